Background: an optimization exercise with open tools, aiming at small area. Do not read the settings as production practice.
The RTL was checked by simulation tests, not by an equivalence proof against the original design.
Order is by start time. A run may have started before the one above it ended, and the first run may already hold edits.
Some runs may be left out. An edit can pass the tests and still lose a function that they never use.
The clock port is modelled as an ideal driver; clocking choices that lean on that would not hold on a real chip.

==> flow/design.v <==
`timescale 1ns / 1ps
module debouncer(
  clk, button,
  bounce_state
  );
  input clk;
  input button;
  output bounce_state;
  reg debounce_temp;
  reg [7:0] counter;
  reg sync_to_clk0;
  reg sync_to_clk1;
  always @ (posedge clk) begin
    sync_to_clk0 <= button;
  end
  always @ (posedge clk) begin
    sync_to_clk1 <= sync_to_clk0;
  end
  always @ (posedge clk) begin
  	if (debounce_temp == sync_to_clk1) begin
		counter <= 0;
	end
	else begin
		counter <= counter + 1'b1;
		if (counter == 8'hff) begin
	     		debounce_temp <= ~bounce_state;
		end
        end
  end
  assign bounce_state = debounce_temp;
endmodule
`timescale 1ns / 1ps
module clk_div(
    sys_clk, rst,
    onehz_clk, twohz_clk, fast_clk, blink_clk,
    onehz_rise, twohz_rise, fast_rise
    );
input sys_clk;
input rst;
output wire onehz_clk;
reg onehz_clk_temp;
output wire twohz_clk;
reg twohz_clk_temp;
output wire fast_clk;
reg fast_clk_temp;
output wire blink_clk;
reg blink_clk_temp;
output wire onehz_rise;
output wire twohz_rise;
output wire fast_rise;
reg [31:0] onehz_count;
reg [31:0] twohz_count;
reg [31:0] fasthz_count;
reg [31:0] blinkhz_count;
    always @ (posedge sys_clk) begin
        if (rst == 1'b1) begin
            onehz_count <= 32'b0;
            onehz_clk_temp <= 1'b0;
        end
        else if (onehz_count == 32'd1000 - 32'b1) begin
            onehz_count <= 32'b0;
            onehz_clk_temp <= ~onehz_clk;
        end
        else begin
            onehz_count <= onehz_count + 32'b1;
            onehz_clk_temp <= onehz_clk;
        end
    end
    always @ (posedge sys_clk) begin
        if (rst == 1'b1) begin
            twohz_count <= 32'b0;
            twohz_clk_temp <= 1'b0;
        end
        else if (twohz_count == 32'd500 - 32'b1) begin
            twohz_count <= 32'b0;
            twohz_clk_temp <= ~twohz_clk;
        end
        else begin
            twohz_count <= twohz_count + 32'b1;
            twohz_clk_temp <= twohz_clk;
        end
    end
    always @ (posedge sys_clk) begin
        if (rst == 1'b1) begin
            fasthz_count <= 32'b0;
            fast_clk_temp <= 1'b0;
        end
        else if (fasthz_count == 32'd25 - 32'b1) begin
            fasthz_count <= 32'b0;
            fast_clk_temp <= ~fast_clk;
        end
        else begin
            fasthz_count <= fasthz_count + 32'b1;
            fast_clk_temp <= fast_clk;
        end
    end
    always @ (posedge sys_clk) begin
        if (rst == 1'b1) begin
            blinkhz_count <= 32'b0;
            blink_clk_temp <= 1'b0;
        end
        else if (blinkhz_count == 32'd250 - 32'b1) begin
            blinkhz_count <= 32'b0;
            blink_clk_temp <= ~blink_clk;
        end
        else begin
            blinkhz_count <= blinkhz_count + 32'b1;
            blink_clk_temp <= blink_clk;
        end
    end
	 assign onehz_clk = onehz_clk_temp;
	 assign twohz_clk = twohz_clk_temp;
	 assign fast_clk = fast_clk_temp;
	 assign blink_clk = blink_clk_temp;
	 assign onehz_rise = ~rst & ~onehz_clk_temp & (onehz_count == 32'd1000 - 32'b1);
	 assign twohz_rise = ~rst & ~twohz_clk_temp & (twohz_count == 32'd500 - 32'b1);
	 assign fast_rise  = ~rst & ~fast_clk_temp  & (fasthz_count == 32'd25 - 32'b1);
endmodule
`timescale 1ns / 1ps
module sel_adj(
	adj, onehz_clk, twohz_clk,
	which_clk
    );
	input adj;
	input onehz_clk;
	input twohz_clk;
	output which_clk;
	reg which_clk_temp;
	always @ (*) begin
		if (adj) begin
			which_clk_temp = twohz_clk;
		end
		else begin
			which_clk_temp = onehz_clk;
		end
	end
	assign which_clk = which_clk_temp;
endmodule
`timescale 1ns / 1ps
module counter(
	clk, onehz_clk, twohz_clk, pause, rst, sel, adj,
	minutes, seconds
    );
	input clk;
	input onehz_clk;
	input twohz_clk;
	input pause;
	input rst;
	input sel;
	input adj;
	output [5:0] minutes;
	output [5:0] seconds;
	reg [5:0] minutes_temp;
	reg [5:0] seconds_temp;
	reg is_pause;
	reg pause_prev;
	wire tick;
   sel_adj adjust(.adj(adj), .onehz_clk(onehz_clk), .twohz_clk(twohz_clk), .which_clk(tick));
	always @ (posedge clk) begin
		if (rst) begin
			is_pause <= 1'b0;
			pause_prev <= pause;
		end
		else begin
			pause_prev <= pause;
			if (pause && !pause_prev) begin
				is_pause <= ~is_pause;
			end
		end
	end
	always @ (posedge clk) begin
		if (rst) begin
			minutes_temp <= 5'b0;
			seconds_temp <= 5'b0;
		end
		else if (tick) begin
		if (~is_pause) begin
			minutes_temp <= minutes;
			seconds_temp <= seconds;
			if (adj) begin
				if (sel) begin
					if (seconds_temp == 59) begin
						seconds_temp <= 5'b0;
					end
					else begin
						seconds_temp <= seconds_temp + 5'b1;
					end
				end
				else begin
					if (minutes_temp == 59) begin
						minutes_temp <= 5'b0;
					end
					else begin
						minutes_temp <= minutes_temp + 5'b1;
					end
				end
			end
			else begin
                if (minutes_temp == 59 && seconds_temp == 59) begin
                    minutes_temp <= 5'b0;
                    seconds_temp <= 5'b0;
                end
                else if (minutes_temp != 59 && seconds_temp == 59) begin
                    minutes_temp <= minutes_temp + 5'b1;
                    seconds_temp <= 5'b0;
                end
                else begin
                    seconds_temp <= seconds_temp + 5'b1;
                end
			end
		end
		end
	end
	assign minutes = minutes_temp;
	assign seconds = seconds_temp;
endmodule
`timescale 1ns / 1ps
module separate_digits(
	minutes, seconds,
	min_10s, min_1s, sec_10s, sec_1s
    );
	input [5:0] minutes;
	input [5:0] seconds;
	output [3:0] min_10s;
	output [3:0] min_1s;
	output [3:0] sec_10s;
	output [3:0] sec_1s;
	assign min_10s = minutes/10;
	assign sec_10s = seconds/10;
	assign min_1s = minutes - (10 * min_10s);
	assign sec_1s = seconds - (10 * sec_10s);
endmodule
`timescale 1ns / 1ps
module display(
	placeholder,
	cathode_vec
   );
	input [3:0] placeholder;
	output [6:0] cathode_vec;
	reg [6:0] cathode_vec_temp;
	always @ (*) begin
		case(placeholder)
			0: cathode_vec_temp = 7'b1000000; 
         1: cathode_vec_temp = 7'b1111001;
         2: cathode_vec_temp = 7'b0100100; 
         3: cathode_vec_temp = 7'b0110000; 
         4: cathode_vec_temp = 7'b0011001; 
         5: cathode_vec_temp = 7'b0010010; 
         6: cathode_vec_temp = 7'b0000010; 
         7: cathode_vec_temp = 7'b1111000; 
         8: cathode_vec_temp = 7'b0000000; 
         9: cathode_vec_temp = 7'b0010000; 
   default: cathode_vec_temp = 7'b1111111;
		endcase
	end
	assign cathode_vec = cathode_vec_temp;
endmodule
`timescale 1ns / 1ps
module final_display(
	clk, rst, fast_en, blink_clk, sel, adj, left_light, middleleft_light, middleright_light, right_light,
	cathode_vec, anode_vec
    );
	input clk;
	input rst;
	input fast_en;
   	input blink_clk;
	input sel;
	input adj;
	input [6:0] left_light;
	input [6:0] middleleft_light;
	input [6:0] middleright_light;
	input [6:0] right_light;
	output [6:0] cathode_vec;
	output [3:0] anode_vec;
	reg [1:0] switch_segment;
	reg [6:0] cathode_vec_temp;
	reg [3:0] anode_vec_temp;
	always @ (posedge clk) begin
		if (rst) begin
			switch_segment <= 2'b00;
			anode_vec_temp <= 4'b1111;
			cathode_vec_temp <= 7'b1111111;
		end
		else if (fast_en) begin
		if (switch_segment == 0) begin
			switch_segment <= switch_segment + 2'b1;
			anode_vec_temp <= 4'b0111;
			if (adj && !sel) begin
				if (blink_clk) begin
					cathode_vec_temp <= left_light;
				end
				else begin
					cathode_vec_temp <= 7'b1111111;
				end
			end
			else begin
				cathode_vec_temp <= left_light;
			end
		end
		else if (switch_segment == 1) begin
			switch_segment <= switch_segment + 2'b1;
			anode_vec_temp <= 4'b1011;
			if (adj && !sel) begin
				if (blink_clk) begin
					cathode_vec_temp <= middleleft_light;
				end
				else begin
					cathode_vec_temp <= 7'b1111111;
				end
			end
			else begin
				cathode_vec_temp <= middleleft_light;
			end
		end
		else if (switch_segment == 2) begin
			switch_segment <= switch_segment + 2'b1;
			anode_vec_temp <= 4'b1101;
			if (adj && sel) begin
				if (blink_clk) begin
					cathode_vec_temp <= middleright_light;
				end
				else begin
					cathode_vec_temp <= 7'b1111111;
				end
			end
			else begin
				cathode_vec_temp <= middleright_light;
			end
		end
		else if (switch_segment == 3) begin
			switch_segment <= 2'b0;
			anode_vec_temp <= 4'b1110;
			if (adj && sel) begin
				if (blink_clk) begin
					cathode_vec_temp <= right_light;
				end
				else begin
					cathode_vec_temp <= 7'b1111111;
				end
			end
			else begin
				cathode_vec_temp <= right_light;
			end
		end
		end
	end
	assign cathode_vec = cathode_vec_temp;
	assign anode_vec = anode_vec_temp;
endmodule
`timescale 1ns / 1ps
module top(
	sel, adj, rst, pause, clk,
	anode_vec, cathode_vec
    );
	input sel;
	input adj;
	input rst;
	input pause;
	input clk;
	output [3:0] anode_vec;
	output [6:0] cathode_vec;
	wire rst_db;
	wire pause_db;
	wire sel_db;
	wire adj_db;
	wire onehz_clk;
	wire twohz_clk;
	wire fast_clk;
	wire blink_clk;
	wire onehz_rise;
	wire twohz_rise;
	wire fast_rise;
	debouncer pause_db_func(.clk(clk), .button(pause), .bounce_state(pause_db));
	debouncer rst_db_func(.clk(clk), .button(rst), .bounce_state(rst_db));
	debouncer sel_db_func(.clk(clk), .button(sel), .bounce_state(sel_db));
	debouncer adj_db_func(.clk(clk), .button(adj), .bounce_state(adj_db));
	clk_div clock_divider(.sys_clk(clk), .rst(rst_db), .onehz_clk(onehz_clk), .twohz_clk(twohz_clk), .fast_clk(fast_clk), .blink_clk(blink_clk),
		.onehz_rise(onehz_rise), .twohz_rise(twohz_rise), .fast_rise(fast_rise));
	wire [5:0] minutes;
	wire [5:0] seconds;
	wire [3:0] min_10s;
	wire [3:0] min_1s;
	wire [3:0] sec_10s;
	wire [3:0] sec_1s;
	wire [6:0] cathode_vec0;
	wire [6:0] cathode_vec1;
	wire [6:0] cathode_vec2;
	wire [6:0] cathode_vec3;
	counter min_sec_counter(.clk(clk), .onehz_clk(onehz_rise), .twohz_clk(twohz_rise), .pause(pause_db), .rst(rst_db), .sel(sel_db), .adj(adj_db), .minutes(minutes), .seconds(seconds));
	separate_digits digits(.minutes(minutes), .seconds(seconds), .min_10s(min_10s), .min_1s(min_1s), .sec_10s(sec_10s), .sec_1s(sec_1s));
	display seven_seg_min10s(.placeholder(min_10s), .cathode_vec(cathode_vec0));
	display seven_seg_min1s(.placeholder(min_1s), .cathode_vec(cathode_vec1));
	display seven_seg_sec10s(.placeholder(sec_10s), .cathode_vec(cathode_vec2));
	display seven_seg_sec1s(.placeholder(sec_1s), .cathode_vec(cathode_vec3));
	final_display cathode_and_anode(.clk(clk), .rst(rst_db), .fast_en(fast_rise), .blink_clk(blink_clk), .sel(sel_db), .adj(adj_db), .left_light(cathode_vec0), .middleleft_light(cathode_vec1), .middleright_light(cathode_vec2), .right_light(cathode_vec3), .cathode_vec(cathode_vec), .anode_vec(anode_vec));
endmodule
==> flow/run.sh <==
#!/bin/bash
# synth_recipe.tcl (not shown) runs the flow's synth.tcl, then flattens the netlist and writes it again
# the make line also repeats each setting of config.mk as NAME=value (left out here)
make -C /OpenROAD-flow-scripts/flow DESIGN_CONFIG=/design/flow/config.mk WORK_HOME=/design/flow/orfs CLKGATE_MAP_FILE= SYNTH_SCRIPT=/design/flow/synth_recipe.tcl finish
==> flow/constraint.sdc <==
create_clock -name core_clock -period 10.0 [get_ports {clk}]
set_input_delay 2.0000 -clock core_clock [delete_from_list [all_inputs] [get_ports {clk}]]
set_output_delay 2.0000 -clock core_clock [all_outputs]
set_load 0.01 [all_outputs]
==> flow/config.mk <==
export PLATFORM = sky130hd
export DESIGN_NAME = top
export DESIGN_NICKNAME = top
export VERILOG_FILES = /design/flow/design.v
export SDC_FILE = /design/flow/constraint.sdc
export NUM_CORES = 4
export LEC_CHECK = 0
export CAP_MARGIN = 20
export CORE_MARGIN = 2
export CORE_UTILIZATION = 40
export SLEW_MARGIN = 20
==> results.py, run 1 <==
metrics = {
    "run_status": {
        "outcome": "no timing/DRC/antenna violations",
    },
    "timing": {
        "worst_pin_slew_ps": 810,
        "slew_viol_final": 0,
        "post-route-period-util": 0.514,
        "rsz0062_at_grt": "no",
        "holdWs_ps": 324,
        "min_period_ps": 5140,
        "hold_viol": 0,
        "timing.setup.tns_ps": 0,
        "worst_slack_ps": 4860,
        "timing.fmax_ghz": 0.195,
        "slew_headroom": 0.456,
        "setup-violations-final": 0,
        "finClkSkew_ps": 9.44,
    },
    "floorplan": {
        "boundaryPins": 16,
        "die-area_um2": 26400,
        "initial_core_util": 0.411,
        "core-area_um2": 24500,
        "fp-row-count": 57,
        "die_h_um": 162,
        "dieWidth_um": 162,
    },
    "global_route": {
        "track_usage": 0.151,
        "antenna_found_initial": 0,
        "grt_pass1_wl_um": 34400,
        "grt_pass1_vias": 7311,
        "grt_max_degree": 33,
        "gr-total-overflow": 0,
    },
    "detailed_routing": {
        "drt_iter0_drc": 499,
        "wl_um": 19200,
        "vias": 7725,
        "ant_nets": 0,
        "drc": 0,
        "vias_per_cell": 5.07,
        "first_pass_iters": 4,
        "wl_per_cell_um": 12.6,
    },
    "clock_network": {
        "insertion_delay_ps": 510,
        "cts_tree": "built",
        "ctsLongestPathBuffers": 3,
        "path_clk_slew_ps": 60,
        "cts.htree.levels": 1,
        "post_cts_buffers": 0,
        "cts_buffers": 24,
        "clock-sinks": 203,
        "postCtsHoldBufs": 0,
        "post_cts_resized": 0,
        "clock-root-buffer": "clkbuf_16",
    },
    "final_layout": {
        "syn2layout_area_growth_pct": 12.9,
        "nets": 1237,
        "multi_input_area_um2": 5590,
        "diodes": 0,
        "regArea_um2": 4100,
        "nFillCells": 2382,
        "drive_gt1_frac": 0.0626,
        "fin_area_um2": 11300,
    },
    "synth": {
        "syn_area_um2": 10000,
        "yosysWarnings": 6,
        "async_flop_share": 0,
        "ys_types": 80,
        "seq_area_frac_synth": 0.409,
        "syn_area_per_cell_um2": 8.59,
        "ys.flop_type": "dfxtp_1",
        "synth-seq-cells": 203,
        "syn_inst": 1170,
        "synth_nets": 1226,
        "synth_edf_count": 4,
    },
    "setup_path": {
        "end_kind": "flip-flop",
        "timing.reg2reg.setup_slack_ps": 4860,
        "required_ps": 10370,
        "start_kind": "flip-flop",
        "cp.arrival_ps": 5510,
        "setup.worst_path.class": "flip-flop to flip-flop",
        "crit_fanout": 14,
    },
    "placement": {
        "dpl.hpwl_um": 13300,
        "place.gp.congestion": 0.848,
        "place_area_um2": 10400,
        "dp_slack_ps": 4880,
        "portBuffers": 15,
    },
    "run": {
        "cap_violations": 0,
    },
    "hold_path": {
        "holdCritPathClass": "flip-flop to flip-flop",
    },
}
## logic make-up after synthesis
group,Yosys count,share of synthesized area
XOR/XNOR,137,0.119
adder cells (fa/ha/maj),51,0.0650
flip-flops,203,0.409
AND/OR/NAND/NOR,547,0.267
multiplexers,7,0.00698
buffers and inverters,77,0.0356
AO/OA/AOI/OAI,148,0.0969
## registers in the layout, indices dropped and copies added (netlist names), 2 cells and up
name                                count
sel_db_func.counter                     8
cathode_and_anode.anode_vec_temp        4
clock_divider.twohz_count              32
rst_db_func.counter                     8
min_sec_counter.seconds_temp            6
pause_db_func.counter                   8
adj_db_func.counter                     8
cathode_and_anode.switch_segment        2
clock_divider.blinkhz_count            32
min_sec_counter.minutes_temp            6
clock_divider.onehz_count              32
cathode_and_anode.cathode_vec_temp      7
clock_divider.fasthz_count             32
## routing by layer
layer	wire, um	up-vias	track usage
li1	-	4060	-
met1	9710	3531	0.213
met2	8400	99	0.238
met3	646	35	0.0227
met4	442	0	0.0471
met5	0	-	0
## critical path, stage by stage, from the launching register on
cell,delay (ps)
dfxtp_1,430
nor2_1,240
inv_1,100
ha_1,310
and2b_1,240
nand2_1,60
a22oi_1,410
ha_1,190
nor3b_1,230
a211oi_2,110
a21oi_1,350
inv_1,140
ha_1,210
fa_1,400
nor3_2,320
nor2_2,80
a211o_2,310
and2_4,200
o31a_1,230
a221oi_1,320
o41ai_1,120
## synthesized netlist by cell type (all sizes together), types with 7 or more instances
library cell,instances,area (um2)
a21oi,43,215
nand4,31,194
nor4b,8,70.1
and4,7,61.3
nand2,93,352
and3,23,149
xnor2,55,482
o31ai,7,52.6
dfxtp,199,3980
buf,9,72.6
nand3,71,360
mux2i,7,70.1
clkbuf,24,120
nor4,26,169
inv,43,161
nor2b,13,81.3
or3,20,125
o21ai,44,224
xor2,82,718
ha,49,613
nor3,18,95.1
nor2,201,757
## stage by stage
step / utilization / cells
5_1_grt: 0.463 / 1523
2_1_floorplan: - / 1170
3_5_place_dp: 0.427 / 1479
4_1_cts: 0.463 / 1523
6_report: 0.463 / 1523
3_3_place_gp: 0.427 / 1479
## final cells by class
type,count,share of cell area
Clock buffer,36,0.0668
Timing Repair Buffer,18,0.0152
Tap cell,324,0.0358
Inverter,44,0.0146
Sequential cell,203,0.362
Multi-Input combinational cell,890,0.493
Clock inverter,8,0.0126
## path summary, 6_finish.rpt
path | depth (start not counted) | startpoint | end
setup / recovery | 20 | min_sec_counter.seconds_temp[3] | cathode_and_anode.cathode_vec_temp[3]
hold / removal | 0 | sel_db_func.sync_to_clk0 | sel_db_func.sync_to_clk1
setup reg to reg | 20 | min_sec_counter.seconds_temp[3] | cathode_and_anode.cathode_vec_temp[3]
hold reg to reg | 0 | sel_db_func.sync_to_clk0 | sel_db_func.sync_to_clk1
## cells in the final DEF, fill, tap and decap left out, drive strengths merged, types with 8 or more instances in the layout
master / instances
clkbuf: 36
nand3: 71
xnor2: 55
nor2b: 13
o21ai: 44
dfxtp: 199
nor4b: 8
inv: 43
ha: 49
nor3: 18
nand4: 31
a21oi: 43
or3: 20
and3: 23
nor4: 26
nor2: 201
clkdlybuf4s50: 15
nand2: 93
xor2: 82
Power of run 1 is not shown: the default activity estimate is doubtful for this run.
==> run 2: changes to the inputs <==
==> flow/design.v (replaced) <==
`timescale 1ns / 1ps
module debouncer(
  input  clk,
  input  button,
  output bounce_state
  );
  reg sync_to_clk0;
  reg sync_to_clk1;
  reg debounce_temp;
  reg [7:0] counter;
  wire differ = debounce_temp ^ sync_to_clk1;
  always @ (posedge clk) begin
    sync_to_clk0 <= button;
    sync_to_clk1 <= sync_to_clk0;
    counter <= differ ? counter + 8'd1 : 8'd0;
    if (differ && counter == 8'hff)
      debounce_temp <= sync_to_clk1;
  end
  assign bounce_state = debounce_temp;
endmodule
`timescale 1ns / 1ps
module clk_div(
    input        sys_clk,
    input        rst,
    output       fast_rise,
    output       twohz_rise,
    output       onehz_rise,
    output       blink_clk,
    output [1:0] digit,
    output [1:0] next_digit
    );
    reg [4:0] c;
    reg       f;
    reg [2:0] p;
    reg [2:0] q;
    wire c_end = (c == 5'd24);
    wire p_step = c_end & f;
    always @ (posedge sys_clk) begin
        if (rst) begin
            c <= 5'd0;
            f <= 1'b0;
            p <= 3'd0;
            q <= 3'd0;
        end
        else begin
            c <= c_end ? 5'd0 : c + 5'd1;
            if (c_end)
                f <= ~f;
            if (p_step) begin
                p <= p + 3'd1;
                q <= (q == 3'd4) ? 3'd0 : q + 3'd1;
            end
        end
    end
    wire q_end = (q == 3'd4);
    assign fast_rise  = c_end & ~f;
    assign twohz_rise = p_step & q_end & ~p[1] & p[0];
    assign onehz_rise = p_step & q_end & ~p[2] & p[1] & p[0];
    assign blink_clk  = p[0] ^ q[0];
    assign digit = p[1:0] - {1'b0, ~f};
    assign next_digit = p[1:0];
endmodule
`timescale 1ns / 1ps
module sel_adj(
	input  adj,
	input  onehz_clk,
	input  twohz_clk,
	output which_clk
    );
	assign which_clk = adj ? twohz_clk : onehz_clk;
endmodule
`timescale 1ns / 1ps
module counter(
	input        clk,
	input        onehz_clk,
	input        twohz_clk,
	input        pause,
	input        rst,
	input        sel,
	input        adj,
	output [2:0] min_10s,
	output [3:0] min_1s,
	output [2:0] sec_10s,
	output [3:0] sec_1s
    );
	reg [2:0] m10;
	reg [3:0] m1;
	reg [2:0] s10;
	reg [3:0] s1;
	reg is_pause;
	reg pause_prev;
	wire tick;
	sel_adj adjust(.adj(adj), .onehz_clk(onehz_clk), .twohz_clk(twohz_clk), .which_clk(tick));
	always @ (posedge clk) begin
		pause_prev <= pause;
		if (rst)
			is_pause <= 1'b0;
		else if (pause && !pause_prev)
			is_pause <= ~is_pause;
	end
	wire run    = tick & ~is_pause;
	wire s1_end = (s1 == 4'd9);
	wire s_end  = s1_end & (s10 == 3'd5);
	wire m1_end = (m1 == 4'd9);
	wire sec_en = run & (~adj | sel);
	wire min_en = run & (adj ? ~sel : s_end);
	always @ (posedge clk) begin
		if (rst) begin
			s1 <= 4'd0; s10 <= 3'd0;
		end
		else if (sec_en) begin
			s1 <= s1_end ? 4'd0 : s1 + 4'd1;
			if (s1_end)
				s10 <= (s10 == 3'd5) ? 3'd0 : s10 + 3'd1;
		end
	end
	always @ (posedge clk) begin
		if (rst) begin
			m1 <= 4'd0; m10 <= 3'd0;
		end
		else if (min_en) begin
			m1 <= m1_end ? 4'd0 : m1 + 4'd1;
			if (m1_end)
				m10 <= (m10 == 3'd5) ? 3'd0 : m10 + 3'd1;
		end
	end
	assign min_10s = m10;
	assign min_1s  = m1;
	assign sec_10s = s10;
	assign sec_1s  = s1;
endmodule
`timescale 1ns / 1ps
module separate_digits(
	input  [1:0] sel,
	input  [2:0] min_10s,
	input  [3:0] min_1s,
	input  [2:0] sec_10s,
	input  [3:0] sec_1s,
	output [3:0] digit
    );
	assign digit = sel[1] ? (sel[0] ? sec_1s : {1'b0, sec_10s})
	                      : (sel[0] ? min_1s : {1'b0, min_10s});
endmodule
`timescale 1ns / 1ps
module display(
	input  [3:0] placeholder,
	output reg [6:0] cathode_vec
   );
	always @ (*) begin
		case (placeholder)
			4'd0: cathode_vec = 7'b1000000;
			4'd1: cathode_vec = 7'b1111001;
			4'd2: cathode_vec = 7'b0100100;
			4'd3: cathode_vec = 7'b0110000;
			4'd4: cathode_vec = 7'b0011001;
			4'd5: cathode_vec = 7'b0010010;
			4'd6: cathode_vec = 7'b0000010;
			4'd7: cathode_vec = 7'b1111000;
			4'd8: cathode_vec = 7'b0000000;
			4'd9: cathode_vec = 7'b0010000;
			default: cathode_vec = 7'b1111111;
		endcase
	end
endmodule
`timescale 1ns / 1ps
module final_display(
	input        clk,
	input        rst,
	input        fast_en,
	input        blink_clk,
	input        sel,
	input        adj,
	input  [1:0] next_digit,
	input  [1:0] shown_digit,
	input  [3:0] digit_value,
	output [6:0] cathode_vec,
	output [3:0] anode_vec
    );
	reg [3:0] code;
	reg       started;
	wire blank = adj & (next_digit[1] ~^ sel) & ~blink_clk;
	always @ (posedge clk) begin
		if (rst) begin
			code <= 4'hf;
			started <= 1'b0;
		end
		else if (fast_en) begin
			code <= blank ? 4'hf : digit_value;
			started <= 1'b1;
		end
	end
	display seg_dec(.placeholder(code), .cathode_vec(cathode_vec));
	assign anode_vec[3] = ~(started & (shown_digit == 2'd0));
	assign anode_vec[2] = ~(started & (shown_digit == 2'd1));
	assign anode_vec[1] = ~(started & (shown_digit == 2'd2));
	assign anode_vec[0] = ~(started & (shown_digit == 2'd3));
endmodule
`timescale 1ns / 1ps
module top(
	input        sel,
	input        adj,
	input        rst,
	input        pause,
	input        clk,
	output [3:0] anode_vec,
	output [6:0] cathode_vec
    );
	wire rst_db, pause_db, sel_db, adj_db;
	debouncer pause_db_func(.clk(clk), .button(pause), .bounce_state(pause_db));
	debouncer rst_db_func(.clk(clk), .button(rst), .bounce_state(rst_db));
	debouncer sel_db_func(.clk(clk), .button(sel), .bounce_state(sel_db));
	debouncer adj_db_func(.clk(clk), .button(adj), .bounce_state(adj_db));
	wire fast_rise, twohz_rise, onehz_rise, blink_clk;
	wire [1:0] shown_digit;
	wire [1:0] next_digit;
	clk_div clock_divider(.sys_clk(clk), .rst(rst_db), .fast_rise(fast_rise), .twohz_rise(twohz_rise),
		.onehz_rise(onehz_rise), .blink_clk(blink_clk), .digit(shown_digit), .next_digit(next_digit));
	wire [2:0] min_10s, sec_10s;
	wire [3:0] min_1s, sec_1s;
	counter min_sec_counter(.clk(clk), .onehz_clk(onehz_rise), .twohz_clk(twohz_rise), .pause(pause_db),
		.rst(rst_db), .sel(sel_db), .adj(adj_db),
		.min_10s(min_10s), .min_1s(min_1s), .sec_10s(sec_10s), .sec_1s(sec_1s));
	wire [3:0] digit_value;
	separate_digits digits(.sel(next_digit), .min_10s(min_10s), .min_1s(min_1s), .sec_10s(sec_10s),
		.sec_1s(sec_1s), .digit(digit_value));
	final_display cathode_and_anode(.clk(clk), .rst(rst_db), .fast_en(fast_rise), .blink_clk(blink_clk),
		.sel(sel_db), .adj(adj_db), .next_digit(next_digit), .shown_digit(shown_digit),
		.digit_value(digit_value), .cathode_vec(cathode_vec), .anode_vec(anode_vec));
endmodule
==> results.py, run 2 <==
metrics = {
    "synth": {
        "synth_compound_area_frac": 0.0939,
        "syn_area_per_cell_um2": 9.72,
        "yosysMostFrequentCell": "dfxtp_1",
        "yosysWarnings": 5,
        "synth_commonest_cells": "dfxtp_1, nor2_1, nand3_1",
        "synth_top_area_frac": 0.437,
        "synth.area.top_cells": "dfxtp_1, ha_1, nor2_1, xnor2_1, xor2_1",
        "ys_types": 51,
        "yosys.area_share.simple": 0.231,
        "syn_area_um2": 3670,
        "async_flop_share": 0,
        "synthAdderAreaFrac": 0.0512,
        "synthXorXnorAreaFrac": 0.0812,
        "ys.flop_type": "dfxtp_1",
        "synth_nets": 397,
        "synth-seq-cells": 84,
        "seq_area_frac_synth": 0.470,
        "synth_area_leader_cell": "dfxtp_1",
        "synth_edf_count": 4,
        "synth_top_family_by_area": "simple AND/OR/NAND/NOR gates",
        "synth_mux_area_frac": 0.0386,
        "syn_inst": 377,
    },
    "timing": {
        "setup-violations-final": 0,
        "slew_viol_final": 0,
        "finClkSkew_ps": 10.9,
        "slew_headroom": 0.504,
        "post-route-period-util": 0.418,
        "rsz0062_at_grt": "no",
        "timing.setup.tns_ps": 0,
        "hold_viol": 0,
        "worst_pin_slew_ps": 738,
        "timing.fmax_ghz": 0.239,
        "min_period_ps": 4180,
        "worst_slack_ps": 5820,
    },
    "clock_network": {
        "cts_tree": "built",
        "cts.htree.levels": 3,
        "clock-root-buffer": "clkbuf_8",
        "path_clk_slew_ps": 90,
        "ctsLongestPathBuffers": 2,
        "insertion_delay_ps": 370,
        "post_cts_resized": 0,
        "clock-sinks": 84,
        "post_cts_buffers": 0,
        "cts_buffers": 9,
        "postCtsHoldBufs": 0,
    },
    "global_route": {
        "grt_use_met3": 0.0450,
        "track_usage": 0.137,
        "busiest_layer": "met2",
        "grt_pass1_wl_um": 10900,
        "grt_pass1_vias": 2380,
        "grtUsageMet2": 0.219,
        "gr-total-overflow": 0,
        "grtUsageMet1": 0.170,
        "antenna_found_initial": 0,
        "grt_max_degree": 37,
    },
    "setup_path": {
        "crit_chain": "inv_1 > ha_1 > nor2b_1 > nand2_1 > clkdlybuf4s50_1",
        "worst_path_largest_cell_delay_ps": 600,
        "setup.worst_path.start": "clock_divider.f",
        "start_kind": "flip-flop",
        "cp_top_family": "buffers and inverters",
        "end_kind": "output port",
        "path_buf_inv": 2,
        "crit_fanout": 12,
        "r2r_start": "clock_divider.c[0]",
        "required_ps": 8000,
        "timing.reg2reg.setup_slack_ps": 7420,
        "setup.worst_path.class": "flip-flop to output port",
        "cp.arrival_ps": 2180,
        "slowest_stage": "dfxtp_1",
    },
    "run": {
        "cap_violations": 0,
    },
    "detailed_routing": {
        "ant_nets": 0,
        "wl_um": 6040,
        "drc": 0,
        "drt_iter0_drc": 132,
        "wl_per_cell_um": 11.9,
        "vias_per_cell": 5.02,
        "first_pass_iters": 4,
        "vias": 2543,
    },
    "floorplan": {
        "fp-row-count": 34,
        "boundaryPins": 16,
        "core-area_um2": 8810,
        "die_h_um": 99.7,
        "dieWidth_um": 99.7,
        "initial_core_util": 0.416,
        "die-area_um2": 9950,
    },
    "final_layout": {
        "diodes": 0,
        "nets": 414,
        "final_cell_mix": "dfxtp_1, nor2_1, nand3_1",
        "mostFrequentLayoutCell": "dfxtp_1",
        "syn2layout_area_growth_pct": 11.4,
        "drive_gt1_frac": 0.0877,
        "instances_no_fill": 507,
    },
    "placement": {
        "dp_slack_ps": 6220,
        "dpl.hpwl_um": 4260,
        "placed_cells": 491,
        "place.gp.congestion": 0.799,
        "portBuffers": 15,
    },
    "hold_path": {
        "holdCritPathClass": "flip-flop to flip-flop",
        "holdCritStartpoint": "pause_db_func.sync_to_clk0",
    },
    "run_status": {
        "outcome": "no timing/DRC/antenna violations",
    },
}
run 2: cell types whose count changed after synthesis, sizes merged, moves of 34 or more:
cell | previous run | this run
ha | 49 | 15
nor2 | 201 | 49
nand2 | 93 | 22
xnor2 | 55 | 20
nand3 | 71 | 23
dfxtp | 199 | 80
xor2 | 82 | 14
run 2: worst register-to-register path, stage by stage (launching register included):
cell and delay, ps:
dfxtp_1 340, inv_1 60, ha_1 160, nand4b_1 230
or3_4 440, o31ai_1 510, inv_1 180, ha_1 220
nor3_1 260, nor3_1 80
run 2: stage by stage:
step           utilization  area, um2  hold slack, ps
2_1_floorplan            -       3670             310
3_3_place_gp         0.443       3900             311
3_5_place_dp         0.443       3900             312
4_1_cts              0.464       4080             334
5_1_grt              0.464       4080             345
6_report             0.464       4080             334
run 2: cells by family after synthesis:
logic type,after synthesis
flops,84
simple gates,158
xor+xnor,34
buf+inv,28
fa+ha+maj,15
mux,10
compound gates,48
run 2: final timing paths:
kind,end,depth (start not counted)
setup / recovery,anode_vec[0],5
hold / removal,pause_db_func.sync_to_clk1,0
setup reg to reg,cathode_vec[0],9
hold reg to reg,pause_db_func.sync_to_clk1,0
run 2: layout make-up:
class | count | area (um2)
clock buffers | 9 | 124
clock inverters | 7 | 57.6
fillers | 860 | 4720
inverters | 18 | 70.1
multi-input cells | 265 | 1820
flip-flops and latches | 84 | 1720
well taps | 108 | 135
repair buffers | 16 | 158
run 2: routing by layer:
metal | vias up | part of all wire
li1 | 1334 | -
met1 | 1173 | 0.48
met2 | 26 | 0.46
met3 | 10 | 0.037
met4 | 0 | 0.017
met5 | - | 0
Power of run 2 is not shown: the default activity estimate is doubtful for this run.
==> run 3: changes to the inputs <==
==> flow/design.v (replaced) <==
`timescale 1ns / 1ps
module debouncer(
  input  clk,
  input  button,
  output bounce_state
  );
  reg sync_to_clk0;
  reg sync_to_clk1;
  reg debounce_temp;
  reg [8:0] counter;
  wire differ = debounce_temp ^ sync_to_clk1;
  wire last   = ((counter & 9'h0cf) == 9'h08a);
  always @ (posedge clk) begin
    sync_to_clk0 <= button;
    sync_to_clk1 <= sync_to_clk0;
    counter <= (differ & ~last) ? {~counter[7:0], counter[8] ^ counter[4]} : 9'h150;
    if (differ & last)
      debounce_temp <= sync_to_clk1;
  end
  assign bounce_state = debounce_temp;
endmodule
`timescale 1ns / 1ps
module clk_div(
    input        sys_clk,
    input        rst,
    output       fast_rise,
    output       twohz_rise,
    output       onehz_rise,
    output       blink_clk,
    output [1:0] d
    );
    reg       g;
    reg [4:0] c;
    reg [1:0] d_r;
    reg       e;
    reg [2:0] q;
    wire c_end = c[4] & ~c[3] & ~c[1];
    wire step  = c_end & ~g;
    always @ (posedge sys_clk) begin
        g <= ~rst & ~g;
        c <= (rst | c_end) ? 5'b00000 : {~c[3:0], c[4] ^ c[1]};
        if (rst) begin
            d_r <= 2'b00;
            e <= 1'b0;
            q <= 3'b000;
        end
        else if (step) begin
            d_r <= {d_r[0], ~d_r[1]};
            if (d_r == 2'b10)
                e <= ~e;
            q <= {q[1:0], ~(q[2] | q[1])};
        end
    end
    wire q0    = ~q[2] & ~q[0];           
    wire mid   = c_end & g;               
    assign fast_rise  = step;
    assign twohz_rise = mid & q0 & (d_r == 2'b11);
    assign onehz_rise = mid & q0 & (d_r == 2'b00) & e;
    assign blink_clk  = d_r[0] ^ d_r[1] ^ q[0] ^ q[1];
    assign d = d_r;
endmodule
`timescale 1ns / 1ps
module sel_adj(
	input  adj,
	input  onehz_clk,
	input  twohz_clk,
	output which_clk
    );
	assign which_clk = adj ? twohz_clk : onehz_clk;
endmodule
`timescale 1ns / 1ps
module counter(
	input        clk,
	input        onehz_clk,
	input        twohz_clk,
	input        pause,
	input        rst,
	input        sel,
	input        adj,
	output [2:0] min_10s,
	output [3:0] min_1s,
	output [2:0] sec_10s,
	output [3:0] sec_1s
    );
	reg [2:0] m10;
	reg [3:0] m1;
	reg [2:0] s10;
	reg [3:0] s1;
	reg is_pause;
	reg pause_prev;
	wire tick;
	sel_adj adjust(.adj(adj), .onehz_clk(onehz_clk), .twohz_clk(twohz_clk), .which_clk(tick));
	always @ (posedge clk) begin
		pause_prev <= pause;
		if (rst)
			is_pause <= 1'b0;
		else if (pause && !pause_prev)
			is_pause <= ~is_pause;
	end
	wire run    = tick & ~is_pause;
	wire s1_end = (s1 == 4'd9);
	wire s_end  = s1_end & (s10 == 3'd5);
	wire m1_end = (m1 == 4'd9);
	wire sec_en = run & (~adj | sel);
	wire min_en = run & (adj ? ~sel : s_end);
	always @ (posedge clk) begin
		if (rst) begin
			s1 <= 4'd0; s10 <= 3'd0;
		end
		else if (sec_en) begin
			s1 <= s1_end ? 4'd0 : s1 + 4'd1;
			if (s1_end)
				s10 <= (s10 == 3'd5) ? 3'd0 : s10 + 3'd1;
		end
	end
	always @ (posedge clk) begin
		if (rst) begin
			m1 <= 4'd0; m10 <= 3'd0;
		end
		else if (min_en) begin
			m1 <= m1_end ? 4'd0 : m1 + 4'd1;
			if (m1_end)
				m10 <= (m10 == 3'd5) ? 3'd0 : m10 + 3'd1;
		end
	end
	assign min_10s = m10;
	assign min_1s  = m1;
	assign sec_10s = s10;
	assign sec_1s  = s1;
endmodule
`timescale 1ns / 1ps
module separate_digits(
	input  [1:0] d,
	input  [2:0] min_10s,
	input  [3:0] min_1s,
	input  [2:0] sec_10s,
	input  [3:0] sec_1s,
	output [3:0] digit
    );
	assign digit = d[1] ? (d[0] ? {1'b0, sec_10s} : sec_1s)
	                    : (d[0] ? min_1s : {1'b0, min_10s});
endmodule
`timescale 1ns / 1ps
module display(
	input  [3:0] placeholder,
	output [6:0] cathode_vec
   );
	wire [3:0] a = placeholder;
	wire n00 = ~(a[1] & a[0]);
	wire n01 = ~(a[2] & n00);
	wire n03 = ~(a[1] | a[0]);
	wire n04 = ~(a[2] & a[3]);
	wire n06 = ~(a[3] | n03);
	wire n07 = ~(a[1] | a[3]);
	wire n08 = ~((a[0] & n07) | a[2]);
	assign cathode_vec[0] = ~((a[2] & n06) | n08);
	assign cathode_vec[1] = ~((n01 | n03) & n04);
	assign cathode_vec[2] = ~((~a[1] | a[3] | a[2] | a[0]) & n04);
	assign cathode_vec[3] = (a[1] & a[0] & a[2]) | cathode_vec[0];
	assign cathode_vec[4] = (~a[1] | a[3] | a[0]) & (a[0] | a[2]);
	assign cathode_vec[5] = ~((~n01 | n03 | a[3]) & n04);
	assign cathode_vec[6] = (a[3] | n01) & (a[2] | n07);
endmodule
`timescale 1ns / 1ps
module final_display(
	input        clk,
	input        rst,
	input        fast_en,
	input        blink_clk,
	input        sel,
	input        adj,
	input  [1:0] d,
	input  [3:0] digit_value,
	output [6:0] cathode_vec,
	output [3:0] anode_vec
    );
	reg [3:0] code;
	reg       started;
	wire blank = adj & (d[1] ~^ sel) & ~blink_clk;
	always @ (posedge clk) begin
		if (rst) begin
			code <= 4'hf;
			started <= 1'b0;
		end
		else if (fast_en) begin
			code <= blank ? 4'hf : digit_value;
			started <= 1'b1;
		end
	end
	display seg_dec(.placeholder(code), .cathode_vec(cathode_vec));
	assign anode_vec[3] = ~(started & (d == 2'b01));
	assign anode_vec[2] = ~(started & (d == 2'b11));
	assign anode_vec[1] = ~(started & (d == 2'b10));
	assign anode_vec[0] = ~(started & (d == 2'b00));
endmodule
`timescale 1ns / 1ps
module top(
	input        sel,
	input        adj,
	input        rst,
	input        pause,
	input        clk,
	output [3:0] anode_vec,
	output [6:0] cathode_vec
    );
	wire rst_db, pause_db, sel_db, adj_db;
	debouncer pause_db_func(.clk(clk), .button(pause), .bounce_state(pause_db));
	debouncer rst_db_func(.clk(clk), .button(rst), .bounce_state(rst_db));
	debouncer sel_db_func(.clk(clk), .button(sel), .bounce_state(sel_db));
	debouncer adj_db_func(.clk(clk), .button(adj), .bounce_state(adj_db));
	wire fast_rise, twohz_rise, onehz_rise, blink_clk;
	wire [1:0] d;
	clk_div clock_divider(.sys_clk(clk), .rst(rst_db), .fast_rise(fast_rise), .twohz_rise(twohz_rise),
		.onehz_rise(onehz_rise), .blink_clk(blink_clk), .d(d));
	wire [2:0] min_10s, sec_10s;
	wire [3:0] min_1s, sec_1s;
	counter min_sec_counter(.clk(clk), .onehz_clk(onehz_rise), .twohz_clk(twohz_rise), .pause(pause_db),
		.rst(rst_db), .sel(sel_db), .adj(adj_db),
		.min_10s(min_10s), .min_1s(min_1s), .sec_10s(sec_10s), .sec_1s(sec_1s));
	wire [3:0] digit_value;
	separate_digits digits(.d(d), .min_10s(min_10s), .min_1s(min_1s), .sec_10s(sec_10s),
		.sec_1s(sec_1s), .digit(digit_value));
	final_display cathode_and_anode(.clk(clk), .rst(rst_db), .fast_en(fast_rise), .blink_clk(blink_clk),
		.sel(sel_db), .adj(adj_db), .d(d),
		.digit_value(digit_value), .cathode_vec(cathode_vec), .anode_vec(anode_vec));
endmodule
==> results.py, run 3 <==
metrics = {
    "run_status": {
        "outcome": "no timing/DRC/antenna violations",
    },
    "clock_network": {
        "path_clk_slew_ps": 80,
        "clock-root-buffer": "clkbuf_8",
        "cts_tree": "built",
        "clock-sinks": 81,
        "insertion_delay_ps": 350,
        "cts_buffers": 9,
        "post_cts_resized": 0,
        "ctsLongestPathBuffers": 2,
        "postCtsHoldBufs": 0,
        "cts.htree.levels": 3,
        "post_cts_buffers": 0,
    },
    "setup_path": {
        "crit_chain": "inv_1 > ha_1 > nand2_1 > clkdlybuf4s50_1",
        "setup.worst_path.class": "flip-flop to output port",
        "worst_path_largest_cell_delay_ps": 570,
        "setup.worst_path.start": "clock_divider.d_r[1]",
        "required_ps": 8000,
        "start_kind": "flip-flop",
        "r2r_start": "clock_divider.d_r[1]",
        "slowest_stage": "dfxtp_1",
        "cp.arrival_ps": 1840,
        "cp_top_family": "buffers and inverters",
        "path_buf_inv": 2,
        "end_kind": "output port",
        "crit_fanout": 11,
    },
    "hold_path": {
        "holdCritStartpoint": "pause_db_func.sync_to_clk0",
        "holdCritPathClass": "flip-flop to flip-flop",
    },
    "synth": {
        "yosysWarnings": 4,
        "ys.flop_type": "dfxtp_1",
        "syn_inst": 317,
        "synthXorXnorAreaFrac": 0.0395,
        "synth_top_area_frac": 0.497,
        "synth_area_leader_cell": "dfxtp_1",
        "async_flop_share": 0,
        "synth-seq-cells": 81,
        "ys_types": 50,
        "synth.area.top_cells": "dfxtp_1, nor2_1, nand2_1, edfxtp_1, xnor2_1",
        "syn_area_um2": 3100,
        "synth_top_family_by_area": "simple AND/OR/NAND/NOR gates",
        "syn_area_per_cell_um2": 9.79,
        "yosysMostFrequentCell": "dfxtp_1",
        "synth_compound_area_frac": 0.102,
        "synth_mux_area_frac": 0.0391,
        "synth_nets": 326,
        "synth_commonest_cells": "dfxtp_1, nor2_1, nand2_1",
        "synth_edf_count": 4,
        "seq_area_frac_synth": 0.535,
        "synthAdderAreaFrac": 0.0161,
        "yosys.area_share.simple": 0.240,
    },
    "final_layout": {
        "syn2layout_area_growth_pct": 13.7,
        "diodes": 0,
        "final_cell_mix": "dfxtp_1, nor2_1, nand2_1",
        "nets": 344,
        "mostFrequentLayoutCell": "dfxtp_1",
        "drive_gt1_frac": 0.109,
    },
    "global_route": {
        "grt_pass1_vias": 2050,
        "gr-total-overflow": 0,
        "antenna_found_initial": 0,
        "track_usage": 0.138,
        "grt_max_degree": 34,
        "grt_pass1_wl_um": 9260,
    },
    "timing": {
        "worst_pin_slew_ps": 488,
        "post-route-period-util": 0.384,
        "rsz0062_at_grt": "no",
        "holdWs_ps": 327,
        "min_period_ps": 3840,
        "setup-violations-final": 0,
        "slew_viol_final": 0,
        "slew_headroom": 0.675,
        "timing.setup.tns_ps": 0,
        "hold_viol": 0,
        "timing.fmax_ghz": 0.261,
        "finClkSkew_ps": 7.51,
    },
    "placement": {
        "portBuffers": 15,
        "place.gp.congestion": 0.737,
        "dpl.hpwl_um": 3720,
    },
    "detailed_routing": {
        "wl_um": 5370,
        "first_pass_iters": 4,
        "drt_iter0_drc": 79,
        "drc": 0,
        "wl_per_cell_um": 12.1,
        "vias_per_cell": 4.98,
        "ant_nets": 0,
        "vias": 2200,
    },
    "run": {
        "cap_violations": 0,
    },
    "floorplan": {
        "die_h_um": 92.1,
        "die-area_um2": 8480,
        "fp-row-count": 32,
        "boundaryPins": 16,
        "initial_core_util": 0.408,
        "dieWidth_um": 92.1,
        "core-area_um2": 7610,
    },
}
-- run 3: final cells by class --
cell class / count / area [um2]
fillers: 741 / 4080
flip-flops and latches: 81 / 1660
multi-input cells: 217 / 1360
repair buffers: 17 / 165
clock buffers: 10 / 138
well taps: 102 / 128
clock inverters: 6 / 47.5
inverters: 9 / 33.8
-- run 3: path summary, 6_finish.rpt --
path	endpoint	slack, ps	depth (start not counted)
worst min register to register	pause_db_func.sync_to_clk1	330	0
worst min-delay path	pause_db_func.sync_to_clk1	330	0
worst max-delay path	anode_vec[0]	6160	4
worst max register to register	min_sec_counter.m10[0]	7880	6
-- run 3: cell families (layout without fill, tap and decap cells) --
| group | Yosys count | count (layout) |
|---|---|---|
| compound gates | 49 | 49 |
| xor+xnor | 12 | 12 |
| fa+ha+maj | 4 | 4 |
| buf+inv | 19 | 42 |
| flops | 81 | 81 |
| mux | 8 | 8 |
| simple gates | 144 | 144 |
-- run 3: per-layer routing --
layer | GRT usage | part of all wire
met1 | 0.168 | 0.49
met4 | 0.0485 | 0.011
met3 | 0.0493 | 0.042
met5 | 0 | 0
met2 | 0.226 | 0.45
-- run 3: stage by stage --
step                      worst slack [ps]  instances  utilization  instance area [um2]
final                                 6160        442        0.464                 3530
after detailed placement              6520        426        0.440                 3340
after floorplan                       6980        317            -                 3100
after global placement                6570        426        0.440                 3340
after CTS                             6130        442        0.464                 3530
after global routing                  6040        442        0.464                 3530
Power of run 3 is not shown: the default activity estimate is doubtful for this run.
==> run 4: changes to the inputs <==
==> flow/flow/run.sh (new file) <==
#!/bin/bash
# Layout flow: the standard flow (standard.sh) with these changes:
#  - synthesis maps logic with an area-oriented ABC script (abc_area.script:
#    strash; dch -f; amap) instead of ORFS's speed script; everything else in
#    synthesis, including synth_recipe.tcl's flags, flattening and renaming, is
#    unchanged, so the registers are the standard synthesis's;
#  - port buffers are sky130_fd_sc_hd__buf_1;
#  - CTS builds its tree from clkbuf_4 without dummy loads; post_cts.tcl then
#    upsizes any clock buffer whose clock-pin slew estimate is high.
set -euo pipefail
HERE=$(pwd)
F=$HERE/flow

# ORFS's synth.tcl, with the ABC script replaced
sed "s#^source \$::env(SCRIPTS_DIR)/synth_preamble.tcl#&\nset abc_args [lreplace \$abc_args 1 1 $F/abc_area.script]#" \
  "$FLOW_HOME/scripts/synth.tcl" > "$HERE/synth_core.tcl"
sed "s#source \$::env(SCRIPTS_DIR)/synth.tcl#source $HERE/synth_core.tcl#" \
  synth_recipe.tcl > "$HERE/synth_area.tcl"
grep -q "abc_area.script" "$HERE/synth_core.tcl"
grep -q "synth_core.tcl" "$HERE/synth_area.tcl"

export BUFFER_PORTS_ARGS="-buffer_cell sky130_fd_sc_hd__buf_1"
export CTS_ARGS="-sink_clustering_enable -repair_clock_nets -dont_use_dummy_load -buf_list sky130_fd_sc_hd__clkbuf_4 -root_buf sky130_fd_sc_hd__clkbuf_4"
export POST_CTS_TCL="$F/post_cts.tcl"

bash standard.sh SYNTH_SCRIPT="$HERE/synth_area.tcl" finish > "$HERE/flow.log" 2>&1
==> flow/flow/abc_area.script (new file) <==
strash
dch -f
amap
topo
==> flow/flow/post_cts.tcl (new file) <==
# After CTS: upsize any clock buffer whose flip-flop clock pins would see a
# slew above the target, then legalise placement again.
set target 0.112
if { [info exists ::env(CLK_SLEW_TARGET)] } { set target $::env(CLK_SLEW_TARGET) }
set_propagated_clock [all_clocks]
estimate_parasitics -placement
set changed 0
foreach inst [get_cells *] {
  set ref [get_property $inst ref_name]
  if { ![string match "sky130_fd_sc_hd__clkbuf_*" $ref] } { continue }
  set out [get_pins -of_objects $inst -filter "direction == output"]
  set worst 0
  foreach p [get_pins -of_objects [get_nets -of_objects $out] -filter "direction == input"] {
    set s [get_property $p slew_max]
    if { $s > $worst } { set worst $s }
  }
  set next ""
  if { $worst > $target } {
    switch $ref {
      sky130_fd_sc_hd__clkbuf_1 { set next sky130_fd_sc_hd__clkbuf_2 }
      sky130_fd_sc_hd__clkbuf_2 { set next sky130_fd_sc_hd__clkbuf_4 }
      sky130_fd_sc_hd__clkbuf_4 { set next sky130_fd_sc_hd__clkbuf_8 }
      sky130_fd_sc_hd__clkbuf_8 { set next sky130_fd_sc_hd__clkbuf_16 }
    }
  }
  puts "clock buffer [get_full_name $inst] $ref worst load slew $worst -> $next"
  if { $next ne "" } {
    replace_cell $inst $next
    incr changed
  }
}
if { $changed } {
  detailed_placement
  estimate_parasitics -placement
}
==> flow/standard.sh (new file) <==
#!/bin/bash
# synth_recipe.tcl (not shown) runs the flow's synth.tcl, then flattens the netlist and writes it again
# the make line also repeats each setting of config.mk as NAME=value (left out here)
make -C /OpenROAD-flow-scripts/flow DESIGN_CONFIG=/design/flow/config.mk WORK_HOME=/design/flow/orfs CLKGATE_MAP_FILE= SYNTH_SCRIPT=/design/flow/synth_recipe.tcl "${@:-finish}"
removed: flow/run.sh
==> results.py, run 4 <==
metrics = {
    "floorplan": {
        "fp-row-count": 30,
        "boundaryPins": 16,
        "initial_core_util": 0.410,
        "die-area_um2": 7560,
        "core-area_um2": 6720,
        "die_h_um": 87.0,
        "dieWidth_um": 87.0,
    },
    "setup_path": {
        "cp.arrival_ps": 1800,
        "crit_fanout": 11,
        "setup.worst_path.class": "flip-flop to output port",
        "required_ps": 8000,
        "worstRegToRegCells": 8,
        "timing.reg2reg.setup_slack_ps": 7400,
        "crit_chain": "clkinv_1 > ha_1 > nand2_1 > buf_1",
        "end_kind": "output port",
        "path_buf_inv": 2,
        "start_kind": "flip-flop",
        "slowest_stage": "dfxtp_1",
        "r2r_start": "clock_divider.d_r[0]",
        "cp_top_family": "flip-flops",
        "worst_path_largest_cell_delay_ps": 540,
        "r2r_end": "cathode_and_anode.code[1]",
    },
    "timing": {
        "worst_pin_slew_ps": 864,
        "setup-violations-final": 0,
        "post-route-period-util": 0.380,
        "min_period_ps": 3800,
        "finClkSkew_ps": 26.6,
        "rsz0062_at_grt": "no",
        "slew_viol_final": 0,
        "timing.fmax_ghz": 0.263,
        "slew_headroom": 0.422,
        "timing.setup.tns_ps": 0,
        "hold_viol": 0,
    },
    "synth": {
        "syn_area_per_cell_um2": 9.21,
        "synth_commonest_cells": "dfxtp_1, nor2_1, nand2_1",
        "synth_edf_count": 4,
        "ys_types": 27,
        "synth.area.top_cells": "dfxtp_1, nor2_1, edfxtp_1, nand2_1, clkinv_1",
        "yosysWarnings": 4,
        "syn_inst": 299,
        "synth_area_leader_cell": "dfxtp_1",
        "async_flop_share": 0,
        "seq_area_frac_synth": 0.604,
        "syn_area_um2": 2750,
        "synth_top_area_frac": 0.560,
        "synth-seq-cells": 81,
        "synth_nets": 308,
        "ys.flop_type": "dfxtp_1",
        "yosysMostFrequentCell": "dfxtp_1",
    },
    "detailed_routing": {
        "ant_nets": 0,
        "vias": 1998,
        "drc": 0,
        "first_pass_iters": 4,
        "wl_um": 4600,
        "vias_per_cell": 4.95,
        "drt_iter0_drc": 71,
        "wl_per_cell_um": 11.4,
    },
    "final_layout": {
        "nFillCells": 676,
        "nets": 335,
        "final_cell_mix": "dfxtp_1, nor2_1, nand2_1",
        "regArea_um2": 1660,
        "multi_input_area_um2": 991,
        "diodes": 0,
        "syn2layout_area_growth_pct": 9.36,
        "mostFrequentLayoutCell": "dfxtp_1",
        "drive_gt1_frac": 0.0309,
    },
    "global_route": {
        "antenna_found_initial": 0,
        "gr-total-overflow": 0,
        "grt_pass1_wl_um": 8050,
        "track_usage": 0.136,
        "grt_pass1_vias": 1808,
        "grt_max_degree": 22,
    },
    "placement": {
        "portBuffers": 15,
        "dpl.hpwl_um": 3340,
        "place.gp.congestion": 0.851,
    },
    "clock_network": {
        "clock-sinks": 81,
        "insertion_delay_ps": 340,
        "cts_tree": "built",
        "path_clk_slew_ps": 90,
    },
    "run_status": {
        "outcome": "no timing/DRC/antenna violations",
    },
    "hold_path": {
        "holdCritStartpoint": "adj_db_func.sync_to_clk0",
        "holdPathStages": 0,
        "holdCritPathClass": "flip-flop to flip-flop",
        "min_to": "adj_db_func.sync_to_clk1",
    },
    "run": {
        "cap_violations": 0,
    },
}
[run 4: cell count changes after synthesis, moves of 5 or more]
cell / previous run / this run
clkinv_1: 0 / 27
nor2_1: 51 / 69
o22ai_1: 1 / 6
nor3_1: 5 / 10
inv_1: 9 / 0
clkbuf_1: 8 / 0
a21oi_1: 16 / 9
a211oi_1: 0 / 8
xnor2_1: 10 / 0
or4_1: 5 / 0
nand2_1: 37 / 30
o21ai_0: 12 / 17
[run 4: logic make-up (layout without fill, tap and decap cells)]
kind of cell	Yosys count	count (layout)	share of synthesized area
AOI/OAI and AO/OA	61	61	0.148
adders and majority gates	4	4	0.0182
buffers and inverters	27	52	0.0368
DFF	81	81	0.604
and+or+nand+nor	126	126	0.194
[run 4: worst max path at each step]
stage                         start           end  slack (ps)  depth (start not counted)
2_1_floorplan  clock_divider.d_r[0]  anode_vec[1]        6880                          3
3_3_place_gp   clock_divider.d_r[0]  anode_vec[1]        6630                          4
3_5_place_dp   clock_divider.d_r[0]  anode_vec[1]        6570                          4
5_1_grt        clock_divider.d_r[0]  anode_vec[1]        6010                          4
6_report       clock_divider.d_r[0]  anode_vec[1]        6200                          4
[run 4: per-layer routing]
layer | wire length, um | vias to the layer above | share of wire | track usage
li1 | - | 1084 | - | -
met1 | 2420 | 888 | 0.53 | 0.183
met2 | 1970 | 19 | 0.43 | 0.199
met3 | 153 | 7 | 0.033 | 0.0483
met4 | 56 | 0 | 0.012 | 0.0511
met5 | 0 | - | 0 | 0
[run 4: stage by stage]
stage | instance area (um2) | worst slack (ps) | utilization | hold slack, ps | instances
2_1_floorplan | 2750 | 6880 | - | 310 | 299
3_3_place_gp | 2920 | 6630 | 0.434 | 311 | 395
3_5_place_dp | 2920 | 6570 | 0.434 | 312 | 395
5_1_grt | 3010 | 6010 | 0.448 | 342 | 404
6_report | 3010 | 6200 | 0.448 | 331 | 404
[run 4: worst register-to-register path: cells and delay by family, from the launching register on]
family | cells | cell delay, ps
compound gates | 5 | 1190
flops | 1 | 540
fa+ha+maj | 1 | 410
buf+inv | 1 | 340
simple gates | 1 | 40
[run 4: layout make-up]
cell class,count,area share
sequential,81,0.552
multi-input combinational,191,0.329
inverter,27,0.0337
tap,80,0.0333
clock buffer,9,0.0308
timing repair buffer,16,0.0212
Power of run 4 is not shown: the default activity estimate is doubtful for this run.
==> run 5: changes to the inputs <==
--- a/flow/design.v
+++ b/flow/design.v
@@ -98,30 +98,22 @@
 			is_pause <= ~is_pause;
 	end
 	wire run    = tick & ~is_pause;
-	wire s1_end = (s1 == 4'd9);
-	wire s_end  = s1_end & (s10 == 3'd5);
-	wire m1_end = (m1 == 4'd9);
 	wire sec_en = run & (~adj | sel);
-	wire min_en = run & (adj ? ~sel : s_end);
+	wire s1_9  = s1[3] & s1[0];
+	wire s10_5 = s10[2] & s10[0];
+	wire m1_9  = m1[3] & m1[0];
+	wire min_en = run & (adj ? ~sel : (s1_9 & s10_5));
+	wire s10_en = sec_en & s1_9;
+	wire m10_en = min_en & m1_9;
+	wire [3:0] s1_t = {sec_en & s1[0] & (s1[3] | (s1[2] & s1[1])), sec_en & s1[0] & s1[1], sec_en & s1[0] & ~s1[3], sec_en};
+	wire [2:0] s10_t = {s10_en & s10[0] & (s10[2] | s10[1]), s10_en & s10[0] & ~s10[2], s10_en};
+	wire [3:0] m1_t = {min_en & m1[0] & (m1[3] | (m1[2] & m1[1])), min_en & m1[0] & m1[1], min_en & m1[0] & ~m1[3], min_en};
+	wire [2:0] m10_t = {m10_en & m10[0] & (m10[2] | m10[1]), m10_en & m10[0] & ~m10[2], m10_en};
 	always @ (posedge clk) begin
-		if (rst) begin
-			s1 <= 4'd0; s10 <= 3'd0;
-		end
-		else if (sec_en) begin
-			s1 <= s1_end ? 4'd0 : s1 + 4'd1;
-			if (s1_end)
-				s10 <= (s10 == 3'd5) ? 3'd0 : s10 + 3'd1;
-		end
-	end
-	always @ (posedge clk) begin
-		if (rst) begin
-			m1 <= 4'd0; m10 <= 3'd0;
-		end
-		else if (min_en) begin
-			m1 <= m1_end ? 4'd0 : m1 + 4'd1;
-			if (m1_end)
-				m10 <= (m10 == 3'd5) ? 3'd0 : m10 + 3'd1;
-		end
+		s1  <= rst ? 4'd0 : s1 ^ s1_t;
+		s10 <= rst ? 3'd0 : s10 ^ s10_t;
+		m1  <= rst ? 4'd0 : m1 ^ m1_t;
+		m10 <= rst ? 3'd0 : m10 ^ m10_t;
 	end
 	assign min_10s = m10;
 	assign min_1s  = m1;
@@ -175,23 +167,19 @@
 	output [3:0] anode_vec
     );
 	reg [3:0] code;
-	reg       started;
 	wire blank = adj & (d[1] ~^ sel) & ~blink_clk;
 	always @ (posedge clk) begin
-		if (rst) begin
-			code <= 4'hf;
-			started <= 1'b0;
-		end
-		else if (fast_en) begin
+		if (rst)
+			code <= 4'he;
+		else if (fast_en)
 			code <= blank ? 4'hf : digit_value;
-			started <= 1'b1;
-		end
 	end
+	wire off = code[3] & code[2] & ~code[0];
 	display seg_dec(.placeholder(code), .cathode_vec(cathode_vec));
-	assign anode_vec[3] = ~(started & (d == 2'b01));
-	assign anode_vec[2] = ~(started & (d == 2'b11));
-	assign anode_vec[1] = ~(started & (d == 2'b10));
-	assign anode_vec[0] = ~(started & (d == 2'b00));
+	assign anode_vec[3] = off | (d != 2'b01);
+	assign anode_vec[2] = off | (d != 2'b11);
+	assign anode_vec[1] = off | (d != 2'b10);
+	assign anode_vec[0] = off | (d != 2'b00);
 endmodule
 `timescale 1ns / 1ps
 module top(
--- a/flow/flow/run.sh
+++ b/flow/flow/run.sh
@@ -1,9 +1,13 @@
 #!/bin/bash
 # Layout flow: the standard flow (standard.sh) with these changes:
 #  - synthesis maps logic with an area-oriented ABC script (abc_area.script:
-#    strash; dch -f; amap) instead of ORFS's speed script; everything else in
+#    AIG optimisation with &deepsyn, then dch and amap) instead of ORFS's
+#    speed script; everything else in
 #    synthesis, including synth_recipe.tcl's flags, flattening and renaming, is
 #    unchanged, so the registers are the standard synthesis's;
+#  - synthesis skips ORFS's half/full adder extraction (ADDER_MAP_FILE empty):
+#    the design has no adders, and the pass only turned XOR/AND pairs into
+#    larger half-adder cells;
 #  - port buffers are sky130_fd_sc_hd__buf_1;
 #  - CTS builds its tree from clkbuf_4 without dummy loads; post_cts.tcl then
 #    upsizes any clock buffer whose clock-pin slew estimate is high.
@@ -23,4 +27,4 @@
 export CTS_ARGS="-sink_clustering_enable -repair_clock_nets -dont_use_dummy_load -buf_list sky130_fd_sc_hd__clkbuf_4 -root_buf sky130_fd_sc_hd__clkbuf_4"
 export POST_CTS_TCL="$F/post_cts.tcl"
 
-bash standard.sh SYNTH_SCRIPT="$HERE/synth_area.tcl" finish > "$HERE/flow.log" 2>&1
+bash standard.sh SYNTH_SCRIPT="$HERE/synth_area.tcl" ADDER_MAP_FILE= finish > "$HERE/flow.log" 2>&1
==> flow/flow/abc_area.script (replaced) <==
strash
&get -n
&deepsyn -I 4 -J 50 -T 60
&put
dch -f
amap
topo
==> results.py, run 5 <==
metrics = {
    "floorplan": {
        "boundaryPins": 16,
        "die-area_um2": 7260,
        "fp-row-count": 29,
        "dieWidth_um": 85.2,
        "die_h_um": 85.2,
        "initial_core_util": 0.415,
        "core-area_um2": 6350,
    },
    "detailed_routing": {
        "vias": 1951,
        "wl_um": 4310,
        "drt_iter0_drc": 99,
        "vias_per_cell": 5.07,
        "first_pass_iters": 4,
        "drc": 0,
        "wl_per_cell_um": 11.2,
        "ant_nets": 0,
    },
    "global_route": {
        "grt_pass1_vias": 1670,
        "track_usage": 0.132,
        "gr-total-overflow": 0,
        "grt_max_degree": 15,
        "grt_pass1_wl_um": 7400,
        "antenna_found_initial": 0,
    },
    "timing": {
        "min_period_ps": 3620,
        "timing.setup.tns_ps": 0,
        "setup-violations-final": 0,
        "hold_viol": 0,
        "finClkSkew_ps": 28.8,
        "holdWs_ps": 330,
        "slew_viol_final": 0,
        "worst_pin_slew_ps": 914,
        "post-route-period-util": 0.362,
        "rsz0062_at_grt": "no",
        "timing.fmax_ghz": 0.276,
        "slew_headroom": 0.384,
    },
    "synth": {
        "ys_types": 28,
        "synth_commonest_cells": "dfxtp_1, nor2_1, clkinv_1",
        "synth.area.top_cells": "dfxtp_1, nor2_1, edfxtp_1, clkinv_1, nand2_1",
        "synth_edf_count": 4,
        "syn_area_per_cell_um2": 9.29,
        "yosysWarnings": 4,
        "syn_area_um2": 2640,
        "synth_nets": 289,
        "async_flop_share": 0,
        "syn_inst": 284,
        "ys.flop_type": "dfxtp_1",
        "synth_area_leader_cell": "dfxtp_1",
        "seq_area_frac_synth": 0.622,
        "synth_top_area_frac": 0.577,
        "synth-seq-cells": 80,
        "yosysMostFrequentCell": "dfxtp_1",
    },
    "clock_network": {
        "path_clk_slew_ps": 90,
        "clock-sinks": 80,
        "cts_tree": "built",
        "insertion_delay_ps": 350,
    },
    "setup_path": {
        "r2r_start": "clock_divider.d_r[0]",
        "end_kind": "output port",
        "slowest_stage": "dfxtp_1",
        "crit_chain": "clkinv_1 > o21ai_0 > nand2_1 > nand2_1 > nand2_1 > o21ai_0 > o21a_1 > buf_1",
        "required_ps": 8000,
        "cp.arrival_ps": 1620,
        "setup.worst_path.start": "cathode_and_anode.code[3]",
        "worst_path_largest_cell_delay_ps": 370,
        "setup.worst_path.class": "flip-flop to output port",
        "start_kind": "flip-flop",
        "cp_common_cell": "nand2_1",
        "crit_fanout": 4,
    },
    "final_layout": {
        "mostFrequentLayoutCell": "dfxtp_1",
        "diodes": 0,
        "multi_input_area_um2": 891,
        "nFillCells": 598,
        "final_cell_mix": "dfxtp_1, nor2_1, clkinv_1",
        "nets": 315,
        "drive_gt1_frac": 0.0292,
        "syn2layout_area_growth_pct": 9.30,
        "regArea_um2": 1640,
    },
    "hold_path": {
        "holdCritStartpoint": "sel_db_func.sync_to_clk0",
        "holdCritPathClass": "flip-flop to flip-flop",
    },
    "placement": {
        "place.gp.congestion": 0.829,
        "dpl.hpwl_um": 3140,
        "portBuffers": 15,
    },
    "run_status": {
        "outcome": "no timing/DRC/antenna violations",
    },
    "run": {
        "cap_violations": 0,
    },
}
[run 5: metal layers]
layer,GRT usage,vias to the layer above,part of all wire
li1,-,1038,-
met1,0.172,866,0.51
met2,0.188,35,0.42
met3,0.0350,12,0.035
met4,0.0938,0,0.035
met5,0,-,0
[run 5: metrics by stage]
step / cells / setup slack [ps] / util / area, um2
floorplan: 284 / 6790 / - / 2640
global placement: 376 / 6820 / 0.439 / 2790
detailed placement: 376 / 6750 / 0.439 / 2790
global route: 385 / 6170 / 0.454 / 2880
finish: 385 / 6380 / 0.454 / 2880
[run 5: layout make-up]
class                      instances  area share
clock buffer                       9      0.0321
inverter                          28      0.0365
multi-input combinational        176       0.309
sequential                        80       0.569
tap                               77      0.0334
timing repair buffer              15      0.0195
[run 5: cell families after synthesis]
group | count (synthesis) | synth area share
flops | 80 | 0.622
buf+inv | 28 | 0.0398
compound gates | 60 | 0.149
simple gates | 116 | 0.189
[run 5: final timing paths]
check,end,slack [ps],cells past startpoint
hold reg to reg,sel_db_func.sync_to_clk1,330,0
setup reg to reg,min_sec_counter.m10[1],7240,14
setup / recovery,cathode_vec[2],6380,8
hold / removal,sel_db_func.sync_to_clk1,330,0
[run 5: worst max-delay path, delay by kind of cell, from the launching register on]
kind / cells / cell delay (ps)
AND/OR/NAND/NOR: 3 / 260
buffers and inverters: 2 / 250
AO/OA/AOI/OAI: 3 / 390
flip-flops: 1 / 370
Power of run 5 is not shown: the default activity estimate is doubtful for this run.
==> run 6: changes to the inputs <==
--- a/flow/flow/run.sh
+++ b/flow/flow/run.sh
@@ -9,8 +9,12 @@
 #    the design has no adders, and the pass only turned XOR/AND pairs into
 #    larger half-adder cells;
 #  - port buffers are sky130_fd_sc_hd__buf_1;
-#  - CTS builds its tree from clkbuf_4 without dummy loads; post_cts.tcl then
-#    upsizes any clock buffer whose clock-pin slew estimate is high.
+#  - global placement is not timing-driven (GPL_TIMING_DRIVEN=0): timing has
+#    ample slack, and the timing-driven pass only added a buffer;
+#  - the clock tree is built by pre_cts.tcl (flip-flops grouped by position,
+#    one clkbuf_4 per group of at most 10, one root clkbuf_4), so CTS finds
+#    it already buffered; post_cts.tcl then upsizes any clock buffer whose
+#    clock-pin slew estimate is high.
 set -euo pipefail
 HERE=$(pwd)
 F=$HERE/flow
@@ -24,7 +28,7 @@
 grep -q "synth_core.tcl" "$HERE/synth_area.tcl"
 
 export BUFFER_PORTS_ARGS="-buffer_cell sky130_fd_sc_hd__buf_1"
-export CTS_ARGS="-sink_clustering_enable -repair_clock_nets -dont_use_dummy_load -buf_list sky130_fd_sc_hd__clkbuf_4 -root_buf sky130_fd_sc_hd__clkbuf_4"
+export PRE_CTS_TCL="$F/pre_cts.tcl"
 export POST_CTS_TCL="$F/post_cts.tcl"
 
-bash standard.sh SYNTH_SCRIPT="$HERE/synth_area.tcl" ADDER_MAP_FILE= finish > "$HERE/flow.log" 2>&1
+bash standard.sh SYNTH_SCRIPT="$HERE/synth_area.tcl" ADDER_MAP_FILE= GPL_TIMING_DRIVEN=0 finish > "$HERE/flow.log" 2>&1
==> flow/flow/pre_cts.tcl (new file) <==
# Runs in ORFS's CTS step before clock_tree_synthesis. Builds a two-level
# clock tree by hand: the flip-flops are split into small groups by position
# (k-means), each group gets one clock buffer at its centre, and one root
# buffer at the centre of the groups drives the group buffers. Every register sees
# the same number of buffers on its clock path. clock_tree_synthesis then
# finds the net already buffered and leaves it alone.
set leaf_cell sky130_fd_sc_hd__clkbuf_4
set root_cell sky130_fd_sc_hd__clkbuf_4
set max_group 10
set block [ord::get_db_block]
set clk_net [$block findNet clk]
set pins {}
set xs {}
set ys {}
foreach it [$clk_net getITerms] {
  set inst [$it getInst]
  set loc [$inst getLocation]
  lappend pins "[$inst getName]/[[$it getMTerm] getName]"
  lappend xs [expr {[lindex $loc 0] / 1000.0}]
  lappend ys [expr {[lindex $loc 1] / 1000.0}]
}
set n [llength $pins]
set k [expr {($n + $max_group - 1) / $max_group}]
puts "clock tree: $n sinks in $k groups"
# k-means with a size cap: initial centres spread along the sorted x order
set order [lsort -real -indices $xs]
set cx {}
set cy {}
for {set c 0} {$c < $k} {incr c} {
  set i [lindex $order [expr {int(($c + 0.5) * $n / $k)}]]
  lappend cx [lindex $xs $i]
  lappend cy [lindex $ys $i]
}
for {set iter 0} {$iter < 30} {incr iter} {
  # assign each sink to its nearest centre that still has room, nearest pairs first
  set pairs {}
  for {set i 0} {$i < $n} {incr i} {
    for {set c 0} {$c < $k} {incr c} {
      set d [expr {abs([lindex $xs $i] - [lindex $cx $c]) + abs([lindex $ys $i] - [lindex $cy $c])}]
      lappend pairs [list $d $i $c]
    }
  }
  set pairs [lsort -real -index 0 $pairs]
  set assign [lrepeat $n -1]
  set size [lrepeat $k 0]
  foreach p $pairs {
    lassign $p d i c
    if {[lindex $assign $i] >= 0} { continue }
    if {[lindex $size $c] >= $max_group} { continue }
    lset assign $i $c
    lset size $c [expr {[lindex $size $c] + 1}]
  }
  set sx [lrepeat $k 0.0]
  set sy [lrepeat $k 0.0]
  for {set i 0} {$i < $n} {incr i} {
    set c [lindex $assign $i]
    lset sx $c [expr {[lindex $sx $c] + [lindex $xs $i]}]
    lset sy $c [expr {[lindex $sy $c] + [lindex $ys $i]}]
  }
  for {set c 0} {$c < $k} {incr c} {
    if {[lindex $size $c] > 0} {
      lset cx $c [expr {[lindex $sx $c] / [lindex $size $c]}]
      lset cy $c [expr {[lindex $sy $c] / [lindex $size $c]}]
    }
  }
}
for {set c 0} {$c < $k} {incr c} {
  set group {}
  for {set i 0} {$i < $n} {incr i} {
    if {[lindex $assign $i] == $c} { lappend group [get_pins [lindex $pins $i]] }
  }
  if {[llength $group] == 0} { continue }
  puts "clock group $c: [llength $group] sinks at ([format %.1f [lindex $cx $c]], [format %.1f [lindex $cy $c]])"
  insert_buffer -buffer_cell $leaf_cell -net clk -load_pins $group \
    -location [list [lindex $cx $c] [lindex $cy $c]] \
    -buffer_name clkbuf_leaf_$c -net_name clk_leaf_$c
}
set mx 0.0
set my 0.0
for {set c 0} {$c < $k} {incr c} {
  set mx [expr {$mx + [lindex $cx $c] / $k}]
  set my [expr {$my + [lindex $cy $c] / $k}]
}
insert_buffer -buffer_cell $root_cell -net clk -buffer_name clkbuf_root -net_name clk_root \
  -location [list $mx $my]
detailed_placement
==> results.py, run 6 <==
metrics = {
    "run_status": {
        "outcome": "no timing/DRC/antenna violations",
    },
    "placement": {
        "dpl.hpwl_um": 3150,
        "place.gp.congestion": 0.800,
        "portBuffers": 15,
        "dp_slack_ps": 6710,
        "placed_cells": 376,
    },
    "clock_network": {
        "insertion_delay_ps": 420,
        "path_clk_slew_ps": 100,
    },
    "setup_path": {
        "required_ps": 8000,
        "cp.arrival_ps": 1730,
        "start_kind": "flip-flop",
        "path_buf_inv": 2,
        "setup.worst_path.class": "flip-flop to output port",
        "worst_path_largest_cell_delay_ps": 470,
        "end_kind": "output port",
        "crit_chain": "clkinv_1 > or3_1 > buf_1",
        "cp_top_family": "flip-flops",
        "slowest_stage": "dfxtp_1",
        "crit_fanout": 10,
    },
    "final_layout": {
        "mostFrequentLayoutCell": "dfxtp_1",
        "syn2layout_area_growth_pct": 8.59,
        "final_cell_mix": "dfxtp_1, nor2_1, clkinv_1",
        "nets": 315,
        "instances_no_fill": 385,
        "diodes": 0,
        "drive_gt1_frac": 0.0292,
    },
    "synth": {
        "syn_area_per_cell_um2": 9.29,
        "async_flop_share": 0,
        "yosys.area_share.simple": 0.189,
        "synthAdderAreaFrac": 0,
        "synth_mux_area_frac": 0,
        "synth_top_area_frac": 0.577,
        "synth_area_leader_cell": "dfxtp_1",
        "synth_compound_area_frac": 0.149,
        "syn_inst": 284,
        "seq_area_frac_synth": 0.622,
        "synth.area.top_cells": "dfxtp_1, nor2_1, edfxtp_1, clkinv_1, nand2_1",
        "synth_commonest_cells": "dfxtp_1, nor2_1, clkinv_1",
        "synth_nets": 289,
        "synth_edf_count": 4,
        "ys.flop_type": "dfxtp_1",
        "ys_types": 28,
        "synth_top_family_by_area": "simple AND/OR/NAND/NOR gates",
        "synth-seq-cells": 80,
        "yosysMostFrequentCell": "dfxtp_1",
        "yosysWarnings": 4,
        "syn_area_um2": 2640,
        "synthXorXnorAreaFrac": 0,
    },
    "global_route": {
        "grtUsageMet2": 0.210,
        "grt_pass1_wl_um": 7730,
        "busiest_layer": "met2",
        "grt_use_met3": 0.0233,
        "grt_max_degree": 15,
        "grt_pass1_vias": 1799,
        "antenna_found_initial": 0,
        "grtUsageMet1": 0.164,
        "gr-total-overflow": 0,
        "track_usage": 0.123,
    },
    "floorplan": {
        "dieWidth_um": 85.2,
        "initial_core_util": 0.415,
        "core-area_um2": 6350,
        "fp-row-count": 29,
        "boundaryPins": 16,
        "die_h_um": 85.2,
        "die-area_um2": 7260,
    },
    "timing": {
        "worst_slack_ps": 6270,
        "timing.setup.tns_ps": 0,
        "worst_pin_slew_ps": 976,
        "finClkSkew_ps": 34.4,
        "holdWs_ps": 330,
        "post-route-period-util": 0.373,
        "min_period_ps": 3730,
        "timing.fmax_ghz": 0.268,
        "hold_viol": 0,
        "slew_viol_final": 0,
        "slew_headroom": 0.342,
        "rsz0062_at_grt": "no",
        "setup-violations-final": 0,
    },
    "detailed_routing": {
        "vias_per_cell": 4.97,
        "drt_iter0_drc": 58,
        "drc": 0,
        "wl_per_cell_um": 11.2,
        "vias": 1915,
        "wl_um": 4310,
        "ant_nets": 0,
        "first_pass_iters": 4,
    },
    "hold_path": {
        "holdCritPathClass": "flip-flop to flip-flop",
    },
    "run": {
        "cap_violations": 0,
    },
}
-- run 6: cell counts after synthesis --
Identical to the previous run, type by type.
-- run 6: final timing paths --
| check | end | cells after the start | slack, ps | startpoint |
|---|---|---|---|---|
| max | anode_vec[3] | 3 | 6270 | clock_divider.d_r[0] |
| max reg2reg | min_sec_counter.m10[1] | 14 | 7140 | clock_divider.d_r[0] |
| min reg2reg | adj_db_func.sync_to_clk1 | 0 | 330 | adj_db_func.sync_to_clk0 |
| min | adj_db_func.sync_to_clk1 | 0 | 330 | adj_db_func.sync_to_clk0 |
-- run 6: routing by layer --
layer  vias up  wire length [um]  part of all wire
li1       1027                 -                 -
met1       847              2140              0.50
met2        33              1860              0.43
met3         8               232             0.054
met4         0                80             0.019
met5         -                 0                 0
-- run 6: cell type report, clock buffers not listed --
class | instances | area (um2)
fillers | 622 | 3490
flip-flops and latches | 80 | 1640
multi-input cells | 176 | 891
inverters | 28 | 105
well taps | 77 | 96.3
repair buffers | 15 | 56.3
-- run 6: stage by stage --
stage               instance area (um2)   util
floorplan                          2640      -
global placement                   2790  0.439
detailed placement                 2790  0.439
global route                       2860  0.451
finish                             2860  0.451
-- run 6: cell families after synthesis --
kind of cell	Yosys count
flip-flops	80
AO/OA/AOI/OAI	60
AND/OR/NAND/NOR	116
buffers and inverters	28
Power of run 6 is not shown: the default activity estimate is doubtful for this run.
==> run 7: changes to the inputs <==
--- a/flow/design.v
+++ b/flow/design.v
@@ -4,20 +4,25 @@
   input  button,
   output bounce_state
   );
-  reg sync_to_clk0;
-  reg sync_to_clk1;
-  reg debounce_temp;
+  reg       sync_to_clk0;
+  reg       sync_to_clk1;
+  reg       debounce_temp;
   reg [8:0] counter;
-  wire differ = debounce_temp ^ sync_to_clk1;
-  wire last   = ((counter & 9'h0cf) == 9'h08a);
+  wire       s0     = sync_to_clk0 ^ 1'b0;
+  wire       s1     = sync_to_clk1 ^ 1'b0;
+  wire       state  = debounce_temp ^ 1'b0;
+  wire [8:0] x      = counter ^ 9'haa;
+  wire differ = state ^ s1;
+  wire last   = ~|(x & 9'h0cf);
+  wire [8:0] x_next = (differ & ~last) ? {x[7:0], x[8] ^ x[4]} : 9'h1fa;
   always @ (posedge clk) begin
-    sync_to_clk0 <= button;
-    sync_to_clk1 <= sync_to_clk0;
-    counter <= (differ & ~last) ? {~counter[7:0], counter[8] ^ counter[4]} : 9'h150;
-    if (differ & last)
-      debounce_temp <= sync_to_clk1;
+    sync_to_clk0 <= button ^ 1'b0;
+    sync_to_clk1 <= s0 ^ 1'b0;
+    counter <= x_next ^ 9'haa;
+    if (last)
+      debounce_temp <= s1 ^ 1'b0;
   end
-  assign bounce_state = debounce_temp;
+  assign bounce_state = state;
 endmodule
 `timescale 1ns / 1ps
 module clk_div(
@@ -29,35 +34,40 @@
     output       blink_clk,
     output [1:0] d
     );
-    reg       g;
-    reg [4:0] c;
+    reg       g_r;
+    reg [4:0] c_r;
     reg [1:0] d_r;
-    reg       e;
-    reg [2:0] q;
-    wire c_end = c[4] & ~c[3] & ~c[1];
+    reg       e_r;
+    reg [2:0] q_r;
+    wire       g  = g_r ^ 1'b1;
+    wire [4:0] c  = c_r ^ 5'ha;
+    wire [1:0] dd = d_r ^ 2'h1;
+    wire       e  = e_r ^ 1'b0;
+    wire [2:0] q  = q_r ^ 3'h0;
+    wire c_end = c[4] & c[3] & c[1];
     wire step  = c_end & ~g;
     always @ (posedge sys_clk) begin
-        g <= ~rst & ~g;
-        c <= (rst | c_end) ? 5'b00000 : {~c[3:0], c[4] ^ c[1]};
+        g_r <= (~rst & ~g) ^ 1'b1;
+        c_r <= ((rst | c_end) ? 5'b01010 : {c[3:0], ~(c[4] ^ c[1])}) ^ 5'ha;
         if (rst) begin
-            d_r <= 2'b00;
-            e <= 1'b0;
-            q <= 3'b000;
+            d_r <= 2'b00 ^ 2'h1;
+            e_r <= 1'b0 ^ 1'b0;
+            q_r <= 3'b000 ^ 3'h0;
         end
         else if (step) begin
-            d_r <= {d_r[0], ~d_r[1]};
-            if (d_r == 2'b10)
-                e <= ~e;
-            q <= {q[1:0], ~(q[2] | q[1])};
+            d_r <= {dd[0], ~dd[1]} ^ 2'h1;
+            if (dd == 2'b10)
+                e_r <= ~e ^ 1'b0;
+            q_r <= {q[1:0], ~(q[2] | q[1])} ^ 3'h0;
         end
     end
     wire q0    = ~q[2] & ~q[0];           
     wire mid   = c_end & g;               
     assign fast_rise  = step;
-    assign twohz_rise = mid & q0 & (d_r == 2'b11);
-    assign onehz_rise = mid & q0 & (d_r == 2'b00) & e;
-    assign blink_clk  = d_r[0] ^ d_r[1] ^ q[0] ^ q[1];
-    assign d = d_r;
+    assign twohz_rise = mid & q0 & (dd == 2'b11);
+    assign onehz_rise = mid & q0 & (dd == 2'b00) & e;
+    assign blink_clk  = dd[0] ^ dd[1] ^ q[0] ^ q[1];
+    assign d = dd;
 endmodule
 `timescale 1ns / 1ps
 module sel_adj(
@@ -82,21 +92,20 @@
 	output [2:0] sec_10s,
 	output [3:0] sec_1s
     );
-	reg [2:0] m10;
-	reg [3:0] m1;
-	reg [2:0] s10;
-	reg [3:0] s1;
-	reg is_pause;
-	reg pause_prev;
+	reg [2:0] m10_r;
+	reg [3:0] m1_r;
+	reg [2:0] s10_r;
+	reg [3:0] s1_r;
+	reg is_pause_r;
+	reg pause_prev_r;
 	wire tick;
 	sel_adj adjust(.adj(adj), .onehz_clk(onehz_clk), .twohz_clk(twohz_clk), .which_clk(tick));
-	always @ (posedge clk) begin
-		pause_prev <= pause;
-		if (rst)
-			is_pause <= 1'b0;
-		else if (pause && !pause_prev)
-			is_pause <= ~is_pause;
-	end
+	wire [2:0] m10 = m10_r ^ 3'h0;
+	wire [3:0] m1  = m1_r ^ 4'h0;
+	wire [2:0] s10 = s10_r ^ 3'h0;
+	wire [3:0] s1  = s1_r ^ 4'h0;
+	wire is_pause   = is_pause_r ^ 1'b0;
+	wire pause_prev = pause_prev_r ^ 1'b0;
 	wire run    = tick & ~is_pause;
 	wire sec_en = run & (~adj | sel);
 	wire s1_9  = s1[3] & s1[0];
@@ -110,10 +119,15 @@
 	wire [3:0] m1_t = {min_en & m1[0] & (m1[3] | (m1[2] & m1[1])), min_en & m1[0] & m1[1], min_en & m1[0] & ~m1[3], min_en};
 	wire [2:0] m10_t = {m10_en & m10[0] & (m10[2] | m10[1]), m10_en & m10[0] & ~m10[2], m10_en};
 	always @ (posedge clk) begin
-		s1  <= rst ? 4'd0 : s1 ^ s1_t;
-		s10 <= rst ? 3'd0 : s10 ^ s10_t;
-		m1  <= rst ? 4'd0 : m1 ^ m1_t;
-		m10 <= rst ? 3'd0 : m10 ^ m10_t;
+		pause_prev_r <= pause ^ 1'b0;
+		if (rst)
+			is_pause_r <= 1'b0 ^ 1'b0;
+		else if (pause && !pause_prev)
+			is_pause_r <= ~is_pause ^ 1'b0;
+		s1_r  <= (rst ? 4'd0 : s1 ^ s1_t) ^ 4'h0;
+		s10_r <= (rst ? 3'd0 : s10 ^ s10_t) ^ 3'h0;
+		m1_r  <= (rst ? 4'd0 : m1 ^ m1_t) ^ 4'h0;
+		m10_r <= (rst ? 3'd0 : m10 ^ m10_t) ^ 3'h0;
 	end
 	assign min_10s = m10;
 	assign min_1s  = m1;
@@ -166,13 +180,14 @@
 	output [6:0] cathode_vec,
 	output [3:0] anode_vec
     );
-	reg [3:0] code;
+	reg [3:0] code_r;
+	wire [3:0] code = code_r ^ 4'h1;
 	wire blank = adj & (d[1] ~^ sel) & ~blink_clk;
 	always @ (posedge clk) begin
 		if (rst)
-			code <= 4'he;
+			code_r <= 4'he ^ 4'h1;
 		else if (fast_en)
-			code <= blank ? 4'hf : digit_value;
+			code_r <= (blank ? 4'hf : digit_value) ^ 4'h1;
 	end
 	wire off = code[3] & code[2] & ~code[0];
 	display seg_dec(.placeholder(code), .cathode_vec(cathode_vec));
==> results.py, run 7 <==
metrics = {
    "run_status": {
        "outcome": "no timing/DRC/antenna violations",
    },
    "placement": {
        "dp_slack_ps": 6640,
        "dpl.hpwl_um": 3010,
        "portBuffers": 15,
        "place.gp.congestion": 0.737,
        "place_area_um2": 2750,
    },
    "setup_path": {
        "required_ps": 8000,
        "path_buf_inv": 2,
        "start_kind": "flip-flop",
        "crit_fanout": 5,
        "cp_top_family": "compound AO/OA/AOI/OAI gates",
        "worst_path_largest_cell_delay_ps": 420,
        "crit_chain": "clkinv_1 > o21ai_0 > nand2_1 > nand2_1 > nand2_1 > o21ai_0 > o21a_1 > buf_1",
        "slowest_stage": "dfxtp_1",
        "cp.arrival_ps": 1820,
        "cp_common_cell": "nand2_1",
        "setup.worst_path.class": "flip-flop to output port",
        "end_kind": "output port",
    },
    "synth": {
        "syn_area_um2": 2600,
        "syn_inst": 274,
        "synth_edf_count": 4,
        "async_flop_share": 0,
        "synth_nets": 279,
        "synth.area.top_cells": "dfxtp_1, nor2_1, edfxtp_1, a211oi_1, nand2_1",
        "yosysMostFrequentCell": "dfxtp_1",
        "synth_commonest_cells": "dfxtp_1, nor2_1, nand2_1",
        "synth_top_area_frac": 0.585,
        "yosysWarnings": 4,
        "ys_types": 24,
        "syn_area_per_cell_um2": 9.49,
        "synth_area_leader_cell": "dfxtp_1",
        "synth-seq-cells": 80,
        "ys.flop_type": "dfxtp_1",
        "seq_area_frac_synth": 0.631,
    },
    "detailed_routing": {
        "vias": 1842,
        "vias_per_cell": 4.91,
        "wl_per_cell_um": 11.5,
        "first_pass_iters": 4,
        "wl_um": 4310,
        "drc": 0,
        "drt_iter0_drc": 58,
        "ant_nets": 0,
    },
    "floorplan": {
        "core-area_um2": 6310,
        "die_h_um": 84.6,
        "fp-row-count": 29,
        "initial_core_util": 0.412,
        "boundaryPins": 16,
        "dieWidth_um": 84.6,
        "die-area_um2": 7160,
    },
    "timing": {
        "slew_headroom": 0.594,
        "worst_pin_slew_ps": 609,
        "min_period_ps": 3820,
        "hold_viol": 0,
        "timing.fmax_ghz": 0.262,
        "setup-violations-final": 0,
        "worst_slack_ps": 6180,
        "slew_viol_final": 0,
        "finClkSkew_ps": 23.1,
        "timing.setup.tns_ps": 0,
        "rsz0062_at_grt": "no",
        "post-route-period-util": 0.382,
    },
    "clock_network": {
        "insertion_delay_ps": 420,
        "path_clk_slew_ps": 100,
    },
    "global_route": {
        "grt_pass1_vias": 1772,
        "track_usage": 0.125,
        "grt_pass1_wl_um": 7740,
        "gr-total-overflow": 0,
        "grt_max_degree": 19,
        "antenna_found_initial": 0,
    },
    "final_layout": {
        "drive_gt1_frac": 0.0302,
        "diodes": 0,
        "nFillCells": 618,
        "mostFrequentLayoutCell": "dfxtp_1",
        "nets": 305,
        "fin_area_um2": 2830,
        "final_cell_mix": "dfxtp_1, nor2_1, nand2_1",
        "syn2layout_area_growth_pct": 8.71,
    },
    "run": {
        "cap_violations": 0,
    },
    "hold_path": {
        "holdCritPathClass": "flip-flop to flip-flop",
    },
}
run 7: cell count changes in the layout (fill, tap and decap cells not counted), sizes merged, moves of 2 or more:
| cell | previous run | this run |
|---|---|---|
| a211oi | 10 | 15 |
| a21oi | 13 | 8 |
| a32o | 3 | 0 |
| and3 | 0 | 2 |
| clkinv | 28 | 25 |
| nand2 | 24 | 28 |
| nor2 | 65 | 58 |
| nor2b | 0 | 2 |
| nor3 | 9 | 11 |
| nor4 | 4 | 0 |
| o21ai | 13 | 8 |
| o22a | 1 | 6 |
| o32a | 2 | 0 |
| o32ai | 1 | 4 |
run 7: metrics by stage:
step / util / hold slack, ps / instances
floorplan: - / 310 / 274
global placement: 0.436 / 312 / 366
detailed placement: 0.436 / 312 / 366
global route: 0.448 / 332 / 375
finish: 0.448 / 320 / 375
run 7: cell type report, clock buffers not listed:
type | instances | area (um2) | area share
flip-flops and latches | 80 | 1640 | 0.581
well taps | 77 | 96.3 | 0.0341
inverters | 25 | 93.8 | 0.0332
multi-input cells | 169 | 866 | 0.306
repair buffers | 15 | 56.3 | 0.0199
run 7: kinds of logic (layout without fill, tap and decap cells):
logic type	after synthesis	in the layout	share of synthesized area
AO/OA/AOI/OAI	53	53	0.139
flip-flops	80	80	0.631
AND/OR/NAND/NOR	116	116	0.193
buffers and inverters	25	49	0.0361
run 7: worst register-to-register path, stage by stage (launching register included):
cell and delay [ps]:
dfxtp_1 440, clkinv_1 160, nand2_1 130, nor2_1 130
a41oi_1 50, nor3_1 240, o21ai_0 170, nor2_1 170
clkinv_1 130, nor2_1 180, nand2_1 120, nor3_1 130
o21ai_0 130, nor2_1 240, clkinv_1 120, nor2_1 200
nand2_1 100, nor2_1 160, o21ai_0 100, a21oi_1 120
run 7: path summary, 6_finish.rpt:
kind / start / end / slack [ps] / depth (start not counted)
worst max register to register: clock_divider.d_r[0] / min_sec_counter.m10_r[1] / 6720 / 19
worst min register to register: rst_db_func.sync_to_clk0 / rst_db_func.sync_to_clk1 / 320 / 0
worst max-delay path: cathode_and_anode.code_r[0] / cathode_vec[2] / 6180 / 8
worst min-delay path: rst_db_func.sync_to_clk0 / rst_db_func.sync_to_clk1 / 320 / 0
run 7: metal layers:
| metal | global-route usage | up-vias | wire length [um] |
|---|---|---|---|
| li1 | - | 996 | - |
| met1 | 0.168 | 806 | 2140 |
| met2 | 0.215 | 29 | 1870 |
| met3 | 0.0157 | 11 | 186 |
| met4 | 0.0274 | 0 | 115 |
| met5 | 0 | - | 0 |
Power of run 7 is not shown: the default activity estimate is doubtful for this run.
==> run 8: changes to the inputs <==
--- a/flow/design.v
+++ b/flow/design.v
@@ -41,7 +41,7 @@
     reg [2:0] q_r;
     wire       g  = g_r ^ 1'b1;
     wire [4:0] c  = c_r ^ 5'ha;
-    wire [1:0] dd = d_r ^ 2'h1;
+    wire [1:0] dd = d_r ^ 2'h3;
     wire       e  = e_r ^ 1'b0;
     wire [2:0] q  = q_r ^ 3'h0;
     wire c_end = c[4] & c[3] & c[1];
@@ -50,12 +50,12 @@
         g_r <= (~rst & ~g) ^ 1'b1;
         c_r <= ((rst | c_end) ? 5'b01010 : {c[3:0], ~(c[4] ^ c[1])}) ^ 5'ha;
         if (rst) begin
-            d_r <= 2'b00 ^ 2'h1;
+            d_r <= 2'b00 ^ 2'h3;
             e_r <= 1'b0 ^ 1'b0;
             q_r <= 3'b000 ^ 3'h0;
         end
         else if (step) begin
-            d_r <= {dd[0], ~dd[1]} ^ 2'h1;
+            d_r <= {dd[0], ~dd[1]} ^ 2'h3;
             if (dd == 2'b10)
                 e_r <= ~e ^ 1'b0;
             q_r <= {q[1:0], ~(q[2] | q[1])} ^ 3'h0;
@@ -181,13 +181,13 @@
 	output [3:0] anode_vec
     );
 	reg [3:0] code_r;
-	wire [3:0] code = code_r ^ 4'h1;
+	wire [3:0] code = code_r ^ 4'h9;
 	wire blank = adj & (d[1] ~^ sel) & ~blink_clk;
 	always @ (posedge clk) begin
 		if (rst)
-			code_r <= 4'he ^ 4'h1;
+			code_r <= 4'he ^ 4'h9;
 		else if (fast_en)
-			code_r <= (blank ? 4'hf : digit_value) ^ 4'h1;
+			code_r <= (blank ? 4'hf : digit_value) ^ 4'h9;
 	end
 	wire off = code[3] & code[2] & ~code[0];
 	display seg_dec(.placeholder(code), .cathode_vec(cathode_vec));
==> results.py, run 8 <==
metrics = {
    "run_status": {
        "outcome": "no timing/DRC/antenna violations",
    },
    "floorplan": {
        "fp-row-count": 29,
        "die-area_um2": 7100,
        "boundaryPins": 16,
        "die_h_um": 84.3,
        "dieWidth_um": 84.3,
        "initial_core_util": 0.410,
        "core-area_um2": 6280,
    },
    "synth": {
        "ys.flop_type": "dfxtp_1",
        "seq_area_frac_synth": 0.637,
        "synth_top_family_by_area": "simple AND/OR/NAND/NOR gates",
        "yosysMostFrequentCell": "dfxtp_1",
        "syn_area_per_cell_um2": 9.51,
        "synth_compound_area_frac": 0.145,
        "synth_mux_area_frac": 0,
        "async_flop_share": 0,
        "yosysWarnings": 4,
        "syn_area_um2": 2580,
        "synth-seq-cells": 80,
        "synth_commonest_cells": "dfxtp_1, nor2_1, nand2_1",
        "synth_top_area_frac": 0.591,
        "syn_inst": 271,
        "synth_nets": 276,
        "synth.area.top_cells": "dfxtp_1, nor2_1, edfxtp_1, nand2_1, a211oi_1",
        "yosys.area_share.simple": 0.190,
        "synth_edf_count": 4,
        "synthXorXnorAreaFrac": 0,
        "synth_area_leader_cell": "dfxtp_1",
        "ys_types": 27,
        "synthAdderAreaFrac": 0,
    },
    "clock_network": {
        "path_clk_slew_ps": 100,
        "insertion_delay_ps": 410,
    },
    "global_route": {
        "antenna_found_initial": 0,
        "track_usage": 0.125,
        "grt_pass1_wl_um": 7740,
        "gr-total-overflow": 0,
        "grt_max_degree": 16,
        "grt_pass1_vias": 1749,
    },
    "placement": {
        "dp_slack_ps": 6440,
        "portBuffers": 15,
        "dpl.hpwl_um": 3050,
        "place.gp.congestion": 0.768,
    },
    "final_layout": {
        "final_core_util": 0.446,
        "final_cell_mix": "dfxtp_1, nor2_1, nand2_1",
        "diodes": 0,
        "nFillCells": 630,
        "drive_gt1_frac": 0.0305,
        "syn2layout_area_growth_pct": 8.79,
        "mostFrequentLayoutCell": "dfxtp_1",
        "nets": 302,
    },
    "run": {
        "cap_violations": 0,
    },
    "hold_path": {
        "holdCritStartpoint": "rst_db_func.sync_to_clk0",
        "min_to": "rst_db_func.sync_to_clk1",
        "holdPathStages": 0,
        "holdCritPathClass": "flip-flop to flip-flop",
    },
    "setup_path": {
        "crit_fanout": 4,
        "cp.arrival_ps": 1990,
        "setup.worst_path.class": "flip-flop to output port",
        "worstRegToRegCells": 9,
        "r2r_start": "clock_divider.d_r[1]",
        "timing.reg2reg.setup_slack_ps": 7610,
        "r2r_end": "min_sec_counter.s10_r[1]",
        "start_kind": "flip-flop",
        "end_kind": "output port",
        "required_ps": 8000,
    },
    "detailed_routing": {
        "ant_nets": 0,
        "first_pass_iters": 4,
        "vias": 1888,
        "wl_per_cell_um": 11.6,
        "vias_per_cell": 5.08,
        "drt_iter0_drc": 61,
        "wl_um": 4310,
        "drc": 0,
    },
    "timing": {
        "timing.setup.tns_ps": 0,
        "min_period_ps": 3990,
        "slew_viol_final": 0,
        "hold_viol": 0,
        "rsz0062_at_grt": "no",
        "worst_slack_ps": 6010,
        "setup-violations-final": 0,
        "timing.fmax_ghz": 0.250,
        "holdWs_ps": 333,
        "slew_headroom": 0.632,
        "post-route-period-util": 0.399,
        "worst_pin_slew_ps": 547,
        "finClkSkew_ps": 15.8,
    },
}
[run 8: cells by family (layout without fill, tap and decap cells)]
kind of cell	Yosys count	count (layout)
simple gates	113	113
flops	80	80
compound gates	59	59
buf+inv	19	43
[run 8: final cells by class, clock buffers not listed]
| cell class | instances | area (um2) | share of cell area |
|---|---|---|---|
| repair buffers | 15 | 56.3 | 0.0201 |
| inverters | 19 | 71.3 | 0.0254 |
| flip-flops and latches | 80 | 1640 | 0.586 |
| multi-input cells | 172 | 863 | 0.308 |
| well taps | 77 | 96.3 | 0.0344 |
[run 8: worst max path at each step]
| stage | from | slack (ps) | to | depth (start not counted) |
|---|---|---|---|---|
| floorplan | cathode_and_anode.code_r[0] | 6490 | cathode_vec[1] | 7 |
| finish | cathode_and_anode.code_r[0] | 6010 | cathode_vec[1] | 8 |
| global placement | cathode_and_anode.code_r[0] | 6460 | cathode_vec[1] | 8 |
| detailed placement | cathode_and_anode.code_r[0] | 6440 | cathode_vec[1] | 8 |
| global route | cathode_and_anode.code_r[0] | 5670 | cathode_vec[1] | 8 |
[run 8: stage by stage]
| stage | instances | area [um2] |
|---|---|---|
| global route | 372 | 2800 |
| global placement | 363 | 2730 |
| floorplan | 271 | 2580 |
| finish | 372 | 2800 |
| detailed placement | 363 | 2730 |
[run 8: critical path, cell delays in order (launching register included)]
cell      delay, ps
dfxtp_1         390
clkinv_1        110
o21ai_0         360
nand2_1         120
nand2_1         100
nand2_1          80
o22ai_1         190
o21ai_0          90
buf_1           140
[run 8: per-layer routing]
metal,track usage,vias up,wire length (um)
met2,0.210,32,1830
li1,-,1001,-
met4,0.0323,0,116
met3,0.0128,11,171
met5,0,-,0
met1,0.173,844,2200
Power of run 8 is not shown: the default activity estimate is doubtful for this run.

[what the ideal ports hide]
No port has a modelled driver above. Below, the same layouts with a new extraction and two added sets of constraints.
Step 1, drivers: a clkbuf_16 drives clk and a buf_2 each remaining input, both assumed.
Step 2 adds t to the input delays and takes it off the output delays; t is the mean of the earliest and latest rising clock arrival at the registers after step 1. Input paths then give back, and output paths get back, about the clock's delay inside the block.
Three values: no drivers, after step 1, after step 2; two values: the first two.
run | t (ns) | setup WS [ns] | worst setup path after step 2 | slew at the worst register clock pin (ns) | worst slew at a driven data input, ns
run 1 | 0.550 | 4.860 / 4.860 / 4.860 | register to register | 0.06 / 0.06 | 0.03
run 2 | 0.389 | 5.818 / 5.790 / 6.179 | register to output | 0.09 / 0.09 | 0.04
run 3 | 0.376 | 6.163 / 6.135 / 6.511 | register to output | 0.09 / 0.09 | 0.03
run 4 | 0.351 | 6.199 / 6.171 / 6.522 | register to output | 0.10 / 0.10 | 0.03
run 5 | 0.358 | 6.378 / 6.351 / 6.710 | register to output | 0.10 / 0.10 | 0.03
run 6 | 0.430 | 6.270 / 6.244 / 6.674 | register to output | 0.11 / 0.11 | 0.03
run 7 | 0.441 | 6.176 / 6.148 / 6.589 | register to output | 0.11 / 0.11 | 0.03
run 8 | 0.428 | 6.007 / 5.983 / 6.411 | register to output | 0.10 / 0.10 | 0.03
After both steps every run listed still meets setup and hold.
